This design comes from an exercise in tuning for small area on the open sky130 flow, not from production work.
RTL that was checked went through simulation tests only; none was proved equivalent to the original.
Runs are listed by start time; runs that overlapped did not see each other's results, and the first one shown may already differ from the original design.
Some runs may be left out. An edit can pass the tests and still lose a function that they never use.
Function not checked in runs 6 and 9: the RTL went through the layout flow alone.
The clock cells of runs 5 to 9 come from the design's own scripts or RTL, not from TritonCTS.
The clock input has no modelled driver; a real chip could not lean on it and would need a root buffer or a full tree.
No activity file was given, so power comes from the tool's default toggle rates.

### flow/config.mk
export PLATFORM = sky130hd
export DESIGN_NAME = Binary_mul_16_1_bi
export DESIGN_NICKNAME = Binary_mul_16_1_bi
export VERILOG_FILES = /design/flow/design.v
export SDC_FILE = /design/flow/constraint.sdc
export NUM_CORES = 4
export LEC_CHECK = 0
export CAP_MARGIN = 20
export CORE_MARGIN = 2
export CORE_UTILIZATION = 40
export SLEW_MARGIN = 20
### flow/constraint.sdc
create_clock -name core_clock -period 10.0 [get_ports {clk}]
set_input_delay 2.0000 -clock core_clock [delete_from_list [all_inputs] [get_ports {clk}]]
set_output_delay 2.0000 -clock core_clock [all_outputs]
set_load 0.01 [all_outputs]
### flow/run.sh
#!/bin/bash
# synth_recipe.tcl (not shown) runs the flow's synth.tcl, then flattens the netlist and writes it again
# the make line also repeats each setting of config.mk as NAME=value (left out here)
make -C /OpenROAD-flow-scripts/flow DESIGN_CONFIG=/design/flow/config.mk WORK_HOME=/design/flow/orfs CLKGATE_MAP_FILE= SYNTH_SCRIPT=/design/flow/synth_recipe.tcl finish
### flow/design.v
module Binary_mul_16_1_bi (P, A, B, clk, rst_n, en);
    input signed [15:0] A;
    input signed [15:0] B;
    input clk, rst_n, en;
    output reg [30:0] P;
    reg  [2:0]  k;
    reg  [15:0] H;
    wire [16:0] Bx = {B, 1'b0};
    wire        b_hi = Bx[{k, 1'b0} + 5'd2];
    wire        b_mi = Bx[{k, 1'b0} + 5'd1];
    wire        b_lo = Bx[{k, 1'b0}];
    wire one = b_mi ^ b_lo;
    wire two = (b_hi & ~b_mi & ~b_lo) | (~b_hi & b_mi & b_lo);
    wire neg = b_hi;
    wire [16:0] mag = one ? {A[15], A} : two ? {A, 1'b0} : 17'd0;
    wire [17:0] pp  = {mag[16], mag} ^ {18{neg}};
    wire [17:0] acc = (k == 3'd0) ? 18'd0 : {{2{H[15]}}, H};
    wire [17:0] T   = acc + pp + {17'd0, neg};
    always @(posedge clk or negedge rst_n) begin
        if (!rst_n) k <= 3'd0;
        else        k <= k + 3'd1;
    end
    always @(posedge clk) begin
        H <= T[17:2];
        case (k)
            3'd0: P[1:0]   <= T[1:0];
            3'd1: P[3:2]   <= T[1:0];
            3'd2: P[5:4]   <= T[1:0];
            3'd3: P[7:6]   <= T[1:0];
            3'd4: P[9:8]   <= T[1:0];
            3'd5: P[11:10] <= T[1:0];
            3'd6: P[13:12] <= T[1:0];
            3'd7: P[30:14] <= T[16:0];
        endcase
    end
endmodule
==> impl_metrics.csv, run 1 <==
group,metric,value,unit
floorplan,die_height,90.4,um
sta,clock_skew,0.00663,ns
power,combPwrFrac,0.293,
yosys,syn_nets,322,
floorplan,die-area,8170,um2
final_layout,diodes,0,
clock_network,cts_resized,0,
final_layout,nFillCells,660,
critical_path,crit_slowest_cell,"mux4_2",
clock_network,h-tree-depth,2,
detailed_routing,routedWlPerCell,14.9,um
power,vdd.ir_drop.worst,48.8,uV
grt,grt_util_met2,0.266,
sta,fin_crit,6.18,ns
grt,grt_use_total,0.160,
sta,hold_viol_final,0,
clock_network,cts_tree,"yes",
final_layout,layout-drive-gt1-share,0.113,
grt,antenna_found_initial,0,
yosys,synth_ff_type,"edfxtp_1",
grt,met1_usage,0.218,
grt,grt_overflow,0,
critical_path,crit_buf_inv,2,
yosys,synth_area,2990,um2
detailed_routing,dr.first_iter.drc_count,73,
critical_path,timing_worst_setup_path_type,"primary input to register",
final_layout,design_area,3820,um2
critical_path,r2r_slack,5.18,ns
yosys,seq_area_frac_synth,0.444,
final_layout,syn_to_final_growth,28.1,%
power,netSwitchingFraction,0.287,
critical_path,path_delay_family,"compound AO/OA/AOI/OAI gates",
detailed_routing,drc_errors,0,
yosys,synth-edff-count,31,
detailed_routing,vias,2211,
floorplan,core,7250,um2
critical_path,cp_max_fo,20,
critical_path,worst_ep_arrival_time,6.23,ns
floorplan,io_pins,66,
floorplan,die_w,90.4,um
worst_hold_path,hold_class,"register to register",
grt,grtUsageMet3,0.0275,
sta,tns,0,ns
clock_network,hold_buffers,0,
critical_path,endpoint_kind,"register",
final_layout,multiInputGateArea,1550,um2
floorplan,rows,31,
power,power_frac_seq,0.445,
sta,hold_ws,0.639,ns
grt,grt_pass1_wl,10600,um
clock_network,postCtsSetupBuffers,0,
clock_network,cts_sinks,50,
final_layout,seqCellArea,1330,um2
job,cap_viol_max_count,0,
sta,rsz0062_at_grt,"no",
clock_network,cts-buffers-inserted,5,
placed_design,place_area,3710,um2
detailed_routing,routed_wl,6360,um
placed_design,port_buffers,64,
yosys,ys_types,46,
clock_network,cts_root_buf,"clkbuf_8",
sta,slew_headroom,0.369,
critical_path,critPathMaxStageDelay,0.46,ns
sta,max_freq,0.162,GHz
grt,grt_busiest_layer,"met2",
grt,grt_pass1_vias,2158,
sta,finalMaxSlewViolations,0,
sta,final-setup-viol-count,0,
clock_network,clock_latency,0.30,ns
final_layout,final_nets,384,
power,switching_power,157,uW
floorplan,initial_core_util,0.412,
critical_path,path_cells,"clkdlybuf4s50_1 > mux4_2 > mux2i_1 > and2_4 > nor3b_1 > buf_4 > a221oi_1 > ha_1 > nor2b_1 > o21ai_0 > a21oi_1 > o21ai_0 > a21oi_1 > o21ai_0 > a21oi_1 > o311ai_0",
sta,tightestPinTransition,0.947,ns
yosys,async_reset_ff_frac,0.0600,
power,internal-power,389,uW
power,power_density,143,nW/um2
outcome,status,"complete, no violations",
detailed_routing,drtPass1Iterations,4,
detailed_routing,vias_per_cell,5.19,
placed_design,gp_congestion,0.815,
yosys,netlist_instances,264,
clock_network,clock_path_buffers,2,
power,p_clk_frac,0.262,
yosys,synth-seq-cells,50,
critical_path,critPathLaunchType,"primary input",
placed_design,dpl.hpwl,4740,um
clock_network,cts.clk_slew.worst_paths,0.09,ns
power,p_leak,0.00145,uW
sta,finalCritPeriodShare,0.618,
critical_path,critPathRequiredTime,10.05,ns
grt,grt_max_degree,21,
detailed_routing,final_antenna_net_count,0,
yosys,avgSynthCellArea,11.3,um2
yosys,ys_warn_count,1,
-- cells in the final DEF (no fill, tap or decap), types with 2 or more instances in the layout --
master	count
mux2i_1	4
a211oi_1	3
a21oi_1	27
nor2_1	6
o21ai_0	8
dfrtp_1	3
clkdlybuf4s50_1	64
nand2b_1	3
edfxtp_1	31
nand4_1	2
xor2_1	4
inv_1	14
and2_1	17
buf_4	2
nor3_1	4
dfxtp_1	16
nand2_1	12
clkinvlp_4	2
nor2b_1	4
ha_1	22
clkbuf_8	5
mux4_2	5
nand3_1	2
a21o_1	7
mux2_2	15
a221oi_1	14
xnor2_1	10
-- path summary, 6_finish.rpt --
path                       depth (start not counted)  endpoint  startpoint
max in group asynchronous                          1      k[1]       rst_n
max                                               16     P[30]       B[12]
min in group asynchronous                          1      k[2]       rst_n
max reg2reg                                       15     P[30]        k[1]
min reg2reg                                        1      k[0]        k[0]
min                                                1      k[0]        k[0]
-- Yosys cell counts (all sizes together), types with 3 or more instances --
library cell	instances	area [um2]
a211oi	3	22.5
a21o	7	52.6
a21oi	28	151
a221oi	14	123
and2	18	115
buf	6	36.3
clkbuf	5	18.8
dfrtp	3	75.1
dfxtp	16	320
edfxtp	31	931
ha	22	275
inv	14	52.6
mux2	15	169
mux2i	4	40.0
mux4	5	113
nand2	12	45.0
nand2b	3	18.8
nor2	6	22.5
nor2b	4	25.0
nor3	4	20.0
o21ai	9	48.8
xnor2	10	87.6
xor2	4	35.0
-- sequential cells by signal, summed over array words and instances, names as in the netlist --
signal,count
H,16
k,3
P,31
-- metrics by stage --
step | utilization | std cells | setup slack, ns | total power (uW)
global route | 0.527 | 426 | 3.34 | 579
detailed placement | 0.511 | 418 | 3.54 | 407
CTS | 0.527 | 426 | 3.79 | 552
global placement | 0.511 | 418 | 3.55 | 405
finish | 0.527 | 426 | 3.82 | 545
floorplan | - | 264 | 4.35 | 361
-- area by class of cell --
cell class,instances,area share
sequential,50,0.347
inverter,14,0.0137
multi-input combinational,189,0.406
timing repair buffer,66,0.171
clock inverter,3,0.0118
tap,99,0.0324
clock buffer,5,0.0180
-- power by group through the flow --
stage | sequential, uW | clock, uW | combinational [uW]
after global placement | 247 | 0 | 158
after detailed placement | 248 | 0 | 160
final | 243 | 143 | 160
after CTS | 243 | 148 | 161
after global routing | 244 | 155 | 180
after floorplan | 247 | 0 | 114
-- metal layers --
| layer | vias to the layer above | part of all wire |
|---|---|---|
| met5 | - | 0 |
| met4 | 0 | 0.012 |
| met3 | 6 | 0.031 |
| met2 | 44 | 0.47 |
| met1 | 1049 | 0.49 |
| li1 | 1112 | - |
-- cells by family after synthesis --
logic type	synth area share
AO/OA/AOI/OAI	0.170
AND/OR/NAND/NOR	0.102
flip-flops	0.444
buffers and inverters	0.0360
multiplexers	0.108
adder cells (fa/ha/maj)	0.0989
XOR/XNOR	0.0411
==> run 2: changes to the inputs <==
==> flow/flow/run.sh (new file) <==
#!/bin/bash
# Standard ORFS layout, with the port buffers made of the smallest buffer cell.
set -euo pipefail
bash standard.sh \
  'BUFFER_PORTS_ARGS=-buffer_cell sky130_fd_sc_hd__buf_1' \
  finish > flow.log 2>&1
==> flow/standard.sh (new file) <==
#!/bin/bash
# synth_recipe.tcl (not shown) runs the flow's synth.tcl, then flattens the netlist and writes it again
# the make line also repeats each setting of config.mk as NAME=value (left out here)
make -C /OpenROAD-flow-scripts/flow DESIGN_CONFIG=/design/flow/config.mk WORK_HOME=/design/flow/orfs CLKGATE_MAP_FILE= SYNTH_SCRIPT=/design/flow/synth_recipe.tcl "${@:-finish}"
removed: flow/run.sh
==> run 2 against run 1 <==
Routed wire length decreased by 2.6%. Via count decreased by 0.72%. Maximum frequency increased by 6.1%. Clock skew about the same. Cell count unchanged. Sequential power about the same. Register-to-register slack about the same. Global-route usage decreased by 0.51 points. Critical path type unchanged. Critical endpoint unchanged.
==> impl_metrics.csv, run 2 <==
group,metric,value,unit
outcome,status,"complete, no violations",
detailed_routing,routedWlPerCell,14.5,um
power,switching_power,158,uW
final_layout,layout-drive-gt1-share,0.113,
detailed_routing,drtPass1Iterations,4,
final_layout,layout_commonest_cell,"buf_1",
detailed_routing,final_antenna_net_count,0,
sta,fin_crit,5.83,ns
floorplan,die-area,8170,um2
final_layout,largest_reg_flops,31,
detailed_routing,vias,2195,
critical_path,cp_max_fo,20,
power,combPwrFrac,0.276,
yosys,yosysTopAreaCell,"edfxtp_1",
placed_design,gp_congestion,0.810,
final_layout,final_cell_mix,"buf_1 (64), edfxtp_1 (31), a21oi_1 (27), ha_1 (22), and2_1 (17)",
power,power_frac_seq,0.452,
critical_path,r2r_slack,5.18,ns
grt,grt_pass1_vias,2112,
placed_design,dpl.hpwl,4540,um
yosys,synth-seq-cells,50,
floorplan,initial_core_util,0.412,
sta,tns,0,ns
critical_path,worst-r2r-cell-count,15,
final_layout,top_register,"P",
yosys,synth_area,2990,um2
yosys,ys_types,46,
yosys,yosys-top-cells-area,"edfxtp_1 (31%), dfxtp_1 (11%), ha_1 (9.2%)",
critical_path,worst_ep_arrival_time,5.89,ns
sta,hold_viol_final,0,
worst_hold_path,hold_class,"register to register",
power,internal-power,379,uW
clock_network,cts_sinks,50,
power,netSwitchingFraction,0.295,
floorplan,die_w,90.4,um
sta,finalCritPeriodShare,0.583,
final_layout,nFillCells,710,
yosys,avgSynthCellArea,11.3,um2
sta,tightestPinTransition,0.987,ns
sta,finalMaxSlewViolations,0,
power,total_power,537,uW
yosys,async_reset_ff_frac,0.0600,
clock_network,cts-buffers-inserted,5,
clock_network,cts_root_buf,"clkbuf_8",
critical_path,regToRegEndpoint,"P[30]",
floorplan,die_height,90.4,um
clock_network,cts_resized,0,
worst_hold_path,holdCritStartpoint,"k[0]",
sta,rsz0062_at_grt,"no",
clock_network,cts_tree,"yes",
critical_path,endpoint_kind,"register",
final_layout,final_nets,384,
critical_path,timing_worst_setup_path_type,"primary input to register",
floorplan,core,7250,um2
floorplan,io_pins,66,
grt,grt_pass1_wl,10300,um
power,vdd.ir_drop.worst,45.7,uV
yosys,syn_nets,322,
critical_path,critPathRequiredTime,10.06,ns
detailed_routing,routed_wl,6200,um
worst_hold_path,holdPathStages,1,
grt,grt_max_degree,21,
sta,hold_ws,0.635,ns
yosys,netlist_instances,264,
sta,max_freq,0.172,GHz
detailed_routing,dr.first_iter.drc_count,96,
clock_network,clock_latency,0.31,ns
placed_design,place_area,3310,um2
final_layout,syn_to_final_growth,14.7,%
clock_network,h-tree-depth,2,
yosys,seq_area_frac_synth,0.444,
critical_path,r2r_start,"k[1]",
yosys,synth_commonest_cells,"edfxtp_1 (31), a21oi_1 (27), ha_1 (22), and2_1 (17), dfxtp_1 (16)",
grt,grt_overflow,0,
power,power_density,157,nW/um2
yosys,yosys.area.top_type_share,0.312,
clock_network,postCtsSetupBuffers,0,
floorplan,rows,31,
yosys,synth-edff-count,31,
placed_design,port_buffers,64,
clock_network,clock_path_buffers,2,
detailed_routing,vias_per_cell,5.15,
grt,antenna_found_initial,0,
critical_path,critPathLaunchType,"primary input",
yosys,synth_ff_type,"edfxtp_1",
clock_network,cts.clk_slew.worst_paths,0.10,ns
grt,grt_use_total,0.155,
power,p_clk_frac,0.272,
job,cap_viol_max_count,0,
detailed_routing,drc_errors,0,
sta,clock_skew,0.00652,ns
sta,slew_headroom,0.342,
final_layout,reg.largest.list,"P: 31 flops, H: 16 flops, k: 3 flops",
final_layout,diodes,0,
power,p_leak,0.00128,uW
yosys,synth.most_common_cell,"edfxtp_1",
final_layout,design_area,3420,um2
worst_hold_path,holdPathEnd,"k[0]",
yosys,ys_warn_count,1,
sta,final-setup-viol-count,0,
clock_network,hold_buffers,0,
[run 2: cell counts after synthesis]
No cell type changed its count.
[run 2: cell type report]
type	instances	area (um2)	area share
clock buffers	5	68.8	0.0201
clock inverters	3	45.0	0.0132
inverters	14	52.6	0.0154
multi-input cells	189	1550	0.453
flip-flops and latches	50	1330	0.387
well taps	99	124	0.0362
repair buffers	66	255	0.0746
[run 2: how the worst max path moves through the flow]
stage / start / to / slack, ns / cells after the start
floorplan: B[12] / P[30] / 4.35 / 15
global placement: B[12] / P[30] / 3.91 / 16
detailed placement: B[12] / P[30] / 3.81 / 16
CTS: B[12] / P[30] / 4.13 / 16
global route: B[12] / P[30] / 3.59 / 16
finish: B[12] / P[30] / 4.17 / 16
[run 2: power by group through the flow]
stage / clock [uW] / sequential (uW) / combinational [uW]
final: 146 / 243 / 149
after detailed placement: 0 / 247 / 148
after global routing: 155 / 244 / 168
after global placement: 0 / 247 / 147
after CTS: 149 / 243 / 150
after floorplan: 0 / 247 / 114
[run 2: metal layers]
metal  GRT usage  vias up  part of all wire
li1            -     1117                 -
met1       0.218     1028              0.48
met2       0.242       44              0.47
met3      0.0309        6             0.042
met4      0.0487        0             0.012
met5           0        -                 0
[run 2: worst max-delay path: stages]
cell and delay, ns:
buf_1 0.07, mux4_2 0.46, mux2i_1 0.30, and2_4 0.35, nor3b_1 0.09, buf_4 0.20
a221oi_1 0.30, ha_1 0.32, nor2b_1 0.14, o21ai_0 0.18, a21oi_1 0.15, o21ai_0 0.28
a21oi_1 0.11, o21ai_0 0.34, a21oi_1 0.16, o311ai_0 0.44
[run 2: stage by stage]
stage,cells,worst slack [ns],util
floorplan,264,4.35,-
global placement,418,3.91,0.456
detailed placement,418,3.81,0.456
CTS,426,4.13,0.472
global route,426,3.59,0.472
finish,426,4.17,0.472
[run 2: cells by family after synthesis]
family                   Yosys count  synth area share
AO/OA/AOI/OAI                     72             0.170
XOR/XNOR                          14            0.0411
adder cells (fa/ha/maj)           23            0.0989
buffers and inverters             25            0.0360
flip-flops                        50             0.444
multiplexers                      24             0.108
AND/OR/NAND/NOR                   56             0.102
==> run 3: changes to the inputs <==
==> flow/design.v (replaced) <==
module Binary_mul_16_1_bi (P, A, B, clk, rst_n, en);
    input signed [15:0] A;
    input signed [15:0] B;
    input clk, rst_n, en;
    output [30:0] P;
    reg  [30:2] Pr;
    assign P = {Pr, (A[1] & B[0]) ^ (A[0] & B[1]), A[0] & B[0]};
    reg  [2:0]  k;
    reg  [15:0] H;
    reg         b_lo;
    wire        b_hi = B[{k, 1'b1}];
    wire        b_mi = B[{k, 1'b0}];
    wire one = b_mi ^ b_lo;
    wire two = (b_hi & ~b_mi & ~b_lo) | (~b_hi & b_mi & b_lo);
    wire neg = b_hi;
    wire [17:0] ax  = {{2{A[15]}}, A};
    wire [17:0] ax2 = {A[15], A, 1'b0};
    wire [17:0] hx  = {{2{H[15]}}, H};
    wire        run = (k != 3'd0);
    wire [17:0] pp, ac, T;
    wire [18:0] c;
    assign c[0] = neg;
    genvar i;
    generate
        for (i = 0; i < 18; i = i + 1) begin : g_add
            assign pp[i] = ((one & ax[i]) | (two & ax2[i])) ^ neg;
            assign ac[i] = run & hx[i];
            assign T[i]  = ac[i] ^ pp[i] ^ c[i];
            assign c[i+1] = (ac[i] & pp[i]) | (ac[i] & c[i]) | (pp[i] & c[i]);
        end
    endgenerate
    always @(posedge clk or negedge rst_n) begin
        if (!rst_n) k <= 3'd0;
        else        k <= k + 3'd1;
    end
    always @(posedge clk) begin
        H <= T[17:2];
        b_lo <= b_hi & (k != 3'd7);
        case (k)
            3'd1: Pr[3:2]   <= T[1:0];
            3'd2: Pr[5:4]   <= T[1:0];
            3'd3: Pr[7:6]   <= T[1:0];
            3'd4: Pr[9:8]   <= T[1:0];
            3'd5: Pr[11:10] <= T[1:0];
            3'd6: Pr[13:12] <= T[1:0];
            3'd7: Pr[30:14] <= T[16:0];
            default: ;
        endcase
    end
endmodule
==> flow/flow/run.sh (replaced) <==
#!/bin/bash
# ORFS layout through standard.sh, with three changes:
#  - synthesis is the standard script with an area-oriented ABC mapping
#    script (flow/area.abc); registers are untouched;
#  - port buffers use the smallest buffer cell;
#  - clock tree: a small tree without dummy loads.
# Each tool's full output stays in orfs/logs; make's output goes to flow.log.
set -euo pipefail
W=$PWD
export MY_ABC_SCRIPT=$W/flow/area.abc
bash standard.sh \
  "SYNTH_SCRIPT=$W/flow/synth.tcl" \
  'BUFFER_PORTS_ARGS=-buffer_cell sky130_fd_sc_hd__buf_1' \
  "CTS_ARGS=-sink_clustering_enable -repair_clock_nets -dont_use_dummy_load -buf_list sky130_fd_sc_hd__clkbuf_8 -root_buf sky130_fd_sc_hd__clkbuf_8 -sink_clustering_size 50 -sink_clustering_max_diameter 400" \
  finish > flow.log 2>&1
==> flow/flow/area.abc (new file) <==
strash
&get -n
&st
&dch -f
&nf -R 1000
&put
topo
==> flow/flow/synth.tcl (new file) <==
proc synth {args} { yosys synth -nofsm -noshare {*}$args }
set fh [open $::env(SCRIPTS_DIR)/synth.tcl]
set body [read $fh]
close $fh
set body [string map [list {log_cmd abc {*}$abc_args} {log_cmd abc {*}[lreplace $abc_args 1 1 $::env(MY_ABC_SCRIPT)]}] $body]
uplevel #0 $body
# left out here: clear keep_hierarchy, flatten, clean up, hide names made inside functions, write 1_2_yosys.v
==> run 3 against run 2 <==
Critical path depth up 9. Routed wire length down 35%. Highest routed layer unchanged. Register-to-register slack worse by 3.6 ns. First-iteration DRC count down 30%. Clock power down 31%. Critical endpoint is now Pr[30]. Sequential power about the same.
==> impl_metrics.csv, run 3 <==
group,metric,value,unit
outcome,status,"complete, no violations",
final_layout,syn_to_final_growth,20.7,%
final_layout,multiInputGateArea,1010,um2
yosys,syn_nets,225,
placed_design,place_area,2740,um2
final_layout,seqCellArea,1290,um2
sta,max_freq,0.104,GHz
clock_network,h-tree-depth,2,
sta,final-setup-viol-count,0,
final_layout,final_nets,300,
floorplan,die-area,6440,um2
yosys,avgSynthCellArea,13.9,um2
power,p_leak,0.000994,uW
power,power_density,165,nW/um2
final_layout,layout-drive-gt1-share,0.104,
detailed_routing,routedWlPerCell,13.0,um
final_layout,top_register,"Pr",
clock_network,cts-buffers-inserted,5,
clock_network,cts.clk_slew.worst_paths,0.09,ns
yosys,yosys.area.top_type_share,0.375,
floorplan,rows,27,
grt,antenna_found_initial,0,
final_layout,largest_reg_flops,29,
grt,grtUsageMet3,0.0371,
critical_path,endpoint_kind,"register",
clock_network,cts_root_buf,"clkbuf_8",
grt,grt_busiest_layer,"met2",
sta,slew_headroom,0.406,
clock_network,cts_tree,"yes",
critical_path,cp_max_fo,3,
sta,fin_crit,9.58,ns
worst_hold_path,hold_class,"register to register",
placed_design,port_buffers,64,
final_layout,reg.largest.list,"Pr: 29 flops, H: 16 flops, k: 3 flops",
sta,rsz0062_at_grt,"no",
sta,finalCritPeriodShare,0.958,
yosys,synth_area,2320,um2
floorplan,core,5570,um2
sta,clock_skew,0.0179,ns
placed_design,place_ws,0.0876,ns
clock_network,clock_path_buffers,2,
floorplan,die_w,80.2,um
placed_design,dp_cells,307,
final_layout,design_area,2810,um2
critical_path,timing_worst_setup_path_type,"primary input to register",
job,cap_viol_max_count,0,
detailed_routing,vias,1449,
critical_path,critPathLaunchType,"primary input",
clock_network,cts_resized,0,
sta,tightestPinTransition,0.891,ns
yosys,netlist_instances,167,
placed_design,dpl.hpwl,3190,um
critical_path,critPathRequiredTime,10.06,ns
yosys,ys_warn_count,1,
yosys,async_reset_ff_frac,0.0612,
detailed_routing,drc_errors,0,
clock_network,cts_sinks,49,
grt,met1_usage,0.177,
grt,grt_use_total,0.136,
detailed_routing,vias_per_cell,4.64,
yosys,ys_types,20,
final_layout,layout_commonest_cell,"buf_1",
grt,grt_pass1_wl,6570,um
yosys,synth_ff_type,"edfxtp_1",
detailed_routing,routed_wl,4050,um
clock_network,postCtsSetupBuffers,0,
grt,grt_overflow,0,
detailed_routing,dr.first_iter.drc_count,67,
final_layout,stdcell_count,312,
yosys,synth.most_common_cell,"edfxtp_1",
clock_network,clock_latency,0.30,ns
floorplan,die_height,80.2,um
floorplan,initial_core_util,0.417,
floorplan,io_pins,66,
yosys,synth-seq-cells,49,
clock_network,hold_buffers,0,
detailed_routing,final_antenna_net_count,0,
sta,finalMaxSlewViolations,0,
yosys,synth_commonest_cells,"edfxtp_1 (29), clkinv_1 (22), nand2_1 (18), dfxtp_1 (17), fa_1 (17)",
sta,setup_ws,0.419,ns
power,vdd.ir_drop.worst,78.1,uV
sta,tns,0,ns
yosys,yosys-top-cells-area,"edfxtp_1 (37%), dfxtp_1 (15%), fa_1 (15%)",
final_layout,nFillCells,531,
sta,hold_viol_final,0,
final_layout,diodes,0,
grt,grt_pass1_vias,1414,
detailed_routing,drtPass1Iterations,4,
sta,hold_ws,0.652,ns
grt,grt_max_degree,19,
placed_design,gp_congestion,0.741,
final_layout,final_cell_mix,"buf_1 (64), edfxtp_1 (29), clkinv_1 (22), nand2_1 (18), dfxtp_1 (17)",
critical_path,worst_ep_arrival_time,9.64,ns
grt,grt_util_met2,0.215,
yosys,synth-edff-count,29,
yosys,yosysTopAreaCell,"edfxtp_1",
yosys,seq_area_frac_synth,0.553,
==> run 3: cell types whose count changed in the layout (fill, tap and decap cells not counted), sizes merged, moves of 15 or more <==
cell | previous run | this run
ha | 22 | 6
clkinv | 0 | 22
fa | 1 | 17
mux2 | 15 | 0
a21oi | 28 | 2
==> run 3: final timing paths <==
check / cells after the start / startpoint / slack [ns] / to
setup / recovery: 25 / B[0] / 0.42 / Pr[30]
hold / removal: 3 / H[5] / 0.65 / H[3]
setup reg to reg: 24 / k[0] / 1.61 / Pr[30]
hold reg to reg: 3 / H[5] / 0.65 / H[3]
max in group asynchronous: 1 / rst_n / 8.33 / k[1]
min in group asynchronous: 1 / rst_n / 1.51 / k[2]
==> run 3: cells by family after synthesis <==
group           share of synthesized area
compound gates                     0.0571
xor+xnor                           0.0678
fa+ha+maj                           0.179
buf+inv                            0.0355
flops                               0.553
mux                                0.0474
simple gates                       0.0603
==> run 3: cell type report <==
class,count,share of cell area
flip-flops and latches,49,0.459
multi-input cells,96,0.359
well taps,72,0.0321
repair buffers,68,0.0963
clock buffers,5,0.0245
inverters,22,0.0294
==> run 3: stage by stage <==
step | util | power, uW
2_1_floorplan | - | 339
3_3_place_gp | 0.491 | 369
3_5_place_dp | 0.491 | 370
4_1_cts | 0.503 | 471
5_1_grt | 0.503 | 496
6_report | 0.503 | 463
==> run 3: power breakdown <==
| group | internal [uW] | switching [uW] |
|---|---|---|
| clock network | 45.1 | 55.4 |
| logic | 50.0 | 67.2 |
| registers | 242 | 3.10 |
==> run 3: layer usage <==
| layer | vias up | part of all wire |
|---|---|---|
| li1 | 711 | - |
| met2 | 50 | 0.48 |
| met3 | 6 | 0.072 |
| met5 | - | 0 |
| met1 | 682 | 0.44 |
| met4 | 0 | 0.012 |
==> run 3: critical path, stage by stage <==
cell and delay [ns]:
buf_1 0.10, mux4_2 0.45, mux2i_1 0.29, nand3b_1 0.20
o21ai_4 0.07, a22oi_2 0.13, xor2_1 0.25, fa_2 0.25
clkinv_1 0.07, fa_1 0.39, fa_1 0.40, fa_1 0.40
fa_1 0.39, fa_1 0.40, fa_1 0.40, fa_2 0.36
fa_2 0.34, fa_2 0.35, fa_2 0.35, fa_2 0.34
fa_2 0.34, fa_2 0.36, fa_2 0.42, fa_1 0.52
clkinv_1 0.07
==> run 4: changes to the inputs <==
==> flow/flow/run.sh (replaced) <==
#!/bin/bash
# ORFS layout through standard.sh, with three changes:
#  - synthesis is the standard script with an area-oriented ABC mapping
#    script (flow/area.abc); registers are untouched;
#  - port buffers use the smallest buffer cell;
#  - clock tree: a single clock buffer (flow/cts_hook.tcl) in place of
#    TritonCTS's two-level tree.
# Each tool's full output stays in orfs/logs; make's output goes to flow.log.
set -euo pipefail
W=$PWD
export MY_ABC_SCRIPT=$W/flow/area.abc
export ONE_CLOCK_BUFFER=sky130_fd_sc_hd__clkbuf_8
bash standard.sh \
  "SYNTH_SCRIPT=$W/flow/synth.tcl" \
  'BUFFER_PORTS_ARGS=-buffer_cell sky130_fd_sc_hd__buf_1' \
  "PRE_CTS_TCL=$W/flow/cts_hook.tcl" \
  finish > flow.log 2>&1
==> flow/flow/cts_hook.tcl (new file) <==
# Clock tree: one clock buffer, placed at the centre of the registers,
# drives every register's clock pin (all registers see the same clock).
rename clock_tree_synthesis orfs_clock_tree_synthesis
proc clock_tree_synthesis {args} {
  set block [ord::get_db_block]
  set sx 0.0
  set sy 0.0
  set n 0
  foreach inst [$block getInsts] {
    if { [[$inst getMaster] isSequential] } {
      set box [$inst getBBox]
      set sx [expr { $sx + ([$box xMin] + [$box xMax]) / 2.0 }]
      set sy [expr { $sy + ([$box yMin] + [$box yMax]) / 2.0 }]
      incr n
    }
  }
  set x [ord::dbu_to_microns [expr { int($sx / $n) }]]
  set y [ord::dbu_to_microns [expr { int($sy / $n) }]]
  puts "Clock buffer at ($x, $y) for $n registers"
  insert_buffer -buffer_cell $::env(ONE_CLOCK_BUFFER) -net clk -location [list $x $y] \
    -buffer_name clkbuf_root -net_name clknet_root
  [$block findNet clknet_root] setSigType CLOCK
  [$block findNet clk] setSigType CLOCK
  set_propagated_clock [all_clocks]
}
==> run 4 against run 3 <==
The flow now stops in 4_1_cts. Area after synthesis stayed put. Synthesized cell count unchanged.
==> impl_metrics.csv, run 4 <==
group,metric,value,unit
placed_design,dp_cells,307,
yosys,yosysTopAreaCell,"edfxtp_1",
placed_design,port_buffers,64,
placed_design,place_ws,0.0876,ns
outcome,status,"did not finish",
yosys,netlist_instances,167,
yosys,async_reset_ff_frac,0.0612,
floorplan,io_pins,66,
yosys,yosys-top-cells-area,"edfxtp_1 (37%), dfxtp_1 (15%), fa_1 (15%)",
yosys,synth-edff-count,29,
yosys,avgSynthCellArea,13.9,um2
yosys,synth-seq-cells,49,
yosys,synth_ff_type,"edfxtp_1",
outcome,stop_stage,"4_1_cts",
floorplan,die_height,80.2,um
floorplan,die_w,80.2,um
yosys,synth_commonest_cells,"edfxtp_1 (29), clkinv_1 (22), nand2_1 (18), dfxtp_1 (17), fa_1 (17)",
yosys,ys_warn_count,1,
yosys,yosys.area.top_type_share,0.375,
floorplan,rows,27,
yosys,seq_area_frac_synth,0.553,
yosys,syn_nets,225,
outcome,tool.error,"Error: cts.tcl, 36 invalid command name \"NULL\"",
yosys,ys_types,20,
yosys,synth.most_common_cell,"edfxtp_1",
placed_design,dpl.hpwl,3190,um
floorplan,initial_core_util,0.417,
yosys,synth_area,2320,um2
placed_design,gp_congestion,0.741,
-- run 4: cell counts after synthesis --
No cell type changed its count.
-- run 4: kinds of logic after synthesis --
kind of cell	after synthesis	synth area share
xor+xnor	18	0.0678
compound gates	19	0.0571
flops	49	0.553
buf+inv	22	0.0355
simple gates	30	0.0603
mux	6	0.0474
fa+ha+maj	23	0.179
-- run 4: worst max-delay path by stage --
stage | start | endpoint | depth (start not counted)
3_5_place_dp | B[0] | Pr[30] | 25
3_3_place_gp | B[0] | Pr[30] | 25
2_1_floorplan | B[15] | Pr[30] | 24
-- run 4: power groups by stage --
stage / registers (uW) / clock network, uW / logic, uW
floorplan: 249 / 0 / 89.5
global placement: 250 / 0 / 119
detailed placement: 250 / 0 / 120
-- run 4: metrics by stage --
step                hold slack (ns)  instance area [um2]
floorplan                     0.594                 2380
global placement              0.650                 2740
detailed placement            0.656                 2740
==> run 5: changes to the inputs <==
==> flow/flow/run.sh (replaced) <==
#!/bin/bash
# ORFS layout through standard.sh, with three changes:
#  - synthesis is the standard script with an area-oriented ABC mapping
#    script (flow/area.abc); registers are untouched;
#  - port buffers use the smallest buffer cell;
#  - clock tree: three clock buffers fed by the clock port (flow/cts_hook.tcl),
#    each driving one cluster of registers, in place of
#    TritonCTS's two-level tree.
# Each tool's full output stays in orfs/logs; make's output goes to flow.log.
set -euo pipefail
W=$PWD
export MY_ABC_SCRIPT=$W/flow/area.abc
export CLOCK_BUFFERS=3
export CLOCK_BUFFER_CELL=sky130_fd_sc_hd__clkbuf_8
bash standard.sh \
  "SYNTH_SCRIPT=$W/flow/synth.tcl" \
  'BUFFER_PORTS_ARGS=-buffer_cell sky130_fd_sc_hd__buf_1' \
  "PRE_CTS_TCL=$W/flow/cts_hook.tcl" \
  finish > flow.log 2>&1
==> flow/flow/cts_hook.tcl (replaced) <==
proc one_level_clock {nbuf cell} {
  set block [ord::get_db_block]
  set pins {}
  set px {}
  set py {}
  foreach it [[$block findNet clk] getITerms] {
    set inst [$it getInst]
    set box [$inst getBBox]
    lappend pins $it
    lappend px [expr { ([$box xMin] + [$box xMax]) / 2.0 }]
    lappend py [expr { ([$box yMin] + [$box yMax]) / 2.0 }]
  }
  set n [llength $pins]
  # initial centres: spread along sorted x
  set order [lsort -real -indices $px]
  set cx {}
  set cy {}
  for {set c 0} {$c < $nbuf} {incr c} {
    set i [lindex $order [expr { int(($c + 0.5) * $n / $nbuf) }]]
    lappend cx [lindex $px $i]
    lappend cy [lindex $py $i]
  }
  for {set iter 0} {$iter < 50} {incr iter} {
    set asg {}
    for {set i 0} {$i < $n} {incr i} {
      set best 0
      set bd 1e30
      for {set c 0} {$c < $nbuf} {incr c} {
        set d [expr { abs([lindex $px $i] - [lindex $cx $c]) + abs([lindex $py $i] - [lindex $cy $c]) }]
        if { $d < $bd } { set bd $d; set best $c }
      }
      lappend asg $best
    }
    for {set c 0} {$c < $nbuf} {incr c} {
      set sx 0.0; set sy 0.0; set m 0
      for {set i 0} {$i < $n} {incr i} {
        if { [lindex $asg $i] == $c } {
          set sx [expr { $sx + [lindex $px $i] }]
          set sy [expr { $sy + [lindex $py $i] }]
          incr m
        }
      }
      if { $m > 0 } {
        lset cx $c [expr { $sx / $m }]
        lset cy $c [expr { $sy / $m }]
      }
    }
  }
  for {set c 0} {$c < $nbuf} {incr c} {
    set loads {}
    for {set i 0} {$i < $n} {incr i} {
      if { [lindex $asg $i] == $c } {
        set it [lindex $pins $i]
        lappend loads [get_pins [[$it getInst] getName]/[[$it getMTerm] getName]]
      }
    }
    if { [llength $loads] == 0 } { continue }
    set x [ord::dbu_to_microns [expr { int([lindex $cx $c]) }]]
    set y [ord::dbu_to_microns [expr { int([lindex $cy $c]) }]]
    puts "Clock buffer $c at ($x, $y) drives [llength $loads] registers"
    insert_buffer -buffer_cell $cell -net clk -load_pins $loads -location [list $x $y] \
      -buffer_name clkbuf_leaf_$c -net_name clknet_leaf_$c
  }
  foreach net [$block getNets] {
    if { [string match clk* [$net getName]] } {
      $net setSigType CLOCK
    }
  }
  set_propagated_clock [all_clocks]
}

rename clock_tree_synthesis orfs_clock_tree_synthesis
proc clock_tree_synthesis {args} {
  one_level_clock $::env(CLOCK_BUFFERS) $::env(CLOCK_BUFFER_CELL)
}
==> run 5 against run 4 <==
Area after synthesis unchanged. Now clean on timing, DRC and antenna. Synthesized cell count unchanged.
==> impl_metrics.csv, run 5 <==
group,metric,value,unit
yosys,yosys-top-cells-area,"edfxtp_1 (37%), dfxtp_1 (15%), fa_1 (15%)",
yosys,synth_xor_area_frac,0.0678,
final_layout,final_cell_mix,"buf_1 (64), edfxtp_1 (29), clkinv_1 (22), nand2_1 (18), dfxtp_1 (17)",
placed_design,place_ws,0.0876,ns
yosys,seq_area_frac_synth,0.553,
detailed_routing,drc_errors,0,
placed_design,port_buffers,64,
detailed_routing,vias,1423,
floorplan,rows,27,
detailed_routing,routed_wl,4030,um
grt,grt_overflow,0,
sta,hold_viol_final,0,
critical_path,endpoint_kind,"register",
yosys,synthAdderAreaFrac,0.179,
final_layout,top_register,"Pr",
outcome,status,"complete, no violations",
final_layout,syn_to_final_growth,19.6,%
yosys,synth_commonest_cells,"edfxtp_1 (29), clkinv_1 (22), nand2_1 (18), dfxtp_1 (17), fa_1 (17)",
yosys,synth-compound-area-share,0.0571,
sta,setup_ws,0.311,ns
yosys,synth_area,2320,um2
yosys,ys_warn_count,1,
job,cap_viol_max_count,0,
sta,tightestPinTransition,0.891,ns
sta,rsz0062_at_grt,"no",
yosys,yosys.area.top_type_share,0.375,
yosys,synth_top_family_by_area,"adder cells",
floorplan,core,5570,um2
final_layout,reg.largest.list,"Pr: 29 flops, H: 16 flops, k: 3 flops",
sta,finalCritPeriodShare,0.969,
floorplan,die-area,6440,um2
grt,grt_use_total,0.127,
grt,grt_pass1_vias,1378,
yosys,syn_nets,225,
yosys,async_reset_ff_frac,0.0612,
power,power_density,157,nW/um2
sta,final-setup-viol-count,0,
grt,antenna_found_initial,0,
detailed_routing,drtPass1Iterations,4,
floorplan,die_height,80.2,um
final_layout,largest_reg_flops,29,
clock_network,cts.clk_slew.worst_paths,0.09,ns
detailed_routing,routedWlPerCell,13.0,um
final_layout,layout-drive-gt1-share,0.101,
detailed_routing,dr.first_iter.drc_count,88,
sta,finalMaxSlewViolations,0,
sta,clock_skew,0.0234,ns
sta,tns,0,ns
final_layout,design_area,2780,um2
clock_network,postCtsSetupBuffers,0,
critical_path,cp_max_fo,3,
yosys,yosysTopAreaCell,"edfxtp_1",
placed_design,gp_congestion,0.741,
worst_hold_path,hold_class,"register to register",
yosys,synth-edff-count,29,
power,total_power,437,uW
yosys,yosys.area_share.simple,0.0603,
grt,grt_max_degree,20,
sta,fin_crit,9.69,ns
critical_path,crit_slowest_cell,"fa_1",
yosys,synth_ff_type,"edfxtp_1",
yosys,ys_types,20,
critical_path,critPathMaxStageDelay,0.52,ns
final_layout,final_nets,298,
yosys,synth-seq-cells,49,
power,p_leak,0.000974,uW
clock_network,clock_latency,0.16,ns
sta,max_freq,0.103,GHz
detailed_routing,final_antenna_net_count,0,
floorplan,initial_core_util,0.417,
placed_design,place_area,2740,um2
grt,grt_pass1_wl,6560,um
final_layout,layout_commonest_cell,"buf_1",
critical_path,timing_worst_setup_path_type,"primary input to register",
critical_path,critPathLaunchType,"primary input",
sta,slew_headroom,0.406,
yosys,muxShareOfSynthArea,0.0474,
placed_design,dpl.hpwl,3190,um
power,vdd.ir_drop.worst,87.3,uV
yosys,netlist_instances,167,
floorplan,io_pins,66,
final_layout,diodes,0,
critical_path,worst_ep_arrival_time,9.59,ns
yosys,avgSynthCellArea,13.9,um2
critical_path,crit_path_frequent_cell,"fa_2",
critical_path,critPathRequiredTime,9.90,ns
yosys,synth.most_common_cell,"edfxtp_1",
floorplan,die_w,80.2,um
detailed_routing,vias_per_cell,4.59,
[run 5: area by class of cell, without the clock buffers]
type	count	area (um2)
fillers	530	2790
inverters	22	82.6
multi-input cells	96	1010
flip-flops and latches	49	1290
well taps	72	90.1
repair buffers	68	270
[run 5: power by group]
group | internal, uW | leakage (uW) | switching [uW]
combinational | 50.1 | 0.000507 | 67.1
sequential | 242 | 0.000445 | 3.15
clock | 27.8 | 0.0000216 | 46.5
total | 320 | 0.000974 | 117
[run 5: what timing repair did]
item,CTS,global route
setup endpoints to repair,0,1
hold buffers,0,0
resized for setup,0,1
[run 5: stage by stage]
| step | hold WS, ns | utilization | std cells |
|---|---|---|---|
| 5_1_grt | 0.710 | 0.499 | 310 |
| 4_1_cts | 0.669 | 0.498 | 310 |
| 3_5_place_dp | 0.656 | 0.491 | 307 |
| 3_3_place_gp | 0.650 | 0.491 | 307 |
| 2_1_floorplan | 0.594 | - | 167 |
| 6_report | 0.656 | 0.499 | 310 |
[run 5: final timing paths]
| kind | startpoint | to | slack, ns | cells after the start |
|---|---|---|---|---|
| worst max-delay path | B[0] | Pr[30] | 0.31 | 25 |
| worst min-delay path | H[5] | H[3] | 0.66 | 3 |
| worst max register to register | k[0] | Pr[30] | 1.60 | 24 |
| worst min register to register | H[5] | H[3] | 0.66 | 3 |
| max in group asynchronous | rst_n | k[1] | 8.23 | 1 |
| min in group asynchronous | rst_n | k[2] | 1.62 | 1 |
[run 5: cell families (layout without fill, tap and decap cells)]
kind of cell,Yosys count,count (layout)
buffers and inverters,22,93
AO/OA/AOI/OAI,19,19
AND/OR/NAND/NOR,30,30
flip-flops,49,49
multiplexers,6,6
adder cells (fa/ha/maj),23,23
XOR/XNOR,18,18
[run 5: routing by layer]
| metal | up-vias | global-route usage | part of all wire |
|---|---|---|---|
| met5 | - | 0 | 0 |
| met1 | 673 | 0.185 | 0.45 |
| met4 | 0 | 0.00847 | 0.0060 |
| li1 | 707 | - | - |
| met2 | 41 | 0.212 | 0.48 |
| met3 | 2 | 0.0202 | 0.064 |
[run 5: worst max-delay path, delay by kind of cell]
| kind | cells | cell delay, ns |
|---|---|---|
| adders and majority gates | 16 | 6.00 |
| xor gates and xnor gates | 1 | 0.25 |
| muxes | 2 | 0.71 |
| AOI/OAI and AO/OA | 2 | 0.20 |
| buffers and inverters | 3 | 0.24 |
| and+or+nand+nor | 1 | 0.19 |
==> run 6: changes to the inputs <==
--- a/flow/design.v
+++ b/flow/design.v
@@ -7,12 +7,11 @@
     assign P = {Pr, (A[1] & B[0]) ^ (A[0] & B[1]), A[0] & B[0]};
     reg  [2:0]  k;
     reg  [15:0] H;
-    reg         b_lo;
-    wire        b_hi = B[{k, 1'b1}];
-    wire        b_mi = B[{k, 1'b0}];
-    wire one = b_mi ^ b_lo;
-    wire two = (b_hi & ~b_mi & ~b_lo) | (~b_hi & b_mi & b_lo);
-    wire neg = b_hi;
+    reg         one, two, neg;
+    wire [2:0]  j    = k + 3'd1;
+    wire        n_hi = B[{j, 1'b1}];
+    wire        n_mi = B[{j, 1'b0}];
+    wire        n_lo = neg & (k != 3'd7);
     wire [17:0] ax  = {{2{A[15]}}, A};
     wire [17:0] ax2 = {A[15], A, 1'b0};
     wire [17:0] hx  = {{2{H[15]}}, H};
@@ -34,8 +33,10 @@
         else        k <= k + 3'd1;
     end
     always @(posedge clk) begin
-        H <= T[17:2];
-        b_lo <= b_hi & (k != 3'd7);
+        H   <= T[17:2];
+        one <= n_mi ^ n_lo;
+        two <= (n_hi & ~n_mi & ~n_lo) | (~n_hi & n_mi & n_lo);
+        neg <= n_hi;
         case (k)
             3'd1: Pr[3:2]   <= T[1:0];
             3'd2: Pr[5:4]   <= T[1:0];
==> run 6 against run 5 <==
Still clean. Maximum frequency up 7.7%. Core utilization down 2.7 points. Critical endpoint unchanged. Total power up 0.34%. Routed wire length down 9.2%. Via count down 2.8%. Largest cell class unchanged. Area after synthesis up 1.8%. Cell count up 0.65%. Sequential power up 6%. Design area down 1.4%. Largest power group unchanged. Highest routed layer unchanged.
==> impl_metrics.csv, run 6 <==
group,metric,value,unit
sta,rsz0062_at_grt,"no",
yosys,async_reset_ff_frac,0.0588,
job,cap_viol_max_count,0,
detailed_routing,routed_wl,3650,um
placed_design,gp_congestion,0.741,
critical_path,critPathLaunchType,"primary input",
power,power_density,160,nW/um2
floorplan,die_w,80.9,um
yosys,yosys-top-cells-area,"edfxtp_1 (37%), dfxtp_1 (16%), fa_1 (14%)",
yosys,yosys.area.top_type_share,0.368,
critical_path,worst_ep_arrival_time,8.92,ns
detailed_routing,dr.first_iter.drc_count,57,
power,vdd.ir_drop.worst,75.3,uV
placed_design,place_ws,0.770,ns
grt,grt_overflow,0,
floorplan,rows,28,
clock_network,clock_latency,0.17,ns
sta,setup_ws,1.00,ns
sta,hold_ws,0.636,ns
final_layout,top_register,"Pr",
placed_design,port_buffers,64,
grt,grt_max_degree,22,
floorplan,die_height,80.9,um
placed_design,dpl.hpwl,2840,um
sta,tightestPinTransition,0.909,ns
yosys,synth.most_common_cell,"edfxtp_1",
grt,grt_pass1_wl,6270,um
final_layout,reg.largest.list,"Pr: 29 flops, H: 16 flops, k: 3 flops",
clock_network,hold_buffers,0,
final_layout,diodes,0,
floorplan,initial_core_util,0.407,
yosys,yosysTopAreaCell,"edfxtp_1",
critical_path,cp_max_fo,6,
final_layout,largest_reg_flops,29,
detailed_routing,vias,1383,
worst_hold_path,holdPathStages,3,
sta,hold_viol_final,0,
yosys,synth-edff-count,29,
yosys,seq_area_frac_synth,0.560,
detailed_routing,final_antenna_net_count,0,
grt,grt_use_total,0.119,
critical_path,endpoint_kind,"register",
sta,tns,0,ns
yosys,synth_ff_type,"edfxtp_1",
final_layout,layout-drive-gt1-share,0.0295,
final_layout,final_cell_mix,"buf_1 (64), edfxtp_1 (29), clkinv_1 (22), nand2_1 (22), dfxtp_1 (19)",
clock_network,postCtsSetupBuffers,0,
yosys,netlist_instances,170,
yosys,ys_types,17,
critical_path,critPathRequiredTime,9.92,ns
worst_hold_path,hold_class,"register to register",
sta,final-setup-viol-count,0,
clock_network,cts_resized,0,
sta,max_freq,0.111,GHz
sta,finalMaxSlewViolations,0,
detailed_routing,vias_per_cell,4.43,
power,p_leak,0.00101,uW
floorplan,core,5820,um2
clock_network,cts.clk_slew.worst_paths,0.11,ns
yosys,synth-seq-cells,51,
critical_path,worst-r2r-cell-count,23,
yosys,synth_area,2370,um2
floorplan,io_pins,66,
critical_path,timing_worst_setup_path_type,"primary input to register",
placed_design,dp_cells,309,
yosys,synth_commonest_cells,"edfxtp_1 (29), clkinv_1 (22), nand2_1 (22), dfxtp_1 (19), fa_1 (17)",
final_layout,syn_to_final_growth,15.9,%
detailed_routing,drtPass1Iterations,4,
grt,antenna_found_initial,0,
sta,fin_crit,9.00,ns
outcome,status,"complete, no violations",
power,total_power,439,uW
detailed_routing,drc_errors,0,
final_layout,layout_commonest_cell,"buf_1",
sta,finalCritPeriodShare,0.900,
yosys,ys_warn_count,1,
yosys,avgSynthCellArea,13.9,um2
sta,clock_skew,0.0233,ns
floorplan,die-area,6550,um2
yosys,syn_nets,228,
grt,grt_pass1_vias,1375,
sta,slew_headroom,0.393,
final_layout,stdcell_count,312,
final_layout,final_nets,297,
detailed_routing,routedWlPerCell,11.7,um
## run 6: cell count changes in the layout (fill, tap and decap cells not counted), sizes merged
| cell | previous run | this run |
|---|---|---|
| a31oi | 0 | 1 |
| buf | 68 | 64 |
| dfxtp | 17 | 19 |
| nand2 | 18 | 22 |
| nand2b | 2 | 0 |
| nand3 | 1 | 0 |
| nand3b | 1 | 0 |
| nor2 | 1 | 0 |
| nor2b | 2 | 3 |
| o21ai | 2 | 1 |
| xnor2 | 15 | 3 |
| xor2 | 3 | 16 |
## run 6: worst paths after layout
check | startpoint | to | slack, ns
min in group asynchronous | rst_n | k[0] | 1.61
max in group asynchronous | rst_n | k[1] | 8.25
min reg2reg | H[3] | H[1] | 0.64
min | H[3] | H[1] | 0.64
max | A[0] | Pr[30] | 1.00
max reg2reg | k[0] | Pr[30] | 1.64
## run 6: kinds of logic (layout without fill, tap and decap cells)
logic type | after synthesis | count (layout) | synth area share
adder cells (fa/ha/maj) | 23 | 23 | 0.175
XOR/XNOR | 19 | 19 | 0.0703
buffers and inverters | 22 | 89 | 0.0349
flip-flops | 51 | 51 | 0.560
multiplexers | 6 | 6 | 0.0465
AO/OA/AOI/OAI | 19 | 19 | 0.0566
AND/OR/NAND/NOR | 30 | 30 | 0.0560
## run 6: where the power goes
part / total [uW] / internal [uW] / leakage, uW / switching [uW]
logic: 103 / 43.3 / 0.000528 / 59.9
clock network: 75.4 / 27.8 / 0.0000216 / 47.6
registers: 260 / 252 / 0.000462 / 7.76
total: 439 / 323 / 0.00101 / 115
## run 6: critical path, stage by stage
cell	delay [ns]
buf_1	0.20
a22oi_1	0.14
xnor2_1	0.22
fa_1	0.21
clkinv_1	0.07
fa_1	0.39
fa_1	0.39
fa_1	0.39
fa_1	0.39
fa_1	0.38
fa_1	0.38
fa_1	0.38
fa_1	0.38
fa_1	0.38
fa_1	0.39
fa_1	0.41
fa_1	0.40
fa_1	0.39
fa_1	0.43
fa_1	0.51
clkinv_1	0.07
## run 6: per-stage QoR
stage | cell area (um2) | util
2_1_floorplan | 2370 | -
3_3_place_gp | 2700 | 0.465
3_5_place_dp | 2700 | 0.465
4_1_cts | 2740 | 0.472
5_1_grt | 2740 | 0.472
6_report | 2740 | 0.472
## run 6: final cells by class, without the clock buffers
class	count	area, um2
Inverter	22	82.6
Multi-Input combinational cell	97	958
Tap cell	75	93.8
Sequential cell	51	1330
Timing Repair Buffer	64	240
Fill cell	556	3070
## run 6: layer usage
metal,GRT usage,wire (um),vias up,part of all wire
li1,-,-,705,-
met1,0.155,1540,647,0.42
met2,0.216,1860,27,0.51
met3,0.0144,182,4,0.050
met4,0.0203,63,0,0.017
met5,0,0,-,0
==> run 7: changes to the inputs <==
--- a/flow/design.v
+++ b/flow/design.v
@@ -8,14 +8,23 @@
     reg  [2:0]  k;
     reg  [15:0] H;
     reg         one, two, neg;
-    wire [2:0]  j    = k + 3'd1;
-    wire        n_hi = B[{j, 1'b1}];
-    wire        n_mi = B[{j, 1'b0}];
+    reg         n_hi, n_mi;
+    always @(*) begin
+        case (k)
+            3'd0: {n_hi, n_mi} = B[3:2];
+            3'd1: {n_hi, n_mi} = B[5:4];
+            3'd2: {n_hi, n_mi} = B[7:6];
+            3'd3: {n_hi, n_mi} = B[9:8];
+            3'd4: {n_hi, n_mi} = B[11:10];
+            3'd5: {n_hi, n_mi} = B[13:12];
+            3'd6: {n_hi, n_mi} = B[15:14];
+            default: {n_hi, n_mi} = B[1:0];
+        endcase
+    end
     wire        n_lo = neg & (k != 3'd7);
     wire [17:0] ax  = {{2{A[15]}}, A};
     wire [17:0] ax2 = {A[15], A, 1'b0};
     wire [17:0] hx  = {{2{H[15]}}, H};
-    wire        run = (k != 3'd0);
     wire [17:0] pp, ac, T;
     wire [18:0] c;
     assign c[0] = neg;
@@ -23,7 +32,7 @@
     generate
         for (i = 0; i < 18; i = i + 1) begin : g_add
             assign pp[i] = ((one & ax[i]) | (two & ax2[i])) ^ neg;
-            assign ac[i] = run & hx[i];
+            assign ac[i] = hx[i];
             assign T[i]  = ac[i] ^ pp[i] ^ c[i];
             assign c[i+1] = (ac[i] & pp[i]) | (ac[i] & c[i]) | (pp[i] & c[i]);
         end
@@ -33,7 +42,7 @@
         else        k <= k + 3'd1;
     end
     always @(posedge clk) begin
-        H   <= T[17:2];
+        H   <= T[17:2] & {16{k != 3'd7}};
         one <= n_mi ^ n_lo;
         two <= (n_hi & ~n_mi & ~n_lo) | (~n_hi & n_mi & n_lo);
         neg <= n_hi;
--- a/flow/flow/run.sh
+++ b/flow/flow/run.sh
@@ -1,7 +1,8 @@
 #!/bin/bash
 # ORFS layout through standard.sh, with three changes:
-#  - synthesis is the standard script with an area-oriented ABC mapping
-#    script (flow/area.abc); registers are untouched;
+#  - synthesis is the standard script (flow/synth.tcl) with an
+#    area-oriented ABC mapping script (flow/area.abc) and only full adders
+#    extracted as adder cells; registers are untouched;
 #  - port buffers use the smallest buffer cell;
 #  - clock tree: three clock buffers fed by the clock port (flow/cts_hook.tcl),
 #    each driving one cluster of registers, in place of
==> flow/flow/synth.tcl (replaced) <==
proc synth {args} { yosys synth -nofsm -noshare {*}$args }
set fh [open $::env(SCRIPTS_DIR)/synth.tcl]
set body [read $fh]
close $fh
set body [string map [list {log_cmd abc {*}$abc_args} {log_cmd abc {*}[lreplace $abc_args 1 1 $::env(MY_ABC_SCRIPT)]} {extract_fa {*}[dont_use_extract_fa_args]} {extract_fa -fa}] $body]
uplevel #0 $body
# left out here: clear keep_hierarchy, flatten, clean up, hide names made inside functions, write 1_2_yosys.v
==> run 7 against run 6 <==
Largest cell class unchanged. Still clean on timing, DRC and antenna. Routed wire length up 8.7%. Maximum frequency down 0.74%. Register-to-register slack better by 0.46 ns. Global-route usage up 0.97 points. Synthesized cell count down 12%. Hold slack worse by 0.039 ns. Die area down 5.6%.
==> impl_metrics.csv, run 7 <==
group,metric,value,unit
yosys,netlist_instances,150,
worst_hold_path,holdCritStartpoint,"k[0]",
final_layout,final_nets,270,
grt,grt_use_total,0.129,
yosys,async_reset_ff_frac,0.0588,
sta,finalMaxSlewViolations,0,
placed_design,gp_congestion,0.714,
critical_path,endpoint_kind,"register",
floorplan,initial_core_util,0.409,
placed_design,port_buffers,64,
job,cap_viol_max_count,0,
yosys,yosysTopAreaCell,"edfxtp_1",
grt,grt_pass1_wl,6510,um
yosys,synth.most_common_cell,"edfxtp_1",
critical_path,r2r_start,"one",
critical_path,cp_max_fo,4,
sta,finalCritPeriodShare,0.907,
critical_path,timing_worst_setup_path_type,"primary input to register",
yosys,yosys-top-cells-area,"edfxtp_1 (39%), dfxtp_1 (17%), fa_1 (14%)",
floorplan,die_height,78.6,um
detailed_routing,vias_per_cell,4.80,
floorplan,die_w,78.6,um
worst_hold_path,holdPathEnd,"k[1]",
yosys,yosys.area.top_type_share,0.391,
critical_path,crit_slowest_cell,"fa_1",
sta,tightestPinTransition,0.968,ns
yosys,synth_area,2230,um2
critical_path,path_cells,"buf_1 > nand2_1 > mux2_1 > fa_1 > fa_1 > fa_1 > fa_1 > fa_1 > fa_1 > fa_1 > fa_1 > fa_1 > fa_1 > fa_1 > fa_1 > fa_1 > fa_1 > fa_1 > fa_1",
sta,clock_skew,0.0275,ns
sta,slew_headroom,0.354,
grt,grt_pass1_vias,1372,
sta,final-setup-viol-count,0,
yosys,syn_nets,201,
final_layout,reg.largest.list,"Pr: 29 flops, H: 16 flops, k: 3 flops",
yosys,synth-edff-count,29,
critical_path,r2r_slack,2.10,ns
clock_network,cts.clk_slew.worst_paths,0.11,ns
grt,grt_max_degree,21,
yosys,ys_types,23,
sta,fin_crit,9.07,ns
floorplan,die-area,6180,um2
detailed_routing,dr.first_iter.drc_count,59,
detailed_routing,final_antenna_net_count,0,
detailed_routing,routedWlPerCell,13.7,um
placed_design,dpl.hpwl,2940,um
critical_path,regToRegEndpoint,"Pr[30]",
final_layout,diodes,0,
final_layout,stdcell_count,289,
yosys,ys_warn_count,1,
grt,grt_overflow,0,
critical_path,critPathRequiredTime,9.92,ns
final_layout,layout-drive-gt1-share,0.0138,
critical_path,crit_path_frequent_cell,"fa_1",
floorplan,io_pins,66,
placed_design,dp_cells,286,
critical_path,worst_ep_arrival_time,8.99,ns
clock_network,hold_buffers,0,
clock_network,postCtsSetupBuffers,0,
critical_path,worst-r2r-cell-count,18,
power,power_density,172,nW/um2
final_layout,largest_reg_flops,29,
sta,rsz0062_at_grt,"no",
yosys,synth-seq-cells,51,
yosys,synth_commonest_cells,"edfxtp_1 (29), dfxtp_1 (19), xnor2_1 (17), and2_0 (16), fa_1 (16)",
detailed_routing,vias,1386,
critical_path,critPathLaunchType,"primary input",
final_layout,syn_to_final_growth,16.7,%
worst_hold_path,holdPathStages,1,
worst_hold_path,hold_class,"register to register",
final_layout,final_cell_mix,"buf_1 (64), edfxtp_1 (29), dfxtp_1 (19), xnor2_1 (17)",
detailed_routing,drtPass1Iterations,4,
sta,hold_viol_final,0,
clock_network,cts_resized,0,
outcome,status,"complete, no violations",
power,p_leak,0.000869,uW
final_layout,layout_commonest_cell,"buf_1",
power,vdd.ir_drop.worst,92.8,uV
sta,max_freq,0.110,GHz
critical_path,critPathMaxStageDelay,0.45,ns
critical_path,crit_buf_inv,1,
yosys,avgSynthCellArea,14.8,um2
yosys,seq_area_frac_synth,0.596,
floorplan,rows,27,
final_layout,top_register,"Pr",
detailed_routing,drc_errors,0,
critical_path,path_delay_family,"adder cells",
sta,tns,0,ns
clock_network,clock_latency,0.17,ns
detailed_routing,routed_wl,3970,um
grt,antenna_found_initial,0,
floorplan,core,5440,um2
yosys,synth_ff_type,"edfxtp_1",
==> run 7: cell type report, without the clock buffers <==
| class | count | area, um2 |
|---|---|---|
| inverters | 3 | 11.3 |
| multi-input cells | 96 | 890 |
| fillers | 512 | 2840 |
| repair buffers | 64 | 240 |
| well taps | 72 | 90.1 |
| flip-flops and latches | 51 | 1330 |
==> run 7: worst max-delay path by stage <==
| stage | from | end | slack (ns) | depth (start not counted) |
|---|---|---|---|---|
| 2_1_floorplan | A[0] | Pr[30] | 1.19 | 18 |
| 3_3_place_gp | A[0] | Pr[30] | 0.81 | 19 |
| 3_5_place_dp | A[0] | Pr[30] | 0.70 | 19 |
| 4_1_cts | A[0] | Pr[30] | 0.91 | 19 |
| 5_1_grt | A[0] | Pr[30] | 0.72 | 19 |
| 6_report | A[0] | Pr[30] | 0.93 | 19 |
==> run 7: kinds of logic after synthesis <==
group / Yosys count / share of synthesized area
XOR/XNOR: 20 / 0.0787
adder cells (fa/ha/maj): 16 / 0.144
flip-flops: 51 / 0.596
AND/OR/NAND/NOR: 35 / 0.0876
buffers and inverters: 3 / 0.00506
AO/OA/AOI/OAI: 23 / 0.0798
multiplexers: 2 / 0.00955
==> run 7: metal layers <==
metal	vias up	routed length, um	GRT usage
met5	-	0	0
met2	32	1910	0.226
met4	0	65	0.0158
li1	680	-	-
met3	7	168	0.0126
met1	667	1830	0.177
==> run 7: power by group <==
part           internal (uW)  total [uW]  switching (uW)
Sequential               252         264            11.5
Clock                   27.8        76.1            48.3
Combinational           55.1         107            51.7
==> run 7: metrics by stage <==
step / power [uW] / utilization / hold slack [ns] / instance area (um2) / worst slack [ns]
after floorplan: 345 / - / 0.543 / 2230 / 1.19
after global placement: 377 / 0.470 / 0.585 / 2560 / 0.806
after detailed placement: 380 / 0.470 / 0.586 / 2560 / 0.697
after CTS: 455 / 0.478 / 0.609 / 2600 / 0.911
after global routing: 478 / 0.478 / 0.639 / 2600 / 0.722
final: 447 / 0.478 / 0.598 / 2600 / 0.933
==> run 8: changes to the inputs <==
--- a/flow/config.mk
+++ b/flow/config.mk
@@ -7,5 +7,6 @@
 export LEC_CHECK = 0
 export CAP_MARGIN = 20
 export CORE_MARGIN = 2
-export CORE_UTILIZATION = 40
+export CORE_UTILIZATION = 65
+export PLACE_DENSITY = 0.85
 export SLEW_MARGIN = 20
==> run 8 against run 7 <==
Flip-flop and latch count stayed put. Sequential share of layout area is 0.65 points higher. Core utilization is 30 points higher. Critical path type unchanged. Synthesized cell count stayed put. Still clean. Total power hardly changed. Largest cell class unchanged. Register-to-register slack better by 0.04 ns.
==> impl_metrics.csv, run 8 <==
group,metric,value,unit
outcome,status,"complete, no violations",
sta,tightestPinTransition,0.952,ns
yosys,yosys.area.top_type_share,0.391,
critical_path,timing_worst_setup_path_type,"primary input to register",
yosys,synth-edff-count,29,
final_layout,largest_reg_flops,29,
power,vdd.ir_drop.worst,112,uV
sta,hold_viol_final,0,
placed_design,gp_congestion,0.874,
power,p_leak,0.000869,uW
sta,rsz0062_at_grt,"no",
final_layout,final_cell_mix,"buf_1 (64), edfxtp_1 (29), dfxtp_1 (19), xnor2_1 (17)",
yosys,syn_nets,201,
yosys,yosys-top-cells-area,"edfxtp_1 (39%), dfxtp_1 (17%), fa_1 (14%)",
yosys,synth_commonest_cells,"edfxtp_1 (29), dfxtp_1 (19), xnor2_1 (17), and2_0 (16), fa_1 (16)",
grt,grt_pass1_vias,1426,
critical_path,worst-r2r-cell-count,17,
critical_path,critPathRequiredTime,9.92,ns
critical_path,critPathLaunchType,"primary input",
power,total_power,447,uW
final_layout,nFillCells,229,
yosys,synth_area,2230,um2
yosys,async_reset_ff_frac,0.0588,
sta,finalCritPeriodShare,0.910,
final_layout,top_register,"Pr",
final_layout,diodes,0,
detailed_routing,drtPass1Iterations,4,
detailed_routing,vias,1418,
clock_network,cts.clk_slew.worst_paths,0.12,ns
detailed_routing,routedWlPerCell,14.7,um
job,cap_viol_max_count,0,
detailed_routing,routed_wl,3860,um
clock_network,cts_resized,0,
grt,grt_use_total,0.205,
yosys,synth.most_common_cell,"edfxtp_1",
sta,fin_crit,9.10,ns
floorplan,die-area,3910,um2
placed_design,dpl.hpwl,2920,um
final_layout,reg.largest.list,"Pr: 29 flops, H: 16 flops, k: 3 flops",
floorplan,rows,21,
floorplan,die_w,62.5,um
sta,hold_ws,0.608,ns
floorplan,io_pins,66,
yosys,netlist_instances,150,
detailed_routing,final_antenna_net_count,0,
clock_network,postCtsSetupBuffers,0,
grt,grt_pass1_wl,6470,um
yosys,avgSynthCellArea,14.8,um2
sta,finalMaxSlewViolations,0,
placed_design,place_area,2520,um2
floorplan,die_height,62.5,um
critical_path,endpoint_kind,"register",
sta,tns,0,ns
worst_hold_path,hold_class,"register to register",
worst_hold_path,holdPathStages,1,
floorplan,core,3310,um2
detailed_routing,vias_per_cell,5.39,
floorplan,initial_core_util,0.673,
placed_design,port_buffers,64,
final_layout,layout-drive-gt1-share,0.0138,
sta,slew_headroom,0.365,
final_layout,layout_commonest_cell,"buf_1",
sta,final-setup-viol-count,0,
grt,grt_max_degree,22,
clock_network,clock_latency,0.17,ns
yosys,ys_warn_count,1,
grt,antenna_found_initial,0,
final_layout,syn_to_final_growth,15.2,%
clock_network,hold_buffers,0,
yosys,synth-seq-cells,51,
critical_path,cp_max_fo,4,
power,power_density,174,nW/um2
final_layout,design_area,2570,um2
sta,clock_skew,0.0317,ns
detailed_routing,dr.first_iter.drc_count,93,
detailed_routing,drc_errors,0,
yosys,synth_ff_type,"edfxtp_1",
grt,grt_overflow,0,
yosys,seq_area_frac_synth,0.596,
yosys,yosysTopAreaCell,"edfxtp_1",
yosys,ys_types,23,
sta,max_freq,0.110,GHz
final_layout,final_nets,270,
critical_path,worst_ep_arrival_time,9.02,ns
==> run 8: cell counts in the layout (fill, tap and decap cells not counted) <==
No cell type changed its count.
==> run 8: area by class of cell, without the clock buffers <==
cell class | count | area (um2) | area share
inverters | 3 | 11.3 | 0.00439
multi-input cells | 96 | 890 | 0.347
flip-flops and latches | 51 | 1330 | 0.517
well taps | 46 | 57.6 | 0.0224
repair buffers | 64 | 240 | 0.0936
==> run 8: worst paths after layout <==
kind / slack, ns / to / startpoint
max: 0.90 / Pr[30] / A[0]
min: 0.61 / k[0] / k[0]
max reg2reg: 2.14 / Pr[30] / neg
min reg2reg: 0.61 / k[0] / k[0]
max in group asynchronous: 8.25 / k[0] / rst_n
min in group asynchronous: 1.61 / k[2] / rst_n
==> run 8: kinds of logic (layout without fill, tap and decap cells) <==
family	Yosys count	in the layout	synth area share
AO/OA/AOI/OAI	23	23	0.0798
XOR/XNOR	20	20	0.0787
adder cells (fa/ha/maj)	16	16	0.144
buffers and inverters	3	70	0.00506
flip-flops	51	51	0.596
multiplexers	2	2	0.00955
AND/OR/NAND/NOR	35	35	0.0876
==> run 8: routing by layer <==
layer / vias to the layer above / track usage / part of all wire
li1: 676 / - / -
met1: 685 / 0.274 / 0.39
met4: 0 / 0.0194 / 0.0088
met2: 53 / 0.380 / 0.53
met5: - / 0 / 0
met3: 4 / 0.0198 / 0.068
==> run 8: worst max-delay path, stage by stage <==
cell     delay [ns]
buf_1          0.16
nand2_1        0.13
mux2_1         0.37
fa_1           0.39
fa_1           0.41
fa_1           0.39
fa_1           0.39
fa_1           0.38
fa_1           0.39
fa_1           0.38
fa_1           0.39
fa_1           0.40
fa_1           0.39
fa_1           0.40
fa_1           0.40
fa_1           0.40
fa_1           0.40
fa_1           0.39
fa_1           0.46
==> run 8: power breakdown <==
part / total (uW) / internal [uW] / switching [uW]
combinational: 109 / 55.5 / 54.0
clock: 74.2 / 27.8 / 46.4
sequential: 264 / 252 / 11.2
==> run 8: per-stage QoR <==
step,setup WS (ns),utilization,std cells
final,0.902,0.775,263
after global routing,0.722,0.775,263
after CTS,0.913,0.775,263
after detailed placement,0.736,0.763,260
after global placement,0.813,0.763,260
after floorplan,1.19,-,150
==> run 9: changes to the inputs <==
--- a/flow/design.v
+++ b/flow/design.v
@@ -7,21 +7,23 @@
     assign P = {Pr, (A[1] & B[0]) ^ (A[0] & B[1]), A[0] & B[0]};
     reg  [2:0]  k;
     reg  [15:0] H;
-    reg         one, two, neg;
-    reg         n_hi, n_mi;
+    reg         b_lo;
+    reg         b_hi, b_mi;
     always @(*) begin
         case (k)
-            3'd0: {n_hi, n_mi} = B[3:2];
-            3'd1: {n_hi, n_mi} = B[5:4];
-            3'd2: {n_hi, n_mi} = B[7:6];
-            3'd3: {n_hi, n_mi} = B[9:8];
-            3'd4: {n_hi, n_mi} = B[11:10];
-            3'd5: {n_hi, n_mi} = B[13:12];
-            3'd6: {n_hi, n_mi} = B[15:14];
-            default: {n_hi, n_mi} = B[1:0];
+            3'd0: {b_hi, b_mi} = B[1:0];
+            3'd1: {b_hi, b_mi} = B[3:2];
+            3'd2: {b_hi, b_mi} = B[5:4];
+            3'd3: {b_hi, b_mi} = B[7:6];
+            3'd4: {b_hi, b_mi} = B[9:8];
+            3'd5: {b_hi, b_mi} = B[11:10];
+            3'd6: {b_hi, b_mi} = B[13:12];
+            default: {b_hi, b_mi} = B[15:14];
         endcase
     end
-    wire        n_lo = neg & (k != 3'd7);
+    wire one = b_mi ^ b_lo;
+    wire two = (b_hi & ~b_mi & ~b_lo) | (~b_hi & b_mi & b_lo);
+    wire neg = b_hi;
     wire [17:0] ax  = {{2{A[15]}}, A};
     wire [17:0] ax2 = {A[15], A, 1'b0};
     wire [17:0] hx  = {{2{H[15]}}, H};
@@ -43,9 +45,7 @@
     end
     always @(posedge clk) begin
         H   <= T[17:2] & {16{k != 3'd7}};
-        one <= n_mi ^ n_lo;
-        two <= (n_hi & ~n_mi & ~n_lo) | (~n_hi & n_mi & n_lo);
-        neg <= n_hi;
+        b_lo <= b_hi & (k != 3'd7);
         case (k)
             3'd1: Pr[3:2]   <= T[1:0];
             3'd2: Pr[5:4]   <= T[1:0];
--- a/flow/config.mk
+++ b/flow/config.mk
@@ -7,6 +7,5 @@
 export LEC_CHECK = 0
 export CAP_MARGIN = 20
 export CORE_MARGIN = 2
-export CORE_UTILIZATION = 65
-export PLACE_DENSITY = 0.85
+export CORE_UTILIZATION = 40
 export SLEW_MARGIN = 20
==> run 9 against run 8 <==
Via count increased by 0.63%. Clock power increased by 1%. Flip-flop and latch count decreased by 2. Combinational power about the same. Setup slack got worse by 0.52 ns. Routed wire length increased by 4.8%. First-iteration DRC count increased by 9.7%.
==> impl_metrics.csv, run 9 <==
group,metric,value,unit
yosys,avgSynthCellArea,14.3,um2
floorplan,die_w,78.2,um
worst_hold_path,hold_class,"register to register",
critical_path,crit_slowest_cell,"fa_1",
final_layout,seqCellArea,1290,um2
floorplan,die-area,6110,um2
yosys,netlist_instances,154,
yosys,ys_types,22,
critical_path,path_delay_family,"adder cells",
sta,tns,0,ns
yosys,yosysTopAreaCell,"edfxtp_1",
job,cap_viol_max_count,0,
placed_design,port_buffers,64,
sta,hold_ws,0.623,ns
placed_design,gp_congestion,0.768,
final_layout,layout-drive-gt1-share,0.0573,
detailed_routing,drtPass1Iterations,4,
placed_design,dp_cells,296,
final_layout,final_cell_mix,"buf_1 (64), edfxtp_1 (29), a22oi_1 (20)",
sta,slew_headroom,0.526,
sta,tightestPinTransition,0.710,ns
yosys,synth_commonest_cells,"edfxtp_1 (29), a22oi_1 (20), and2_0 (17), dfxtp_1 (17), xor2_1 (17)",
grt,grt_pass1_wl,6810,um
critical_path,crit_buf_inv,1,
critical_path,timing_worst_setup_path_type,"primary input to register",
yosys,syn_nets,205,
detailed_routing,vias,1427,
yosys,synth-edff-count,29,
final_layout,top_register,"Pr",
final_layout,nFillCells,515,
floorplan,die_height,78.2,um
detailed_routing,drc_errors,0,
critical_path,worst_ep_arrival_time,9.53,ns
sta,finalMaxSlewViolations,0,
sta,clock_skew,0.0162,ns
critical_path,crit_path_frequent_cell,"fa_1",
power,power_density,165,nW/um2
power,vdd.ir_drop.worst,75.3,uV
detailed_routing,routed_wl,4050,um
yosys,async_reset_ff_frac,0.0612,
yosys,yosys.area.top_type_share,0.396,
sta,hold_viol_final,0,
grt,antenna_found_initial,0,
critical_path,cp_max_fo,4,
critical_path,endpoint_kind,"register",
yosys,ys_warn_count,1,
detailed_routing,dr.first_iter.drc_count,102,
grt,grt_overflow,0,
final_layout,syn_to_final_growth,19.8,%
yosys,synth_area,2200,um2
sta,max_freq,0.104,GHz
sta,final-setup-viol-count,0,
clock_network,hold_buffers,0,
floorplan,initial_core_util,0.407,
grt,grt_max_degree,20,
outcome,status,"complete, no violations",
detailed_routing,vias_per_cell,4.77,
yosys,synth-seq-cells,49,
sta,fin_crit,9.62,ns
detailed_routing,routedWlPerCell,13.5,um
grt,grt_use_total,0.136,
yosys,synth_ff_type,"edfxtp_1",
grt,grt_pass1_vias,1407,
placed_design,dpl.hpwl,3060,um
final_layout,reg.largest.list,"Pr: 29 flops, H: 16 flops, k: 3 flops",
final_layout,stdcell_count,299,
final_layout,final_nets,280,
yosys,seq_area_frac_synth,0.584,
final_layout,diodes,0,
clock_network,cts.clk_slew.worst_paths,0.10,ns
yosys,yosys-top-cells-area,"edfxtp_1 (40%), dfxtp_1 (15%), fa_1 (15%)",
yosys,synth.most_common_cell,"edfxtp_1",
clock_network,clock_latency,0.16,ns
floorplan,core,5410,um2
floorplan,io_pins,66,
critical_path,critPathMaxStageDelay,0.45,ns
critical_path,critPathLaunchType,"primary input",
sta,finalCritPeriodShare,0.962,
power,p_leak,0.000904,uW
final_layout,largest_reg_flops,29,
final_layout,layout_commonest_cell,"buf_1",
detailed_routing,final_antenna_net_count,0,
sta,rsz0062_at_grt,"no",
floorplan,rows,27,
final_layout,multiInputGateArea,920,um2
critical_path,critPathRequiredTime,9.91,ns
-- run 9: cell count changes after synthesis, sizes merged, moves of 2 or more --
cell	change
a22oi	+5
xor2	+14
a22o	-2
xnor2	-14
o21ai	+2
dfxtp	-2
a222oi	-2
a221oi	-2
-- run 9: worst paths after layout --
kind                       startpoint      to  slack (ns)  cells past startpoint
max reg2reg                      k[0]  Pr[30]        1.14                     24
max in group asynchronous       rst_n    k[1]        8.22                      1
min                              k[0]    k[0]        0.62                      1
min in group asynchronous       rst_n    k[2]        1.62                      1
min reg2reg                      k[0]    k[0]        0.62                      1
max                              B[1]  Pr[30]        0.38                     25
-- run 9: timing repair --
item / 4_1_cts / 5_1_grt
setup buffers: 0 / 0
setup endpoints to repair: 0 / 2
resized for setup: 0 / 2
-- run 9: cell families after synthesis --
family,Yosys count,synth area share
AO/OA/AOI/OAI,26,0.0847
XOR/XNOR,20,0.0796
adder cells (fa/ha/maj),16,0.146
buffers and inverters,4,0.00682
flip-flops,49,0.584
AND/OR/NAND/NOR,39,0.0989
-- run 9: final cells by class, without the clock buffers --
type / instances / share of cell area
Inverter: 4 / 0.00569
Multi-Input combinational cell: 101 / 0.349
Sequential cell: 49 / 0.488
Tap cell: 72 / 0.0342
Timing Repair Buffer: 70 / 0.108
-- run 9: per-layer routing --
metal,up-vias,part of all wire,global-route usage
met2,34,0.50,0.232
met5,-,0,0
met3,4,0.046,0.0115
li1,704,-,-
met1,685,0.45,0.198
met4,0,0.0091,0.0105
-- run 9: where the power goes --
| group | internal (uW) | switching, uW |
|---|---|---|
| registers | 243 | 6.25 |
| clock network | 27.8 | 47.2 |
| logic | 54.3 | 56.8 |
-- run 9: through the flow --
| step | instance area [um2] | util | total power [uW] | setup WS [ns] |
|---|---|---|---|---|
| after global routing | 2640 | 0.488 | 468 | 0.0504 |
| after detailed placement | 2590 | 0.479 | 368 | 0.0819 |
| after CTS | 2630 | 0.487 | 441 | 0.238 |
| final | 2640 | 0.488 | 436 | 0.377 |
| after floorplan | 2220 | - | 332 | 0.0285 |
| after global placement | 2590 | 0.479 | 364 | 0.126 |

## what the ideal ports hide
In the flow no input, the clock included, has a driving cell. The finished layouts below were timed again as built, in two steps. Step 1, drivers: a clkbuf_16 drives clk and a buf_2 each remaining input, both assumed. Step 2 moves the port delays by t, midway between the first and last clock arrival at a register: inputs arrive t later, outputs are due t later. That takes back most of the time a late clock gives input paths. Slacks: no drivers / after step 1 / after step 2; pairs: no drivers / after step 1.
run | t (ns) | slack for setup (ns) | worst register clock-pin slew, ns
run 1 | 0.327 | 3.817 / 3.822 / 3.496 | 0.10 / 0.10
run 2 | 0.331 | 4.170 / 4.179 / 3.848 | 0.10 / 0.10
run 3 | 0.316 | 0.419 / 0.423 / 0.107 | 0.09 / 0.09
run 5 | 0.197 | 0.311 / 0.331 / 0.135 | 0.11 / 0.11
run 6 | 0.204 | 1.000 / 1.026 / 0.823 | 0.11 / 0.11
run 7 | 0.203 | 0.933 / 0.958 / 0.755 | 0.11 / 0.11
run 8 | 0.199 | 0.902 / 0.916 / 0.717 | 0.12 / 0.12
run 9 | 0.197 | 0.377 / 0.397 / 0.200 | 0.10 / 0.10
After both steps every run listed still meets setup and hold. For run 2, which loses most, drivers alone change the setup slack by +0.009 ns; drivers and shift together by -0.322 ns.
